Source: an optimization exercise on an open RTL-to-GDS flow (aim: small area). Production flows keep margins and buffers that such runs may drop.
At most, simulation tests tie the RTL to the original design; equivalence was not proved.
Order is by start time. A run may have started before the one above it ended, and the first run may already hold edits.
Some runs may be left out. An edit can pass the tests and still lose a function that they never use.
Function not checked in runs 2 and 3: the RTL went through the layout flow alone.

[flow/config.mk]
export PLATFORM = sky130hd
export DESIGN_NAME = snake_wrapper
export DESIGN_NICKNAME = snake_wrapper
export VERILOG_FILES = /design/flow/design.v
export SDC_FILE = /design/flow/constraint.sdc
export NUM_CORES = 4
export LEC_CHECK = 0
export CAP_MARGIN = 20
export CORE_MARGIN = 2
export CORE_UTILIZATION = 40
export SLEW_MARGIN = 20
[flow/constraint.sdc]
create_clock -name core_clock -period 10.0 [get_ports {CLK}]
set_input_delay 2.0000 -clock core_clock [delete_from_list [all_inputs] [get_ports {CLK}]]
set_output_delay 2.0000 -clock core_clock [all_outputs]
set_load 0.01 [all_outputs]
[flow/design.v]
`timescale 1ns / 1ps
module Generic_counter(
    CLK,
    RESET,
    ENABLE_IN,
    TRIG_OUT,
    COUNT
);
    parameter COUNTER_WIDTH = 1;
    parameter COUNTER_MAX = 1;
    input CLK;
    input RESET;
    input ENABLE_IN;
    output TRIG_OUT;
    output [COUNTER_WIDTH-1:0] COUNT;
    reg [COUNTER_WIDTH-1:0] count_value;
    reg Trigger_out;
    always @ (posedge CLK)
        if (RESET)
            count_value <= 0;
        else
            if (ENABLE_IN)
                if (count_value == COUNTER_MAX)
                    count_value <= 0;
                else
                    count_value <= count_value + 1;
    always @ (posedge CLK)
        if (RESET)
            Trigger_out <= 0;
        else
            if (ENABLE_IN && (count_value == COUNTER_MAX))
                Trigger_out <= 1;
            else
                Trigger_out <= 0;
    assign COUNT = count_value;
    assign TRIG_OUT = Trigger_out;
endmodule
`timescale 1ns / 1ps
module Master_state_machine(
    input BTNC,
    input CLK,
    input RESET,
    input LOST,
    output [1:0] MSM_STATE
);
    parameter START = 2'b00;
    parameter PLAY = 2'b01;
    parameter LOSS = 2'b10;
    reg [1:0] Curr_state;
    reg [1:0] Next_state;
    assign MSM_STATE = Curr_state;
    always @ (posedge CLK)
        if (RESET) 
            Curr_state <= START;
        else if (LOST)
            Curr_state <= LOSS;
        else 
            Curr_state <= Next_state;
    always @ (Curr_state or RESET or BTNC)
        case (Curr_state)
            START :
                if (BTNC)
                    Next_state = PLAY;
                else
                    Next_state = Curr_state;
            default :
                Next_state = Curr_state;
        endcase
endmodule
`timescale 1ns / 1ps
module Navigation_state_machine(
    input CLK,
    input BTNR,
    input BTNL,
    input BTND,
    input BTNU,
    input RESET,
    output [1:0] NAV_STATE
);
    parameter UP = 2'd0;
    parameter LEFT = 2'd1;
    parameter RIGHT = 2'd2;
    parameter DOWN = 2'd3;
    reg [1:0] Curr_state;
    reg [1:0] Next_state;
    assign NAV_STATE = Curr_state;
    always @ (posedge CLK)
        if (RESET) 
            Curr_state <= 0;
        else 
            Curr_state <= Next_state;
    always @ (Curr_state or BTNL or BTNU or BTNR or BTND or RESET)
        case (Curr_state)
            UP : begin
                if (BTNL)
                    Next_state <= 2'd1;
                else if (BTNR)
                    Next_state <= 2'd2;
                else
                    Next_state <= Curr_state;
            end
            LEFT : begin
                if (BTNU)
                    Next_state <= 2'd0;
                else if (BTND)
                    Next_state <= 2'd3;
                else 
                    Next_state <= Curr_state; 
            end
            RIGHT : begin
                if (BTNU)
                    Next_state <= 2'd0;
                else if (BTND)
                    Next_state <= 2'd3;
                else
                    Next_state <= Curr_state;
            end
            DOWN : begin
                if (BTNL)
                    Next_state <= 2'd1;
                else if (BTNR)
                    Next_state <= 2'd2;
                else
                    Next_state <= Curr_state;
            end
        endcase
endmodule
`timescale 1ns / 1ps
module random_num_gen(
    input RESET,
    input CLK,
    input TARGET_REACHED,
    output reg [7:0] TARGET_ADDR_H,
    output reg [6:0] TARGET_ADDR_V
);
    reg [7:0] LFSR_1;
    reg [6:0] LFSR_2;
    wire R_INPUT_1 = (LFSR_1[3] ~^ (LFSR_1[4] ~^ (LFSR_1[5] ~^ LFSR_1[7])));   
    wire R_INPUT_2 = LFSR_2[6] ~^ LFSR_2[5];
    always @ (posedge CLK)
        if (RESET)
            LFSR_1 <= 8'b00000000;
        else begin
            LFSR_1[7] <= LFSR_1[6];
            LFSR_1[6] <= LFSR_1[5];
            LFSR_1[5] <= LFSR_1[4];
            LFSR_1[4] <= LFSR_1[3];
            LFSR_1[3] <= LFSR_1[2];
            LFSR_1[2] <= LFSR_1[1];
            LFSR_1[1] <= LFSR_1[0];
            LFSR_1[0] <= R_INPUT_1;
        end
    always @ (posedge CLK)
        if (RESET) 
            LFSR_2 <= 7'b0000000;
        else begin
            LFSR_2[6] <= LFSR_2[5];
            LFSR_2[5] <= LFSR_2[4];
            LFSR_2[4] <= LFSR_2[3];
            LFSR_2[3] <= LFSR_2[2];
            LFSR_2[2] <= LFSR_2[1];
            LFSR_2[1] <= LFSR_2[0];
            LFSR_2[0] <= R_INPUT_2;
        end
    always @ (posedge CLK)
        if (TARGET_REACHED) begin
            if (LFSR_1 < 160)
                TARGET_ADDR_H <= LFSR_1;
            else
                TARGET_ADDR_H <= 80;
            if (LFSR_2 < 120)
                TARGET_ADDR_V <= LFSR_2;
            else 
                TARGET_ADDR_V <= 60;
        end else if (RESET) begin
            TARGET_ADDR_H <= 80;
            TARGET_ADDR_V <= 60;
        end
endmodule
`timescale 1ns / 1ps
module VGA_module(
    input CLK,
    input RESET,
    input [11:0] COLOUR_IN,
    output reg [11:0] COLOUR_OUT,
    output reg HS,
    output reg VS,
    output reg [9:0] ADDRH,
    output reg [8:0] ADDRV
);
    wire  TRIG_1;
    wire  HorTriggOut;
    wire  VerticalTriggOut;
    wire  [9:0] HorCount;
    wire  [9:0] VerticalCount;
    parameter VertTimeToPulseWidthEnd   = 10'd2;
    parameter VertTimeToBackPorchEnd    = 10'd31;
    parameter VertTimeToDisplayTimeEnd  = 10'd511;
    parameter VertTimeToFrontPorchEnd   = 10'd521;
    parameter HorzTimeToPulseWidthEnd   = 10'd96;
    parameter HorzTimeToBackPorchEnd    = 10'd144;
    parameter HorzTimeToDisplayTimeEnd  = 10'd784;
    parameter HorzTimeToFrontPorchEnd   = 10'd800;
    Generic_counter # (
        .COUNTER_WIDTH(2),
        .COUNTER_MAX(3)
    ) FreqCounter (
        .CLK(CLK),
        .ENABLE_IN(1'b1),
        .RESET(RESET),
        .TRIG_OUT(TRIG_1)
    );
    Generic_counter # (
        .COUNTER_WIDTH(10),
        .COUNTER_MAX(799)
    ) HorizCounter (
        .CLK(CLK),
        .ENABLE_IN(TRIG_1),
        .RESET(RESET),
        .TRIG_OUT(HorTriggOut),
        .COUNT(HorCount)
    );
    Generic_counter # (
        .COUNTER_WIDTH(10),
        .COUNTER_MAX(520)
    ) VerticalCounter (
        .CLK(CLK),
        .ENABLE_IN(HorTriggOut),
        .RESET(RESET),
        .COUNT(VerticalCount)
    );
    always @ (posedge CLK)
        if (HorCount < HorzTimeToPulseWidthEnd)
            HS <= 0;
        else 
            HS <= 1;
    always @ (posedge CLK)
        if (VerticalCount < VertTimeToPulseWidthEnd)
            VS <= 0;
        else 
            VS <= 1;
    always @ (posedge CLK)
        if (HorCount < HorzTimeToDisplayTimeEnd && 
            HorCount > HorzTimeToBackPorchEnd && 
            VerticalCount < VertTimeToDisplayTimeEnd && 
            VerticalCount > VertTimeToBackPorchEnd)
            COLOUR_OUT <= COLOUR_IN;    
        else 
            COLOUR_OUT <= 0;  
    always @ (posedge CLK)
        if (HorCount < HorzTimeToDisplayTimeEnd && HorCount > HorzTimeToBackPorchEnd)
            ADDRH <= HorCount - HorzTimeToBackPorchEnd;
        else 
            ADDRH <= 0;
    always @ (posedge CLK)
        if (VerticalCount < VertTimeToDisplayTimeEnd && VerticalCount > VertTimeToBackPorchEnd)
            ADDRV <= VerticalCount - VertTimeToBackPorchEnd;
        else 
            ADDRV <= 0;
endmodule
`timescale 1ns / 1ps
module Snake_control(
    input       CLK,
    input       RESET,
    input [1:0] MSM_STATE,
    input [1:0] NAV_STATE,
    input [7:0] TARGET_ADDR_H,
    input [6:0] TARGET_ADDR_V,
    input [9:0] ADDRH,
    input [9:0] ADDRV,
    output reg [11:0] COLOUR_OUT,
    output reg TARGET_REACHED,
    output reg LOST
);
    parameter SnakeLength = 30;
    parameter SmallSnake = 2;
    parameter MaxX = 159;
    parameter MaxY = 119;
    parameter RED = 12'b000000001111;
    parameter BLUE = 12'b111100000000;
    parameter DARKBLUE = 12'b011100000000;
    parameter YELLOW = 12'b000011111111;
    parameter BLACK = 12'b000000000000;
    reg [7:0] SnakeState_X [0 : SnakeLength - 1];
    reg [6:0] SnakeState_Y [0 : SnakeLength - 1];
    reg [4:0] SnakeVar;
    integer i;
    wire TRIG_FRAME;
    Generic_counter # (
        .COUNTER_WIDTH(10),
        .COUNTER_MAX(999)
    ) FreqCounter (
        .CLK(CLK),
        .ENABLE_IN(1'b1),
        .RESET(RESET),
        .TRIG_OUT(TRIG_FRAME)
    );
    always @ (posedge CLK)
        if (RESET) begin
            LOST <= 1'b0;
            SnakeVar <= SmallSnake;
            TARGET_REACHED <= 1'b0;
        end else
            case (MSM_STATE)
                2'b00 : begin
                    if ((ADDRH >= 125 && ADDRH <= 250 && ADDRV >= 75 && ADDRV <= 100) ||
                        (ADDRH >= 100 && ADDRH <= 275 && ADDRV >= 100 && ADDRV <= 175) ||
                        (ADDRH >= 75 && ADDRH <= 150 && ADDRV >= 175 && ADDRV <= 350) ||
                        (ADDRH >= 125 && ADDRH <= 225 && ADDRV >= 325 && ADDRV <= 400) ||
                        (ADDRH >= 175 && ADDRH <= 325 && ADDRV >= 375 && ADDRV <= 450) ||
                        (ADDRH >= 250 && ADDRH <= 500 && ADDRV >= 450 && ADDRV <= 480) ||
                        (ADDRH >= 475 && ADDRH <= 500 && ADDRV >= 425 && ADDRV <= 450))
                        COLOUR_OUT <= YELLOW;
                    else if ((ADDRH >= 275 && ADDRH <= 400 && ADDRV >= 150 && ADDRV <= 160) ||
                             (ADDRH >= 370 && ADDRH <= 380 && ADDRV >= 130 && ADDRV <= 150))
                        COLOUR_OUT <= RED;
                    else if ((ADDRH >= 450 && ADDRH <= 495 && ADDRV >= 225 && ADDRV <= 240) ||
                             (ADDRH >= 450 && ADDRH <= 465 && ADDRV >= 240 && ADDRV <= 270) ||
                             (ADDRH >= 465 && ADDRH <= 495 && ADDRV >= 270 && ADDRV <= 285) ||
                             (ADDRH >= 495 && ADDRH <= 510 && ADDRV >= 285 && ADDRV <= 315) ||
                             (ADDRH >= 465 && ADDRH <= 510 && ADDRV >= 315 && ADDRV <= 330) ||
                             (ADDRH >= 495 && ADDRH <= 510 && ADDRV >= 240 && ADDRV <= 255) ||
                             (ADDRH >= 450 && ADDRH <= 465 && ADDRV >= 300 && ADDRV <= 315))
                        COLOUR_OUT <= BLUE;
                    else
                        COLOUR_OUT <= BLACK;
                    if ((ADDRH >= 210 && ADDRH <= 225 && ADDRV >= 120 && ADDRV <= 135))
                        COLOUR_OUT <= BLACK;
                    SnakeVar <= SmallSnake;
                end
                2'b01 : begin
                    if (ADDRH[9:2] == SnakeState_X[0] && ADDRV[8:2] == SnakeState_Y[0]) 
                        COLOUR_OUT <= YELLOW;
                    else if (ADDRH[9:2] == TARGET_ADDR_H && ADDRV[8:2] == TARGET_ADDR_V)
                        COLOUR_OUT <= RED;
                    else
                        COLOUR_OUT <= DARKBLUE;
                    for (i = 0; i < SnakeLength; i = i + 1)
                        if (i < SnakeVar &&
                            ADDRH[9:2] == SnakeState_X[i] && 
                            ADDRV[8:2] == SnakeState_Y[i])
                            COLOUR_OUT <= YELLOW;
                    if (SnakeState_X[1] == TARGET_ADDR_H && 
                        SnakeState_Y[1] == TARGET_ADDR_V &&
                        TARGET_REACHED == 0) begin
                        TARGET_REACHED <= 1; 
                        if (SnakeVar < SnakeLength)
                            SnakeVar <= SnakeVar + 1; 
                    end else
                        TARGET_REACHED <= 0;
                    if (SnakeState_X[0] < 1 || SnakeState_X[0] > MaxX+1 || 
                        SnakeState_Y[0] < 1 || SnakeState_Y[0] > MaxY+1)
                        LOST <= 1'b1;
                    for (i = 1; i < SnakeLength; i = i + 1)
                        if (i < SnakeVar &&
                            SnakeState_X[0] == SnakeState_X[i] && 
                            SnakeState_Y[0] == SnakeState_Y[i])
                            LOST <= 1'b1;
                end
                2'b10 : begin
                    if ((ADDRH >= 0 && ADDRH <= 275 && ADDRV >= 375 && ADDRV <= 480) ||
                        (ADDRH >= 250 && ADDRH <= 400 && ADDRV >= 400 && ADDRV <= 480))
                        COLOUR_OUT <= YELLOW;
                    else if ((ADDRH >= 400 && ADDRH <= 550 && ADDRV >= 460 && ADDRV <= 470) ||
                             (ADDRH >= 520 && ADDRH <= 530 && ADDRV >= 440 && ADDRV <= 460))
                        COLOUR_OUT <= RED;
                    else if ((ADDRH >= 450 && ADDRH <= 465 && ADDRV >= 175 && ADDRV <= 265) ||
                             (ADDRH >= 465 && ADDRH <= 480 && ADDRV >= 190 && ADDRV <= 205) ||
                             (ADDRH >= 480 && ADDRH <= 510 && ADDRV >= 175 && ADDRV <= 190) ||
                             (ADDRH >= 510 && ADDRH <= 525 && ADDRV >= 190 && ADDRV <= 205))
                        COLOUR_OUT <= BLUE;
                    else
                        COLOUR_OUT <= BLACK;
                    if ((ADDRH >= 205 && ADDRH <= 210 && ADDRV >= 400 && ADDRV <= 405) ||
                        (ADDRH >= 210 && ADDRH <= 215 && ADDRV >= 405 && ADDRV <= 410) ||
                        (ADDRH >= 215 && ADDRH <= 220 && ADDRV >= 410 && ADDRV <= 415) ||
                        (ADDRH >= 220 && ADDRH <= 225 && ADDRV >= 415 && ADDRV <= 420) ||
                        (ADDRH >= 225 && ADDRH <= 230 && ADDRV >= 420 && ADDRV <= 425) ||
                        (ADDRH >= 225 && ADDRH <= 230 && ADDRV >= 400 && ADDRV <= 405) ||
                        (ADDRH >= 220 && ADDRH <= 225 && ADDRV >= 405 && ADDRV <= 410) ||
                        (ADDRH >= 210 && ADDRH <= 215 && ADDRV >= 415 && ADDRV <= 420) ||
                        (ADDRH >= 205 && ADDRH <= 210 && ADDRV >= 420 && ADDRV <= 425))
                        COLOUR_OUT <= BLACK;
                    else if ((ADDRH[9:3] >= 10 && ADDRH[9:3] < 70 && ADDRV[8:3] == 10) && 
                             ((ADDRH[9:3]-10)%2 == 0 && (ADDRH[9:3]-10)/2 < SnakeVar-2))
                        COLOUR_OUT <= RED;
                end
            endcase  
    always @ (posedge CLK)
        for (i = 0; i < SnakeLength - 1; i = i + 1)
            if (RESET) begin
                SnakeState_X[i+1] <= 80;
                SnakeState_Y[i+1] <= 100;
            end else if (TRIG_FRAME) begin
                SnakeState_X[i+1] <= SnakeState_X[i];
                SnakeState_Y[i+1] <= SnakeState_Y[i];
            end
    always @ (posedge CLK)
        if (RESET) begin
            SnakeState_X[0] <= 80;
            SnakeState_Y[0] <= 100;
        end else if (TRIG_FRAME)
            case (NAV_STATE)
                2'b00 : SnakeState_Y[0] <= SnakeState_Y[0] - 1;   
                2'b10 : SnakeState_X[0] <= SnakeState_X[0] + 1;   
                2'b01 : SnakeState_X[0] <= SnakeState_X[0] - 1;   
                2'b11 : SnakeState_Y[0] <= SnakeState_Y[0] + 1;   
            endcase
endmodule
`timescale 1ns / 1ps
module PmodJSTK_Demo(
    input [9:0] posDataX,        
    input [9:0] posDataY,        
    output reg BTNU,
    output reg BTND,
    output reg BTNL,
    output reg BTNR,
    output reg [3:0] LED
);
    always @(posDataX or posDataY)
        if (posDataX >= 1023-256 &&
            posDataY < posDataX &&
            posDataY >= 1023-posDataX) begin
            BTNU <= 1'b1;
            BTND <= 1'b0;
            BTNL <= 1'b0;
            BTNR <= 1'b0;
            LED <= 4'b1000;
        end else if (posDataX < 256 &&
                     posDataY >= posDataX &&
                     posDataY < 1023-posDataX) begin
            BTNU <= 1'b0;
            BTND <= 1'b1;
            BTNL <= 1'b0;
            BTNR <= 1'b0;
            LED <= 4'b0100;
        end else if (posDataY >= 1023-256 &&
                     posDataX < posDataY &&
                     posDataX >= 1023-posDataY) begin
            BTNU <= 1'b0;
            BTND <= 1'b0;
            BTNL <= 1'b1;
            BTNR <= 1'b0;
            LED <= 4'b0010;
        end else if (posDataY < 256 &&
                     posDataX >= posDataY &&
                     posDataX < 1023-posDataY) begin
            BTNU <= 1'b0;
            BTND <= 1'b0;
            BTNL <= 1'b0;
            BTNR <= 1'b1;
            LED <= 4'b0001;
        end else begin
            BTNU <= 1'b0;
            BTND <= 1'b0;
            BTNL <= 1'b0;
            BTNR <= 1'b0;
            LED <= 4'b0000;
        end
endmodule
`timescale 1ns / 1ps
module snake_wrapper(
    input CLK,
    input RESET,
    input BTNC,
    input [9:0] JSTK_X,
    input [9:0] JSTK_Y,
    output [11:0] COLOUR_OUT,
    output HS,
    output VS,
    output [3:0] LED
);
    wire [1:0] MSM_STATE;
    wire [1:0] NAV_STATE;
    wire [7:0] TARGET_ADDR_H;
    wire [6:0] TARGET_ADDR_V;
    wire TARGET_REACHED;
    wire LOST;
    wire [11:0] COLOUR_OUTS;
    wire [9:0] ADDRH;
    wire [8:0] ADDRV;
    wire Timed_Mode;
    wire BTNU;
    wire BTND;
    wire BTNL;
    wire BTNR;
    Master_state_machine Master(
        .BTNC(BTNC),
        .CLK(CLK),
        .RESET(RESET),
        .LOST(LOST),
        .MSM_STATE(MSM_STATE)
    );
    Navigation_state_machine Navigation(
        .BTNU(BTNU),
        .BTND(BTND),
        .BTNR(BTNR),
        .BTNL(BTNL),
        .CLK(CLK),
        .RESET(RESET),
        .NAV_STATE(NAV_STATE)
    );
    random_num_gen Target(
        .RESET(RESET),
        .CLK(CLK),
        .TARGET_REACHED(TARGET_REACHED),
        .TARGET_ADDR_H(TARGET_ADDR_H),
        .TARGET_ADDR_V(TARGET_ADDR_V)
    );                    
    VGA_module VGA(
        .COLOUR_IN(COLOUR_OUTS),
        .CLK(CLK),
        .RESET(RESET),
        .HS(HS),
        .VS(VS),
        .ADDRH(ADDRH),
        .ADDRV(ADDRV),
        .COLOUR_OUT(COLOUR_OUT)
    );
    Snake_control Control(
        .MSM_STATE(MSM_STATE),
        .NAV_STATE(NAV_STATE),
        .TARGET_ADDR_H(TARGET_ADDR_H),
        .TARGET_ADDR_V(TARGET_ADDR_V),
        .ADDRH(ADDRH),
        .ADDRV({1'b0, ADDRV}),
        .COLOUR_OUT(COLOUR_OUTS),
        .TARGET_REACHED(TARGET_REACHED),
        .CLK(CLK),
        .LOST(LOST),
        .RESET(RESET)
    );
    PmodJSTK_Demo PmodJSTK (
        .posDataX(JSTK_X),
        .posDataY(JSTK_Y),
        .BTNU(BTNU),
        .BTND(BTND),
        .BTNL(BTNL),
        .BTNR(BTNR),
        .LED(LED)
    );
endmodule
[flow/run.sh]
#!/bin/bash
# synth_recipe.tcl (not shown) runs the flow's synth.tcl, then flattens the netlist and writes it again
# the make line also repeats each setting of config.mk as NAME=value (left out here)
make -C /OpenROAD-flow-scripts/flow DESIGN_CONFIG=/design/flow/config.mk WORK_HOME=/design/flow/orfs CLKGATE_MAP_FILE= SYNTH_SCRIPT=/design/flow/synth_recipe.tcl finish
==> results of run 1 <==
[per-stage QoR]
stage                     utilization, %  area (sq um)
final                               44.0         36900
after global routing                44.0         36900
after CTS                           44.0         36900
after detailed placement            41.5         34800
after global placement              41.5         34800
after floorplan                        -         34000
[kinds of logic after synthesis]
| family | after synthesis | synth area share (%) |
|---|---|---|
| adders and majority gates | 60 | 2.21 |
| buffers and inverters | 350 | 4.89 |
| and+or+nand+nor | 1181 | 17.0 |
| xor gates and xnor gates | 965 | 24.9 |
| DFF | 555 | 33.3 |
| AOI/OAI and AO/OA | 245 | 4.84 |
| muxes | 438 | 12.9 |
[final cells by class]
| cell class | instances | area (sq um) | share of cell area [%] |
|---|---|---|---|
| tap | 1134 | 1420 | 3.85 |
| inverter | 54 | 208 | 0.563 |
| sequential | 555 | 11300 | 30.8 |
| timing repair buffer | 92 | 808 | 2.19 |
| multi-input combinational | 2889 | 21000 | 56.9 |
| clock inverter | 29 | 394 | 1.07 |
| clock buffer | 82 | 1720 | 4.65 |
[cell usage in the layout, fill, tap and decap left out, types with 49 or more instances in the layout]
master,count
ha_1,60
nand4_1,163
a21oi_1,51
clkbuf_16,62
buf_4,51
o21ai_0,49
nor4_1,133
dfxtp_1,505
nand3_1,51
nand2_1,231
mux2i_1,437
nor2_1,403
inv_1,53
xor2_1,417
xnor2_1,548
[critical path, delay by kind of cell]
kind	cells	cell delay, ps
and+or+nand+nor	3	920
AOI/OAI and AO/OA	2	330
adders and majority gates	1	310
buffers and inverters	3	1210
[state kept, by name, summed over array words and instances (netlist names), 2 cells and up]
register                         flops
Target.LFSR_1                        8
Control.SnakeState_X               240
Navigation.Curr_state                2
Target.TARGET_ADDR_H                 8
Target.TARGET_ADDR_V                 7
Control.SnakeState_Y               210
VGA.VerticalCounter.count_value     10
Control.FreqCounter.count_value     10
VGA.ADDRV                            9
VGA.HorizCounter.count_value        10
Target.LFSR_2                        7
Control.COLOUR_OUT                   4
Master.Curr_state                    2
VGA.COLOUR_OUT                       4
Control.SnakeVar                     5
VGA.ADDRH                           10
VGA.FreqCounter.count_value          2
[final timing paths]
check                                       from                              to  slack, ps  cells after the start
hold / removal    VGA.FreqCounter.count_value[0]  VGA.FreqCounter.count_value[0]        430                      1
hold reg to reg   VGA.FreqCounter.count_value[0]  VGA.FreqCounter.count_value[0]        430                      1
setup / recovery                       JSTK_Y[1]                          LED[1]       3220                      9
setup reg to reg             Control.SnakeVar[2]           Control.COLOUR_OUT[3]       5380                     10
[routing by layer]
layer / global-route usage (%) / vias to the layer above
li1: - / 12600
met1: 34.0 / 13000
met2: 38.7 / 1144
met3: 3.76 / 229
met4: 8.33 / 0
met5: 0 / -
==> qor.yml, run 1 <==
global_route:
  grt_pass1_wl_mm: 165
  grt_max_degree: 125
  grt_pass1_vias: 25700
  antenna_found_initial: 0
  grt-ovfl-total: 0
  grt_util_all_layers_pct: 24.5
place:
  pre_cts_ws_ps: 3230
  gp_congestion: 0.903
  place_hpwl_mm: 71.1
  placed_cells: 4724
  io_buffer_count: 40
worst_setup_path:
  cp_common_cell: "clkdlybuf4s50_1"
  path_max_fanout: 4
  cp_cell_sequence: "clkdlybuf4s50_1 > inv_1 > ha_1 > or4b_1 > o21bai_1 > a21oi_1 > nor2_1 > nor3_1 > clkdlybuf4s50_1"
  start_kind: "input port"
  worstPathArrival_ps: 4780
  cpMaxStageDelayCell: "clkdlybuf4s50_1"
  crit_type: "input port to primary output"
  critPathCaptureType: "primary output"
  critPathRequiredTime_ps: 8000
  max_stage_delay_ps: 620
floorplan:
  io_pins: 41
  die_area_sq_mm: 0.0872
  start_util_pct: 40.5
  rows: 106
  die_w_um: 295
  fp.dieH_um: 295
  core_area_sq_mm: 0.0838
yosys:
  netlist_area_sq_mm: 0.0340
  yosysSeqAreaShare_pct: 33.3
  netlist_top_cells_area: "dfxtp_1 32%, xnor2_1 14%, mux2i_1 13%"
  synthFlopType: "dfxtp_1"
  netlist_instances: 3794
  synth-seq-cells: 555
  synth_commonest_cells: "548 x xnor2_1, 536 x dfxtp_1, 437 x mux2i_1, 417 x xor2_1, 403 x nor2_1"
  yosysMostFrequentCell: "xnor2_1"
  yosysTopAreaCellShare_pct: 31.6
  syn-num-nets: 3877
  synth_edf_count: 19
  synthArstFlopShare_pct: 0
  yosysUniqueCellTypes: 80
  avgSynthCellArea_sq_um: 8.95
  ys_warn_count: 12
  yosysTopAreaCell: "dfxtp_1"
routing:
  drtPass1Iterations: 6
  dr_wl_met2_mm: 48.8
  wl_met3_mm: 8.37
  wl_met1_mm: 48.7
  vias_per_cell: 5.59
  detail_route.iter0.violations: 2723
  wl_per_cell_um: 22.6
  vias: 27000
  routed_wl_mm: 109
  antenna_left: 0
  drc_errors: 0
  top_layer: "met4"
timing:
  final_max_slew_viol_count: 0
  final.setup.tns_ps: 0
  worst_clock_skew_ps: 34.4
  worst-slew-pin-transition_ps: 1180
  slew_headroom_pct: 20.9
  min_period_ps: 6780
  hold_viol: 0
  max_freq_mhz: 148
  finalSetupViolations: 0
  setup_ws_ps: 3220
  hold_ws_ps: 433
  finalCritPeriodShare_pct: 67.8
  rsz0062_at_grt: "false"
clock_tree:
  cts-resized-gates: 0
  cts_buffers: 60
  cts_root_buf: "clkbuf_16"
  clock_sinks: 555
  cts_hold_buf: 0
  h-tree-depth: 2
  postCtsSetupBuffers: 0
  clk_path_buf_depth: 3
  clk_latency_ps: 650
  path_clk_slew_ps: 60
  cts_tree: "built"
flow_run:
  cap_viol_max_count: 0
hold_path:
  hold_class: "register to register"
cells_and_area:
  syn_to_final_growth_pct: 8.67
  instances_no_fill: 4835
  n_antenna_cell: 0
  nets: 3735
  layout-drive-gt1-share_pct: 5.16
  nFillCells: 8364
status:
  status: "timing/DRC/antenna clean"
Power of run 1 is not shown: the default activity estimate is doubtful for this run.
==> inputs of run 2 (changes only) <==
--- a/flow/design.v
+++ b/flow/design.v
@@ -182,24 +182,20 @@
     input CLK,
     input RESET,
-    input [11:0] COLOUR_IN,
-    output reg [11:0] COLOUR_OUT,
+    input [3:0] COLOUR_IN,
+    output reg [3:0] COLOUR_OUT,
     output reg HS,
     output reg VS,
-    output reg [9:0] ADDRH,
-    output reg [8:0] ADDRV
+    output [9:0] ADDRH,
+    output reg [8:0] ADDRV,
+    output [7:0] NEXTX,
+    output SLOT_END
 );
-    wire  TRIG_1;
-    wire  HorTriggOut;
-    wire  VerticalTriggOut;
-    wire  [9:0] HorCount;
-    wire  [9:0] VerticalCount;
-    parameter VertTimeToPulseWidthEnd   = 10'd2;
-    parameter VertTimeToBackPorchEnd    = 10'd31;
-    parameter VertTimeToDisplayTimeEnd  = 10'd511;
-    parameter VertTimeToFrontPorchEnd   = 10'd521;
-    parameter HorzTimeToPulseWidthEnd   = 10'd96;
-    parameter HorzTimeToBackPorchEnd    = 10'd144;
-    parameter HorzTimeToDisplayTimeEnd  = 10'd784;
-    parameter HorzTimeToFrontPorchEnd   = 10'd800;
+    wire TRIG_1;
+    wire HorTriggOut;
+    wire [1:0] PixCount;
+    wire [9:0] HorCount;
+    wire [9:0] VerticalCount;
+    reg [9:0] raw_h;    
+    reg in_h;           
     Generic_counter # (
         .COUNTER_WIDTH(2),
@@ -209,5 +205,6 @@
         .ENABLE_IN(1'b1),
         .RESET(RESET),
-        .TRIG_OUT(TRIG_1)
+        .TRIG_OUT(TRIG_1),
+        .COUNT(PixCount)
     );
     Generic_counter # (
@@ -231,30 +228,24 @@
     );
     always @ (posedge CLK)
-        if (HorCount < HorzTimeToPulseWidthEnd)
-            HS <= 0;
-        else 
-            HS <= 1;
-    always @ (posedge CLK)
-        if (VerticalCount < VertTimeToPulseWidthEnd)
-            VS <= 0;
-        else 
-            VS <= 1;
-    always @ (posedge CLK)
-        if (HorCount < HorzTimeToDisplayTimeEnd && 
-            HorCount > HorzTimeToBackPorchEnd && 
-            VerticalCount < VertTimeToDisplayTimeEnd && 
-            VerticalCount > VertTimeToBackPorchEnd)
-            COLOUR_OUT <= COLOUR_IN;    
-        else 
-            COLOUR_OUT <= 0;  
-    always @ (posedge CLK)
-        if (HorCount < HorzTimeToDisplayTimeEnd && HorCount > HorzTimeToBackPorchEnd)
-            ADDRH <= HorCount - HorzTimeToBackPorchEnd;
-        else 
-            ADDRH <= 0;
-    always @ (posedge CLK)
-        if (VerticalCount < VertTimeToDisplayTimeEnd && VerticalCount > VertTimeToBackPorchEnd)
-            ADDRV <= VerticalCount - VertTimeToBackPorchEnd;
-        else 
+        HS <= !(HorCount < 96);
+    always @ (posedge CLK)
+        VS <= !(VerticalCount < 2);
+    always @ (posedge CLK)
+        if (HorCount < 784 && HorCount > 144 &&
+            VerticalCount < 511 && VerticalCount > 31)
+            COLOUR_OUT <= COLOUR_IN;
+        else
+            COLOUR_OUT <= 0;
+    always @ (posedge CLK) begin
+        raw_h <= HorCount - 10'd144;
+        in_h <= (HorCount < 784 && HorCount > 144);
+    end
+    assign ADDRH = in_h ? raw_h : 10'd0;
+    assign NEXTX = raw_h[9:2] + 8'd1;
+    assign SLOT_END = (PixCount == 2'd1) && (raw_h[1:0] == 2'd3);
+    always @ (posedge CLK)
+        if (VerticalCount < 511 && VerticalCount > 31)
+            ADDRV <= VerticalCount - 10'd31;
+        else
             ADDRV <= 0;
 endmodule
@@ -268,6 +259,8 @@
     input [6:0] TARGET_ADDR_V,
     input [9:0] ADDRH,
-    input [9:0] ADDRV,
-    output reg [11:0] COLOUR_OUT,
+    input [8:0] ADDRV,
+    input [7:0] NEXTX,
+    input       SLOT_END,
+    output reg [3:0] COLOUR_OUT,    
     output reg TARGET_REACHED,
     output reg LOST
@@ -277,23 +270,134 @@
     parameter MaxX = 159;
     parameter MaxY = 119;
-    parameter RED = 12'b000000001111;
-    parameter BLUE = 12'b111100000000;
-    parameter DARKBLUE = 12'b011100000000;
-    parameter YELLOW = 12'b000011111111;
-    parameter BLACK = 12'b000000000000;
-    reg [7:0] SnakeState_X [0 : SnakeLength - 1];
-    reg [6:0] SnakeState_Y [0 : SnakeLength - 1];
+    parameter RED      = 4'b0001;
+    parameter BLUE     = 4'b1100;
+    parameter DARKBLUE = 4'b0100;
+    parameter YELLOW   = 4'b0011;
+    parameter BLACK    = 4'b0000;
+    localparam NONE = 5'd31;
     reg [4:0] SnakeVar;
+    reg [9:0] step_cnt;
+    wire tick = (step_cnt == 10'd999);
+    always @ (posedge CLK)
+        if (RESET || tick)
+            step_cnt <= RESET ? 10'd1023 : 10'd0;
+        else
+            step_cnt <= step_cnt + 1'b1;
+    reg [7:0] head_x;
+    reg [6:0] head_y;
+    reg [1:0] last_dir;
+    reg [4:0] steps;           
+    function [14:0] back;
+        input [14:0] p;
+        input [1:0] d;
+        input v;
+        begin
+            back = p;
+            if (v)
+                case (d)
+                    2'd0: back[6:0]  = p[6:0]  + 1'b1;   
+                    2'd1: back[14:7] = p[14:7] + 1'b1;   
+                    2'd2: back[14:7] = p[14:7] - 1'b1;   
+                    2'd3: back[6:0]  = p[6:0]  - 1'b1;   
+                endcase
+        end
+    endfunction
+    always @ (posedge CLK)
+        if (RESET) begin
+            head_x <= 80;
+            head_y <= 100;
+            steps <= 0;
+        end else if (tick) begin
+            case (NAV_STATE)
+                2'b00 : head_y <= head_y - 1;   
+                2'b10 : head_x <= head_x + 1;   
+                2'b01 : head_x <= head_x - 1;   
+                2'b11 : head_y <= head_y + 1;   
+            endcase
+            last_dir <= NAV_STATE;
+            if (steps != 5'd29)
+                steps <= steps + 1'b1;
+        end
+    reg [1:0] ring [0:28];
     integer i;
-    wire TRIG_FRAME;
-    Generic_counter # (
-        .COUNTER_WIDTH(10),
-        .COUNTER_MAX(999)
-    ) FreqCounter (
-        .CLK(CLK),
-        .ENABLE_IN(1'b1),
-        .RESET(RESET),
-        .TRIG_OUT(TRIG_FRAME)
-    );
+    always @ (posedge CLK) begin
+        for (i = 1; i < 29; i = i + 1)
+            ring[i] <= ring[i-1];
+        ring[0] <= tick ? NAV_STATE : ring[28];
+    end
+    reg [4:0] kb;
+    wire [4:0] ka = (kb == 5'd28) ? 5'd0 : kb + 1'b1;
+    always @ (posedge CLK)
+        if (RESET)
+            kb <= 5'd26;
+        else if (tick)
+            kb <= 5'd0;
+        else
+            kb <= (kb >= 5'd27) ? kb - 5'd27 : kb + 5'd2;
+    reg [14:0] walk;
+    wire [14:0] in1 = (kb == 5'd0 || steps == 5'd0) ? 15'd0 : walk;
+    wire [14:0] o1 = back(in1, ring[0], kb < steps);
+    wire [14:0] in2 = (ka == 5'd0) ? 15'd0 : o1;
+    wire [14:0] o2 = back(in2, ring[14], ka < steps);
+    wire [4:0] i1 = kb + 1'b1;    
+    wire [4:0] i2 = ka + 1'b1;    
+    always @ (posedge CLK)
+        walk <= o2;
+    wire [14:0] trel = {NEXTX - head_x, ADDRV[8:2] - head_y};
+    wire m1 = (o1 == trel);
+    wire m2 = (o2 == trel);
+    reg [4:0] acc;      
+    reg [4:0] cur;      
+    wire [4:0] a1 = (m1 && i1 < acc) ? i1 : acc;
+    wire [4:0] a2 = (m2 && i2 < a1) ? i2 : a1;
+    wire [4:0] a_next = !tick ? a2 :
+                        (trel == 15'd0) ? 5'd1 :
+                        (a2 >= 5'd29) ? NONE : a2 + 1'b1;
+    wire head_hit = (ADDRH[9:2] == head_x) && (ADDRV[8:2] == head_y);
+    wire [4:0] cur_tick = head_hit ? 5'd1 : (cur >= 5'd29) ? NONE : cur + 1'b1;
+    always @ (posedge CLK)
+        if (SLOT_END) begin
+            cur <= a_next;
+            acc <= NONE;
+        end else begin
+            acc <= a_next;
+            if (tick)
+                cur <= cur_tick;
+        end
+    function [3:0] unit;
+        input [14:0] p;
+        begin
+            unit[0] = (p[14:7] == 8'd0)   && (p[6:0] == 7'd127);
+            unit[1] = (p[14:7] == 8'd255) && (p[6:0] == 7'd0);
+            unit[2] = (p[14:7] == 8'd1)   && (p[6:0] == 7'd0);
+            unit[3] = (p[14:7] == 8'd0)   && (p[6:0] == 7'd1);
+        end
+    endfunction
+    wire [3:0] u1 = unit(o1) & {4{kb != 5'd28}};
+    wire [3:0] u2 = unit(o2) & {4{ka != 5'd28}};
+    reg [4:0] near [0:3];
+    reg [4:0] near_next [0:3];
+    reg [4:0] hit;     
+    integer u;
+    always @ (*)
+        for (u = 0; u < 4; u = u + 1) begin
+            near_next[u] = near[u];
+            if (near_next[u] == NONE && u1[u])
+                near_next[u] = i1;
+            if (near_next[u] == NONE && u2[u])
+                near_next[u] = i2;
+        end
+    always @ (posedge CLK)
+        for (u = 0; u < 4; u = u + 1)
+            if (RESET || tick)
+                near[u] <= NONE;
+            else
+                near[u] <= near_next[u];
+    always @ (posedge CLK)
+        if (RESET)
+            hit <= 5'd1;
+        else if (tick)
+            hit <= (near_next[NAV_STATE] == NONE) ? NONE : near_next[NAV_STATE] + 1'b1;
+    wire [14:0] seg1 = back({head_x, head_y}, last_dir, steps != 5'd0);
     always @ (posedge CLK)
         if (RESET) begin
@@ -330,5 +434,5 @@
                 end
                 2'b01 : begin
-                    if (ADDRH[9:2] == SnakeState_X[0] && ADDRV[8:2] == SnakeState_Y[0]) 
+                    if (head_hit || cur < SnakeVar)
                         COLOUR_OUT <= YELLOW;
                     else if (ADDRH[9:2] == TARGET_ADDR_H && ADDRV[8:2] == TARGET_ADDR_V)
@@ -336,25 +440,15 @@
                     else
                         COLOUR_OUT <= DARKBLUE;
-                    for (i = 0; i < SnakeLength; i = i + 1)
-                        if (i < SnakeVar &&
-                            ADDRH[9:2] == SnakeState_X[i] && 
-                            ADDRV[8:2] == SnakeState_Y[i])
-                            COLOUR_OUT <= YELLOW;
-                    if (SnakeState_X[1] == TARGET_ADDR_H && 
-                        SnakeState_Y[1] == TARGET_ADDR_V &&
+                    if (seg1 == {TARGET_ADDR_H, TARGET_ADDR_V} &&
                         TARGET_REACHED == 0) begin
-                        TARGET_REACHED <= 1; 
+                        TARGET_REACHED <= 1;
                         if (SnakeVar < SnakeLength)
-                            SnakeVar <= SnakeVar + 1; 
+                            SnakeVar <= SnakeVar + 1;
                     end else
                         TARGET_REACHED <= 0;
-                    if (SnakeState_X[0] < 1 || SnakeState_X[0] > MaxX+1 || 
-                        SnakeState_Y[0] < 1 || SnakeState_Y[0] > MaxY+1)
+                    if (head_x < 1 || head_x > MaxX+1 ||
+                        head_y < 1 || head_y > MaxY+1 ||
+                        hit < SnakeVar)
                         LOST <= 1'b1;
-                    for (i = 1; i < SnakeLength; i = i + 1)
-                        if (i < SnakeVar &&
-                            SnakeState_X[0] == SnakeState_X[i] && 
-                            SnakeState_Y[0] == SnakeState_Y[i])
-                            LOST <= 1'b1;
                 end
                 2'b10 : begin
@@ -382,28 +476,8 @@
                         (ADDRH >= 205 && ADDRH <= 210 && ADDRV >= 420 && ADDRV <= 425))
                         COLOUR_OUT <= BLACK;
-                    else if ((ADDRH[9:3] >= 10 && ADDRH[9:3] < 70 && ADDRV[8:3] == 10) && 
+                    else if ((ADDRH[9:3] >= 10 && ADDRH[9:3] < 70 && ADDRV[8:3] == 10) &&
                              ((ADDRH[9:3]-10)%2 == 0 && (ADDRH[9:3]-10)/2 < SnakeVar-2))
                         COLOUR_OUT <= RED;
                 end
-            endcase  
-    always @ (posedge CLK)
-        for (i = 0; i < SnakeLength - 1; i = i + 1)
-            if (RESET) begin
-                SnakeState_X[i+1] <= 80;
-                SnakeState_Y[i+1] <= 100;
-            end else if (TRIG_FRAME) begin
-                SnakeState_X[i+1] <= SnakeState_X[i];
-                SnakeState_Y[i+1] <= SnakeState_Y[i];
-            end
-    always @ (posedge CLK)
-        if (RESET) begin
-            SnakeState_X[0] <= 80;
-            SnakeState_Y[0] <= 100;
-        end else if (TRIG_FRAME)
-            case (NAV_STATE)
-                2'b00 : SnakeState_Y[0] <= SnakeState_Y[0] - 1;   
-                2'b10 : SnakeState_X[0] <= SnakeState_X[0] + 1;   
-                2'b01 : SnakeState_X[0] <= SnakeState_X[0] - 1;   
-                2'b11 : SnakeState_Y[0] <= SnakeState_Y[0] + 1;   
             endcase
 endmodule
@@ -477,8 +551,10 @@
     wire TARGET_REACHED;
     wire LOST;
-    wire [11:0] COLOUR_OUTS;
+    wire [3:0] COLOUR_OUTS;
+    wire [3:0] COLOUR;
     wire [9:0] ADDRH;
     wire [8:0] ADDRV;
-    wire Timed_Mode;
+    wire [7:0] NEXTX;
+    wire SLOT_END;
     wire BTNU;
     wire BTND;
@@ -507,5 +583,5 @@
         .TARGET_ADDR_H(TARGET_ADDR_H),
         .TARGET_ADDR_V(TARGET_ADDR_V)
-    );                    
+    );
     VGA_module VGA(
         .COLOUR_IN(COLOUR_OUTS),
@@ -516,5 +592,7 @@
         .ADDRH(ADDRH),
         .ADDRV(ADDRV),
-        .COLOUR_OUT(COLOUR_OUT)
+        .NEXTX(NEXTX),
+        .SLOT_END(SLOT_END),
+        .COLOUR_OUT(COLOUR)
     );
     Snake_control Control(
@@ -524,5 +602,7 @@
         .TARGET_ADDR_V(TARGET_ADDR_V),
         .ADDRH(ADDRH),
-        .ADDRV({1'b0, ADDRV}),
+        .ADDRV(ADDRV),
+        .NEXTX(NEXTX),
+        .SLOT_END(SLOT_END),
         .COLOUR_OUT(COLOUR_OUTS),
         .TARGET_REACHED(TARGET_REACHED),
@@ -531,4 +611,5 @@
         .RESET(RESET)
     );
+    assign COLOUR_OUT = {COLOUR[3], {3{COLOUR[2]}}, {4{COLOUR[1]}}, {4{COLOUR[0]}}};
     PmodJSTK_Demo PmodJSTK (
         .posDataX(JSTK_X),
==> qor.yml, run 2 <==
timing:
  min_period_ps: 9100  # was 6780 ps
  rsz0062_at_grt: "false"  # unchanged
  hold_viol: 0  # unchanged
  final_max_slew_viol_count: 0  # unchanged
  final.setup.tns_ps: 0  # unchanged
  worst-slew-pin-transition_ps: 1070  # was 1180 ps
  worst_clock_skew_ps: 18.7  # was 34.4 ps
  max_freq_mhz: 110  # was 148 MHz
  finalCritPeriodShare_pct: 91.0  # was 67.8%
  slew_headroom_pct: 29.0  # was 20.9%
  finalSetupViolations: 0  # unchanged
cells_and_area:
  nFillCells: 4389  # was 8364
  top_register: "Control.ring"  # was Control.SnakeState_X
  register_area_sq_mm: 0.00506  # was 0.0113 sq mm
  largest_reg_flops: 58  # was 240
  n_antenna_cell: 0  # unchanged
  multi_input_area_sq_mm: 0.0119  # was 0.0210 sq mm
  reg_top3: "Control.ring: 58 flops, Control.near: 20 flops, Control.walk: 15 flops"  # was Control.SnakeState_X: 240 flops, Control.SnakeState_Y: 210 flops
  layout-drive-gt1-share_pct: 5.76  # was 5.16%
  fin_area_sq_mm: 0.0198  # was 0.0369 sq mm
  final_common_cell: "dfxtp_1"  # was xnor2_1
  syn_to_final_growth_pct: 10.0  # was 8.67%
  nets: 2408  # was 3735
  layout_common_cells: "214 x dfxtp_1, 212 x nand2_1, 177 x nor2_1"  # was 548 x xnor2_1, 505 x dfxtp_1, 437 x mux2i_1
yosys:
  netlist_top_cells_area: "dfxtp_1 24%, ha_1 9.9%, nand2_1 4.4%"  # was dfxtp_1 32%, xnor2_1 14%, mux2i_1 13%
  synth_commonest_cells: "214 x dfxtp_1, 212 x nand2_1, 177 x nor2_1, 144 x o21ai_0, 142 x ha_1"  # was 548 x xnor2_1, 536 x dfxtp_1, 437 x mux2i_1, 417 x xor2_1, 403 x nor2_1
  yosysTopAreaCellShare_pct: 23.8  # was 31.6%
  syn-num-nets: 2424  # was 3877
  synthFlopType: "dfxtp_1"  # unchanged
  synth-seq-cells: 240  # was 555
  yosysSeqAreaShare_pct: 28.1  # was 33.3%
  avgSynthCellArea_sq_um: 8.00  # was 8.95 sq um
  netlist_instances: 2253  # was 3794
  yosysTopAreaCell: "dfxtp_1"  # unchanged
  synth_edf_count: 26  # was 19
  synthArstFlopShare_pct: 0  # unchanged
  ys_warn_count: 12  # unchanged
  yosysMostFrequentCell: "dfxtp_1"  # was xnor2_1
  netlist_area_sq_mm: 0.0180  # was 0.0340 sq mm
  yosysUniqueCellTypes: 105  # was 80
routing:
  vias: 17000  # was 27.0k
  antenna_left: 0  # unchanged
  drtPass1Iterations: 6  # unchanged
  vias_per_cell: 5.95  # was 5.59
  drc_errors: 0  # unchanged
  detail_route.iter0.violations: 1789  # was 2723
  routed_wl_mm: 55.9  # was 109 mm
  wl_per_cell_um: 19.6  # was 22.6 um
place:
  io_buffer_count: 40  # unchanged
  gp_congestion: 0.971  # was 0.903
  placed_area_sq_mm: 0.0189  # was 0.0348 sq mm
  place_hpwl_mm: 42.5  # was 71.1 mm
global_route:
  grt_pass1_wl_mm: 87.9  # was 165 mm
  grt_pass1_vias: 15700  # was 25.7k
  grt-ovfl-total: 0  # unchanged
  grt_max_degree: 51  # was 125
  grt_util_all_layers_pct: 23.2  # was 24.5%
  antenna_found_initial: 0  # unchanged
flow_run:
  cap_viol_max_count: 0  # unchanged
clock_tree:
  cts-resized-gates: 0  # unchanged
  h-tree-depth: 1  # was 2
  cts_hold_buf: 0  # unchanged
  cts_root_buf: "clkbuf_16"  # unchanged
  clk_latency_ps: 580  # was 650 ps
  cts_tree: "built"  # unchanged
  postCtsSetupBuffers: 0  # unchanged
  clock_sinks: 240  # was 555
  cts_buffers: 27  # was 60
  clk_path_buf_depth: 3  # unchanged
  path_clk_slew_ps: 70  # was 60 ps
floorplan:
  start_util_pct: 40.7  # was 40.5%
  die_w_um: 216  # was 295 um
  rows: 77  # was 106
  die_area_sq_mm: 0.0468  # was 0.0872 sq mm
  io_pins: 41  # unchanged
  core_area_sq_mm: 0.0443  # was 0.0838 sq mm
  fp.dieH_um: 216  # was 295 um
worst_setup_path:
  cpLargestDelayFamily: "compound AO/OA/AOI/OAI gates"  # was buffers and inverters
  crit_type: "register to register"  # was input port to primary output
  worstPathArrival_ps: 9420  # was 4780 ps
  max_stage_delay_ps: 540  # was 620 ps
  critPathCaptureType: "register"  # was primary output
  r2r_setup_slack_ps: 900  # was 5380 ps
  critPathRequiredTime_ps: 10310  # was 8000 ps
  start_kind: "register"  # was input port
  worst-path-buf-inv: 3  # unchanged
  path_max_fanout: 16  # was 4
  cpMaxStageDelayCell: "nor4_4"  # was clkdlybuf4s50_1
hold_path:
  hold_class: "register to register"  # unchanged
status:
  status: "timing/DRC/antenna clean"  # unchanged
## run 2: cell types whose count changed after synthesis, sizes merged, moves of 34 or more
| cell | change |
|---|---|
| a21oi | +62 |
| buf | -172 |
| dfxtp | -322 |
| ha | +82 |
| inv | +86 |
| mux2i | -412 |
| nand3 | +34 |
| nand4 | -107 |
| nor2 | -224 |
| nor4 | -115 |
| o21ai | +100 |
| xnor2 | -457 |
| xor2 | -346 |
## run 2: final timing paths
path | depth (start not counted) | to | start
min | 0 | Control.ring[28][1] | Control.ring[27][1]
max reg2reg | 33 | Control.cur[3] | Control.kb[1]
max | 33 | Control.cur[3] | Control.kb[1]
min reg2reg | 0 | Control.ring[28][1] | Control.ring[27][1]
## run 2: stage by stage
stage	hold slack, ps	worst slack [ps]	utilization, %	instances
2_1_floorplan	310	1550	-	2253
3_3_place_gp	312	1380	42.6	2800
3_5_place_dp	312	1110	42.6	2800
4_1_cts	325	1080	44.8	2850
5_1_grt	325	288	44.8	2850
6_report	321	896	44.8	2850
## run 2: area by class of cell
type,instances,area share [%]
Clock buffer,32,3.77
Clock inverter,18,1.15
Inverter,144,2.72
Multi-Input combinational cell,1759,60.2
Sequential cell,240,25.5
Tap cell,592,3.73
Timing Repair Buffer,65,2.94
## run 2: kinds of logic after synthesis
logic type	synth area share (%)
fa+ha+maj	10.5
simple gates	24.1
xor+xnor	8.17
buf+inv	5.72
mux	2.14
compound gates	21.3
flops	28.1
## run 2: routing by layer
metal / track usage (%) / wire, um / vias to the layer above
met5: 0 / 0 / -
met4: 6.89 / 1490 / 0
li1: - / - / 8125
met3: 2.79 / 4460 / 107
met1: 34.0 / 26000 / 7977
met2: 35.6 / 23900 / 753
Power of run 2 is not shown: the default activity estimate is doubtful for this run.
==> inputs of run 3 (changes only) <==
--- a/flow/config.mk
+++ b/flow/config.mk
@@ -6,6 +6,7 @@
 export NUM_CORES = 4
 export LEC_CHECK = 0
+export ABC_AREA = 1
 export CAP_MARGIN = 20
 export CORE_MARGIN = 2
-export CORE_UTILIZATION = 40
+export CORE_UTILIZATION = 60
 export SLEW_MARGIN = 20
==> qor.yml, run 3 <==
timing:
  setup_ws_ps: 2860  # was 896 ps
  worst_clock_skew_ps: 20.7  # was 18.7 ps
  finalSetupViolations: 0  # unchanged
  finalCritPeriodShare_pct: 71.4  # was 91.0%
  min_period_ps: 7140  # was 9100 ps
  final.setup.tns_ps: 0  # unchanged
  final_max_slew_viol_count: 0  # unchanged
  max_freq_mhz: 140  # was 110 MHz
  hold_viol: 0  # unchanged
  slew_headroom_pct: 33.4  # was 29.0%
  worst-slew-pin-transition_ps: 973  # was 1070 ps
  rsz0062_at_grt: "false"  # unchanged
hold_path:
  worstHoldStart: "Control.ring[8][1]"  # was Control.ring[27][1]
  worstHoldPathCells: 0  # unchanged
  hold_class: "register to register"  # unchanged
  whs_endpoint: "Control.ring[9][1]"  # was Control.ring[28][1]
yosys:
  synthSimpleGateAreaFrac_pct: 31.7  # was 24.1%
  netlist_area_sq_mm: 0.0178  # was 0.0180 sq mm
  synth_top_family_by_area: "simple AND/OR/NAND/NOR gates"  # unchanged
  synth_commonest_cells: "562 x nand2_1, 371 x inv_1, 257 x nor2_1, 214 x dfxtp_1, 178 x nand3_1"  # was 214 x dfxtp_1, 212 x nand2_1, 177 x nor2_1, 144 x o21ai_0, 142 x ha_1
  netlist_top_cells_area: "dfxtp_1 24%, nand2_1 12%, ha_1 10%"  # was dfxtp_1 24%, ha_1 9.9%, nand2_1 4.4%
  synth_xor_area_share_pct: 4.72  # was 8.17%
  synth_fa_ha_area_share_pct: 10.7  # was 10.5%
  synth_compound_area_share_pct: 14.3  # was 21.3%
  syn-num-nets: 2766  # was 2424
  yosysUniqueCellTypes: 77  # was 105
  yosysSeqAreaShare_pct: 28.5  # was 28.1%
  synthFlopType: "dfxtp_1"  # unchanged
  synthArstFlopShare_pct: 0  # unchanged
  synthMuxAreaShare_pct: 0.0563  # was 2.14%
  yosysTopAreaCellShare_pct: 24.1  # was 23.8%
  netlist_instances: 2595  # was 2253
  yosysMostFrequentCell: "nand2_1"  # was dfxtp_1
  synth-seq-cells: 240  # unchanged
  avgSynthCellArea_sq_um: 6.85  # was 8.00 sq um
  yosysTopAreaCell: "dfxtp_1"  # unchanged
  synth_edf_count: 26  # unchanged
  ys_warn_count: 12  # unchanged
cells_and_area:
  largest_reg_flops: 58  # unchanged
  final_common_cell: "nand2_1"  # was dfxtp_1
  nets: 2787  # was 2408
  layout-drive-gt1-share_pct: 6.41  # was 5.76%
  utilization_pct: 65.5  # was 44.8%
  layout_common_cells: "562 x nand2_1, 371 x inv_1, 256 x nor2_1"  # was 214 x dfxtp_1, 212 x nand2_1, 177 x nor2_1
  n_antenna_cell: 0  # unchanged
  syn_to_final_growth_pct: 8.21  # was 10.0%
  fin_area_sq_mm: 0.0192  # was 0.0198 sq mm
  reg_top3: "Control.ring: 58 flops, Control.near: 20 flops, Control.walk: 15 flops"  # unchanged
  top_register: "Control.ring"  # unchanged
worst_setup_path:
  worstReg2RegEnd: "Control.cur[2]"  # was Control.cur[3]
  worstSetupStartpoint: "Control.kb[0]"  # was Control.kb[1]
  crit_type: "register to register"  # unchanged
  cp_common_cell: "nand2_1"
  max_stage_delay_ps: 550  # was 540 ps
  r2r-start: "Control.kb[0]"  # was Control.kb[1]
  worstPathArrival_ps: 7450  # was 9420 ps
  worst-path-buf-inv: 6  # was 3
  critPathRequiredTime_ps: 10310  # about the same
  critPathCaptureType: "register"  # unchanged
  start_kind: "register"  # unchanged
  cpMaxStageDelayCell: "dfxtp_1"  # was nor4_4
  r2r_setup_slack_ps: 2860  # was 900 ps
  path_max_fanout: 12  # was 16
  cpLargestDelayFamily: "simple AND/OR/NAND/NOR gates"  # was compound AO/OA/AOI/OAI gates
  r2r.worst_path.cells: 41  # was 33
clock_tree:
  cts_tree: "built"  # unchanged
  clk_path_buf_depth: 3  # unchanged
  path_clk_slew_ps: 70  # about the same
  clock_sinks: 240  # unchanged
  cts-resized-gates: 0  # unchanged
  cts_root_buf: "clkbuf_16"  # unchanged
  postCtsSetupBuffers: 0  # unchanged
  cts_buffers: 26  # was 27
  clk_latency_ps: 550  # was 580 ps
  h-tree-depth: 1  # unchanged
  cts_hold_buf: 0  # unchanged
routing:
  drc_errors: 0  # unchanged
  drtPass1Iterations: 7  # was 6
  routed_wl_mm: 55.1  # was 55.9 mm
  vias: 18200  # was 17.0k
  wl_per_cell_um: 18.2  # was 19.6 um
  antenna_left: 0  # unchanged
  detail_route.iter0.violations: 2357  # was 1789
  vias_per_cell: 6.02  # was 5.95
place:
  gp_congestion: 1.01  # was 0.971
  place_hpwl_mm: 43.0  # was 42.5 mm
  placed_area_sq_mm: 0.0184  # was 0.0189 sq mm
  pre_cts_ws_ps: 3140  # was 1110 ps
  io_buffer_count: 40  # unchanged
global_route:
  grt-ovfl-total: 0  # unchanged
  antenna_found_initial: 0  # unchanged
  grt_util_all_layers_pct: 34.7  # was 23.2%
  grt_max_degree: 42  # was 51
  grt_pass1_wl_mm: 86.9  # was 87.9 mm
  grt_pass1_vias: 16600  # was 15.7k
floorplan:
  fp.dieH_um: 176  # was 216 um
  die_area_sq_mm: 0.0310  # was 0.0468 sq mm
  io_pins: 41  # unchanged
  start_util_pct: 60.5  # was 40.7%
  rows: 63  # was 77
  core_area_sq_mm: 0.0294  # was 0.0443 sq mm
  die_w_um: 176  # was 216 um
status:
  status: "timing/DRC/antenna clean"  # unchanged
flow_run:
  cap_viol_max_count: 0  # unchanged
run 3: changes by cell type after synthesis, sizes merged, moves of 17 or more:
cell,previous run,this run
nand2,212,588
inv,140,392
nand3,85,190
nor2,180,281
xnor2,91,11
clkbuf,84,30
nand2b,43,0
nor2b,38,0
and3,33,3
mux2i,25,1
nand4,56,78
a211oi,26,8
and2,22,5
run 3: worst max-delay path by stage:
stage,endpoint,slack [ps],cells past startpoint
floorplan,Control.cur[4],4380,49
global placement,LED[0],3180,13
detailed placement,LED[0],3140,12
CTS,LED[0],3100,13
global route,Control.cur[4],2350,49
finish,Control.cur[2],2860,41
run 3: cell families after synthesis:
family | count (synthesis)
AO/OA/AOI/OAI | 417
XOR/XNOR | 89
adder cells (fa/ha/maj) | 148
buffers and inverters | 457
flip-flops | 240
multiplexers | 1
AND/OR/NAND/NOR | 1243
run 3: through the flow:
stage | hold slack, ps | cells
4_1_cts | 320 | 3025
6_report | 319 | 3025
2_1_floorplan | 310 | 2595
3_3_place_gp | 310 | 2978
3_5_place_dp | 312 | 2978
5_1_grt | 333 | 3025
run 3: worst register-to-register path: cells and delay by family, from the launching register on:
family	cells	cell delay (ps)
AO/OA/AOI/OAI	6	1130
buffers and inverters	6	710
XOR/XNOR	1	190
flip-flops	1	550
adder cells (fa/ha/maj)	4	1370
AND/OR/NAND/NOR	24	2960
run 3: layer usage:
layer	up-vias	track usage [%]	share of wire (%)
met2	1007	55.2	43
met4	0	11.7	3.7
met3	187	6.33	9.9
met5	-	0	0
met1	8339	47.6	43
li1	8663	-	-
run 3: area by class of cell:
class / instances / area [sq um]
multi-input cells: 1898 / 10900
fillers: 2571 / 10200
flip-flops and latches: 240 / 5060
inverters: 406 / 1530
clock buffers: 31 / 689
well taps: 390 / 488
repair buffers: 44 / 425
clock inverters: 16 / 126
Power of run 3 is not shown: the default activity estimate is doubtful for this run.
==> inputs of run 4 (changes only) <==
--- a/flow/design.v
+++ b/flow/design.v
@@ -187,66 +187,53 @@
     output reg VS,
     output [9:0] ADDRH,
-    output reg [8:0] ADDRV,
+    output [8:0] ADDRV,
     output [7:0] NEXTX,
     output SLOT_END
 );
-    wire TRIG_1;
-    wire HorTriggOut;
-    wire [1:0] PixCount;
-    wire [9:0] HorCount;
-    wire [9:0] VerticalCount;
-    reg [9:0] raw_h;    
-    reg in_h;           
-    Generic_counter # (
-        .COUNTER_WIDTH(2),
-        .COUNTER_MAX(3)
-    ) FreqCounter (
-        .CLK(CLK),
-        .ENABLE_IN(1'b1),
-        .RESET(RESET),
-        .TRIG_OUT(TRIG_1),
-        .COUNT(PixCount)
-    );
-    Generic_counter # (
-        .COUNTER_WIDTH(10),
-        .COUNTER_MAX(799)
-    ) HorizCounter (
-        .CLK(CLK),
-        .ENABLE_IN(TRIG_1),
-        .RESET(RESET),
-        .TRIG_OUT(HorTriggOut),
-        .COUNT(HorCount)
-    );
-    Generic_counter # (
-        .COUNTER_WIDTH(10),
-        .COUNTER_MAX(520)
-    ) VerticalCounter (
-        .CLK(CLK),
-        .ENABLE_IN(HorTriggOut),
-        .RESET(RESET),
-        .COUNT(VerticalCount)
-    );
+    reg [2:0] phase;
+    wire [1:0] pix = phase[1:0];
     always @ (posedge CLK)
-        HS <= !(HorCount < 96);
+        if (RESET)
+            phase <= 3'd4;
+        else if (phase == 3'd4)
+            phase <= 3'd5;
+        else if (phase == 3'd5)
+            phase <= 3'd2;
+        else
+            phase <= {1'b0, phase[1:0] + 2'd1};
+    reg [9:0] hcnt;
+    reg reset_d;
+    always @ (posedge CLK)
+        reset_d <= RESET;
+    wire [9:0] hcnt_next = reset_d ? 10'd880 :
+                           (phase == 3'd1) ? ((hcnt == 10'd655) ? 10'd880 : hcnt + 1'b1) :
+                           hcnt;
+    always @ (posedge CLK)
+        hcnt <= hcnt_next;
+    reg [9:0] vcnt;
+    reg h_end;
+    always @ (posedge CLK)
+        if (RESET) begin
+            h_end <= 1'b0;
+            vcnt <= 10'd993;
+        end else begin
+            h_end <= (phase == 3'd0) && (hcnt_next == 10'd655);
+            if (h_end)
+                vcnt <= (vcnt == 10'd489) ? 10'd993 : vcnt + 1'b1;
+        end
+    always @ (posedge CLK)
+        HS <= !(hcnt_next >= 10'd880 && hcnt_next <= 10'd975);
     always @ (posedge CLK)
-        VS <= !(VerticalCount < 2);
+        VS <= !(vcnt == 10'd993 || vcnt == 10'd994);
     always @ (posedge CLK)
-        if (HorCount < 784 && HorCount > 144 &&
-            VerticalCount < 511 && VerticalCount > 31)
+        if (hcnt_next >= 10'd1 && hcnt_next <= 10'd639 &&
+            vcnt >= 10'd1 && vcnt <= 10'd479)
             COLOUR_OUT <= COLOUR_IN;
         else
             COLOUR_OUT <= 0;
-    always @ (posedge CLK) begin
-        raw_h <= HorCount - 10'd144;
-        in_h <= (HorCount < 784 && HorCount > 144);
-    end
-    assign ADDRH = in_h ? raw_h : 10'd0;
-    assign NEXTX = raw_h[9:2] + 8'd1;
-    assign SLOT_END = (PixCount == 2'd1) && (raw_h[1:0] == 2'd3);
-    always @ (posedge CLK)
-        if (VerticalCount < 511 && VerticalCount > 31)
-            ADDRV <= VerticalCount - 10'd31;
-        else
-            ADDRV <= 0;
+    assign ADDRH = hcnt;
+    assign ADDRV = vcnt[8:0];
+    assign NEXTX = hcnt[9:2] + 8'd1;
+    assign SLOT_END = (pix == 2'd1) && (hcnt[1:0] == 2'd3);
 endmodule
 `timescale 1ns / 1ps
@@ -303,4 +290,8 @@
         end
     endfunction
+    wire [7:0] hx_inc = head_x + 1'b1;
+    wire [7:0] hx_dec = head_x - 1'b1;
+    wire [6:0] hy_inc = head_y + 1'b1;
+    wire [6:0] hy_dec = head_y - 1'b1;
     always @ (posedge CLK)
         if (RESET) begin
@@ -310,8 +301,8 @@
         end else if (tick) begin
             case (NAV_STATE)
-                2'b00 : head_y <= head_y - 1;   
-                2'b10 : head_x <= head_x + 1;   
-                2'b01 : head_x <= head_x - 1;   
-                2'b11 : head_y <= head_y + 1;   
+                2'b00 : head_y <= hy_dec;   
+                2'b10 : head_x <= hx_inc;   
+                2'b01 : head_x <= hx_dec;   
+                2'b11 : head_y <= hy_inc;   
             endcase
             last_dir <= NAV_STATE;
@@ -319,4 +310,17 @@
                 steps <= steps + 1'b1;
         end
+    reg [7:0] seg1_x;
+    reg [6:0] seg1_y;
+    always @ (*) begin
+        seg1_x = head_x;
+        seg1_y = head_y;
+        if (steps != 5'd0)
+            case (last_dir)
+                2'd0: seg1_y = hy_inc;
+                2'd1: seg1_x = hx_inc;
+                2'd2: seg1_x = hx_dec;
+                2'd3: seg1_y = hy_dec;
+            endcase
+    end
     reg [1:0] ring [0:28];
     integer i;
@@ -354,5 +358,5 @@
                         (trel == 15'd0) ? 5'd1 :
                         (a2 >= 5'd29) ? NONE : a2 + 1'b1;
-    wire head_hit = (ADDRH[9:2] == head_x) && (ADDRV[8:2] == head_y);
+    wire head_hit = (trel == {8'd1, 7'd0});    
     wire [4:0] cur_tick = head_hit ? 5'd1 : (cur >= 5'd29) ? NONE : cur + 1'b1;
     always @ (posedge CLK)
@@ -399,5 +403,4 @@
         else if (tick)
             hit <= (near_next[NAV_STATE] == NONE) ? NONE : near_next[NAV_STATE] + 1'b1;
-    wire [14:0] seg1 = back({head_x, head_y}, last_dir, steps != 5'd0);
     always @ (posedge CLK)
         if (RESET) begin
@@ -440,5 +443,5 @@
                     else
                         COLOUR_OUT <= DARKBLUE;
-                    if (seg1 == {TARGET_ADDR_H, TARGET_ADDR_V} &&
+                    if (seg1_x == TARGET_ADDR_H && seg1_y == TARGET_ADDR_V &&
                         TARGET_REACHED == 0) begin
                         TARGET_REACHED <= 1;
==> qor.yml, run 4 <==
yosys:
  synth-seq-cells: 221  # was 240
  synth_commonest_cells: "562 x nand2_1, 356 x inv_1, 265 x nor2_1, 208 x nand3_1, 195 x dfxtp_1"  # was 562 x nand2_1, 371 x inv_1, 257 x nor2_1, 214 x dfxtp_1, 178 x nand3_1
  yosysSeqAreaShare_pct: 27.0  # was 28.5%
  synthFlopType: "dfxtp_1"  # unchanged
  ys_warn_count: 9  # was 12
  yosysUniqueCellTypes: 79  # was 77
  yosysMostFrequentCell: "nand2_1"  # unchanged
  yosysTopAreaCellShare_pct: 22.5  # was 24.1%
  avgSynthCellArea_sq_um: 6.77  # was 6.85 sq um
  netlist_top_cells_area: "dfxtp_1 22%, nand2_1 12%, ha_1 10%"  # was dfxtp_1 24%, nand2_1 12%, ha_1 10%
  netlist_instances: 2564  # was 2595
  synth_edf_count: 26  # unchanged
  synthArstFlopShare_pct: 0  # unchanged
  syn-num-nets: 2731  # was 2766
  netlist_area_sq_mm: 0.0174  # was 0.0178 sq mm
  yosysTopAreaCell: "dfxtp_1"  # unchanged
routing:
  antenna_left: 0  # unchanged
  detail_route.iter0.violations: 2189  # was 2357
  routed_wl_mm: 54.9  # was 55.1 mm
  vias_per_cell: 5.99  # was 6.02
  vias: 17900  # was 18.2k
  drc_errors: 0  # unchanged
  wl_per_cell_um: 18.4  # was 18.2 um
  drtPass1Iterations: 6  # was 7
clock_tree:
  postCtsSetupBuffers: 0  # unchanged
  clock_sinks: 221  # was 240
  cts_root_buf: "clkbuf_16"  # unchanged
  clk_path_buf_depth: 3  # unchanged
  clk_latency_ps: 560  # was 550 ps
  path_clk_slew_ps: 60  # was 70 ps
  cts_buffers: 26  # unchanged
  cts-resized-gates: 0  # unchanged
  h-tree-depth: 1  # unchanged
  cts_tree: "built"  # unchanged
  cts_hold_buf: 0  # unchanged
global_route:
  grt_pass1_vias: 16700  # was 16.6k
  antenna_found_initial: 0  # unchanged
  grt-ovfl-total: 0  # unchanged
  grt_util_all_layers_pct: 35.5  # was 34.7%
  grt_max_degree: 37  # was 42
  grt_pass1_wl_mm: 86.8  # was 86.9 mm
timing:
  finalSetupViolations: 0  # unchanged
  finalCritPeriodShare_pct: 71.9  # was 71.4%
  rsz0062_at_grt: "false"  # unchanged
  min_period_ps: 7190  # was 7140 ps
  final.setup.tns_ps: 0  # unchanged
  hold_viol: 0  # unchanged
  worst-slew-pin-transition_ps: 965  # was 973 ps
  setup_ws_ps: 2810  # was 2860 ps
  max_freq_mhz: 139  # was 140 MHz
  slew_headroom_pct: 34.0  # was 33.4%
  final_max_slew_viol_count: 0  # unchanged
  worst_clock_skew_ps: 16.6  # was 20.7 ps
worst_setup_path:
  crit_type: "input port to primary output"  # was register to register
  worstPathArrival_ps: 5190  # was 7450 ps
  critPathRequiredTime_ps: 8000  # was 10310 ps
  critPathCaptureType: "primary output"  # was register
  start_kind: "input port"  # was register
  path_max_fanout: 5  # was 12
floorplan:
  io_pins: 41  # unchanged
  die_w_um: 174  # was 176 um
  core_area_sq_mm: 0.0286  # was 0.0294 sq mm
  rows: 62  # was 63
  start_util_pct: 60.6  # was 60.5%
  fp.dieH_um: 174  # was 176 um
  die_area_sq_mm: 0.0303  # was 0.0310 sq mm
place:
  place_hpwl_mm: 42.5  # was 43.0 mm
  io_buffer_count: 40  # unchanged
  pre_cts_ws_ps: 2880  # was 3140 ps
  gp_congestion: 1.06  # was 1.01
cells_and_area:
  nFillCells: 2465  # was 2571
  layout-drive-gt1-share_pct: 7.19  # was 6.41%
  n_antenna_cell: 0  # unchanged
  syn_to_final_growth_pct: 8.78  # was 8.21%
  largest_reg_flops: 58  # unchanged
  final_common_cell: "nand2_1"  # unchanged
  nets: 2749  # was 2787
  layout_common_cells: "562 x nand2_1, 356 x inv_1, 265 x nor2_1"  # was 562 x nand2_1, 371 x inv_1, 256 x nor2_1
  top_register: "Control.ring"  # unchanged
  reg_top3: "Control.ring: 58 flops, Control.near: 20 flops, Control.walk: 15 flops"  # unchanged
flow_run:
  cap_viol_max_count: 0  # unchanged
hold_path:
  hold_class: "register to register"  # unchanged
status:
  status: "timing/DRC/antenna clean"  # unchanged
==> run 4: changes by cell type in the layout (fill, tap and decap cells not counted), sizes merged, moves of 11 or more <==
cell	before	now
nand3	190	226
dfxtp	214	195
a21oi	115	97
nand2	588	602
xnor2	11	24
inv	397	386
==> run 4: per-layer routing <==
layer / GRT usage (%) / vias up / routed length (um) / share of wire, %
met5: 0 / - / 0 / 0
met4: 13.3 / 0 / 1910 / 3.5
met3: 6.30 / 155 / 5430 / 9.9
met2: 56.0 / 991 / 24000 / 44
met1: 48.5 / 8241 / 23600 / 43
li1: - / 8496 / - / -
==> run 4: final timing paths <==
| kind | startpoint | depth (start not counted) | slack [ps] | endpoint |
|---|---|---|---|---|
| max | JSTK_Y[9] | 9 | 2810 | LED[0] |
| min | Control.ring[20][1] | 0 | 320 | Control.ring[21][1] |
| max reg2reg | Control.kb[0] | 46 | 3000 | Control.cur[2] |
| min reg2reg | Control.ring[20][1] | 0 | 320 | Control.ring[21][1] |
==> run 4: cell type report <==
class | count | area, sq um | share of cell area, %
flip-flops and latches | 221 | 4680 | 24.8
multi-input cells | 1892 | 10900 | 57.6
inverters | 395 | 1490 | 7.90
clock inverters | 16 | 174 | 0.921
clock buffers | 32 | 734 | 3.89
repair buffers | 46 | 445 | 2.36
well taps | 384 | 480 | 2.55
==> run 4: cell families (layout without fill, tap and decap cells) <==
group / Yosys count / count (layout) / share of synthesized area (%)
compound gates: 373 / 373 / 13.1
xor+xnor: 103 / 103 / 5.44
fa+ha+maj: 144 / 144 / 10.6
buf+inv: 451 / 489 / 10.4
flops: 221 / 221 / 27.0
simple gates: 1272 / 1272 / 33.6
==> run 4: worst max-delay path, stage by stage <==
cell and delay (ps):
clkdlybuf4s50_1 480, inv_1 70, ha_1 360, nand2_1 120, nor4_1 410, nand2_1 170
a2111oi_0 880, nor4_1 160, clkdlybuf4s50_1 540
==> run 4: through the flow <==
step | std cells | cell area (sq um) | util [%] | hold WS, ps
floorplan | 2564 | 17400 | - | 310
global placement | 2938 | 18000 | 62.8 | 310
detailed placement | 2938 | 18000 | 62.8 | 312
CTS | 2986 | 18900 | 65.9 | 327
global route | 2986 | 18900 | 65.9 | 331
finish | 2986 | 18900 | 65.9 | 324
Power of run 4 is not shown: the default activity estimate is doubtful for this run.
==> inputs of run 5 (changes only) <==
==> flow/flow/run.sh (new file) <==
#!/bin/bash
# Standard ORFS layout with two synthesis changes that keep every register
# (names, count, cell types) as the standard synthesis makes them:
#  - no adder extraction (ADDER_MAP_FILE empty), so ABC maps the arithmetic
#  - an area-only ABC mapping script (repeated choice-based area mapping)
#    instead of ORFS's abc_area.script, which also buffers and upsizes
set -euo pipefail
cp -r "$FLOW_HOME/scripts" ./scripts_area
printf 'strash\ndch\nmap -a\nstrash\ndch\nmap -a\nstrash\ndch\nmap -a\ntopo\n' > ./scripts_area/abc_area.script
export SCRIPTS_DIR="$PWD/scripts_area"
export ADDER_MAP_FILE=
bash standard.sh > flow_make.log 2>&1
==> flow/standard.sh (new file) <==
#!/bin/bash
# synth_recipe.tcl (not shown) runs the flow's synth.tcl, then flattens the netlist and writes it again
# the make line also repeats each setting of config.mk as NAME=value (left out here)
make -C /OpenROAD-flow-scripts/flow DESIGN_CONFIG=/design/flow/config.mk WORK_HOME=/design/flow/orfs CLKGATE_MAP_FILE= SYNTH_SCRIPT=/design/flow/synth_recipe.tcl "${@:-finish}"
removed: flow/run.sh
==> qor.yml, run 5 <==
yosys:
  synth_commonest_cells: "416 x nor2_1, 372 x clkinv_1, 269 x nand2_1, 195 x dfxtp_1, 165 x o21ai_0"  # was 562 x nand2_1, 356 x inv_1, 265 x nor2_1, 208 x nand3_1, 195 x dfxtp_1
  ys_warn_count: 9  # unchanged
  yosysMostFrequentCell: "nor2_1"  # was nand2_1
  synth-seq-cells: 221  # unchanged
  yosysSeqAreaShare_pct: 34.4  # was 27.0%
  synthFlopType: "dfxtp_1"  # unchanged
  yosysTopAreaCellShare_pct: 28.7  # was 22.5%
  avgSynthCellArea_sq_um: 6.55  # was 6.77 sq um
  synthArstFlopShare_pct: 0  # unchanged
  yosysTopAreaCell: "dfxtp_1"  # unchanged
  syn-num-nets: 2104  # was 2731
  synth_edf_count: 26  # unchanged
  netlist_top_cells_area: "dfxtp_1 29%, nor2_1 11%, clkinv_1 10%"  # was dfxtp_1 22%, nand2_1 12%, ha_1 10%
  netlist_area_sq_mm: 0.0136  # was 0.0174 sq mm
  yosysUniqueCellTypes: 44  # was 79
  netlist_instances: 2081  # was 2564
clock_tree:
  path_clk_slew_ps: 60  # about the same
  clk_path_buf_depth: 3  # unchanged
  clk_latency_ps: 540  # was 560 ps
  clock_sinks: 221  # unchanged
  cts_tree: "built"  # unchanged
  h-tree-depth: 1  # unchanged
  cts_root_buf: "clkbuf_16"  # unchanged
  cts_buffers: 24  # was 26
  cts-resized-gates: 0  # unchanged
  cts_hold_buf: 0  # unchanged
  postCtsSetupBuffers: 0  # unchanged
worst_setup_path:
  worstPathArrival_ps: 8320  # was 5190 ps
  start_kind: "register"  # was input port
  cpMaxStageDelayCell: "clkinv_1"  # was a2111oi_0
  cp_common_cell: "clkinv_1"
  max_stage_delay_ps: 500  # was 880 ps
  critPathRequiredTime_ps: 10270  # was 8000 ps
  path_max_fanout: 18  # was 5
  crit_type: "register to register"  # was input port to primary output
  critPathCaptureType: "register"  # was primary output
routing:
  drc_errors: 0  # unchanged
  vias_per_cell: 6.14  # was 5.99
  antenna_left: 0  # unchanged
  detail_route.iter0.violations: 1579  # was 2189
  drtPass1Iterations: 7  # was 6
  routed_wl_mm: 45.1  # was 54.9 mm
  wl_per_cell_um: 18.4  # about the same
  vias: 15000  # was 17.9k
timing:
  finalCritPeriodShare_pct: 80.4  # was 71.9%
  max_freq_mhz: 124  # was 139 MHz
  final.setup.tns_ps: 0  # unchanged
  finalSetupViolations: 0  # unchanged
  hold_viol: 0  # unchanged
  rsz0062_at_grt: "false"  # unchanged
  final_max_slew_viol_count: 0  # unchanged
  setup_ws_ps: 1960  # was 2810 ps
  worst-slew-pin-transition_ps: 1040  # was 965 ps
  slew_headroom_pct: 29.6  # was 34.0%
  worst_clock_skew_ps: 10.6  # was 16.6 ps
  min_period_ps: 8040  # was 7190 ps
cells_and_area:
  nFillCells: 1987  # was 2465
  nets: 2165  # was 2749
  largest_reg_flops: 58  # unchanged
  instances_no_fill: 2445  # was 2986
  syn_to_final_growth_pct: 11.5  # was 8.78%
  register_area_sq_mm: 0.00468  # unchanged
  reg_top3: "Control.ring: 58 flops, Control.near: 20 flops, Control.walk: 15 flops"  # unchanged
  multi_input_area_sq_mm: 0.00746  # was 0.0109 sq mm
  layout_common_cells: "416 x nor2_1, 373 x clkinv_1, 269 x nand2_1"  # was 562 x nand2_1, 356 x inv_1, 265 x nor2_1
  top_register: "Control.ring"  # unchanged
  final_common_cell: "nor2_1"  # was nand2_1
  n_antenna_cell: 0  # unchanged
  layout-drive-gt1-share_pct: 3.47  # was 7.19%
status:
  status: "timing/DRC/antenna clean"  # unchanged
floorplan:
  die_w_um: 155  # was 174 um
  fp.dieH_um: 155  # was 174 um
  start_util_pct: 60.7  # was 60.6%
  io_pins: 41  # unchanged
  die_area_sq_mm: 0.0239  # was 0.0303 sq mm
  core_area_sq_mm: 0.0224  # was 0.0286 sq mm
  rows: 55  # was 62
global_route:
  grt_max_degree: 41  # was 37
  grt_pass1_vias: 14300  # was 16.7k
  antenna_found_initial: 0  # unchanged
  grt_pass1_wl_mm: 71.2  # was 86.8 mm
  grt_util_all_layers_pct: 36.8  # was 35.5%
  grt-ovfl-total: 0  # unchanged
place:
  placed_cells: 2401  # was 2938
  place_hpwl_mm: 34.6  # was 42.5 mm
  gp_congestion: 1.11  # was 1.06
  pre_cts_ws_ps: 2390  # was 2880 ps
  io_buffer_count: 40  # unchanged
hold_path:
  hold_class: "register to register"  # unchanged
flow_run:
  cap_viol_max_count: 0  # unchanged
run 5: critical path: cells and delay by family, from the launching register on:
kind | cells | cell delay [ps]
flops | 1 | 370
simple gates | 17 | 3390
xor+xnor | 1 | 210
compound gates | 10 | 2350
buf+inv | 9 | 1470
run 5: area by class of cell:
type                    count  area share, %
multi-input cells        1476           49.1
flip-flops and latches    221           30.8
inverters                 372           9.20
clock buffers              32           4.49
repair buffers             47           2.95
well taps                 285           2.35
clock inverters            12           1.05
run 5: cells by family (layout without fill, tap and decap cells):
family                    count (synthesis)  count (layout)  share of synthesized area, %
and+or+nand+nor                         919             919                          28.4
DFF                                     221             221                          34.4
buffers and inverters                   384             463                          10.9
xor gates and xnor gates                 90              90                          5.79
AOI/OAI and AO/OA                       467             467                          20.5
run 5: path summary, 6_finish.rpt:
kind                                       endpoint  slack, ps  cells past startpoint                start
worst min-delay path            Control.ring[25][1]        330                      0  Control.ring[24][1]
worst max register to register       Control.cur[2]       1960                     37     Control.steps[4]
worst min register to register  Control.ring[25][1]        330                      0  Control.ring[24][1]
worst max-delay path                 Control.cur[2]       1960                     37     Control.steps[4]
run 5: layer usage:
layer	wire, um	vias to the layer above	global-route usage (%)
met5	0	-	0
met4	2960	0	21.4
met3	3970	239	5.30
met2	20900	842	62.8
met1	17200	6791	44.4
li1	-	7140	-
run 5: stage by stage:
step	util, %	cell area (sq um)	hold slack, ps
after CTS	67.7	15200	328
after global routing	67.7	15200	333
after detailed placement	63.9	14300	313
after global placement	63.9	14300	310
final	67.7	15200	327
after floorplan	-	13600	310
Power of run 5 is not shown: the default activity estimate is doubtful for this run.
==> inputs of run 6 (changes only) <==
--- a/flow/design.v
+++ b/flow/design.v
@@ -344,6 +344,4 @@
     wire [14:0] in2 = (ka == 5'd0) ? 15'd0 : o1;
     wire [14:0] o2 = back(in2, ring[14], ka < steps);
-    wire [4:0] i1 = kb + 1'b1;    
-    wire [4:0] i2 = ka + 1'b1;    
     always @ (posedge CLK)
         walk <= o2;
@@ -353,11 +351,11 @@
     reg [4:0] acc;      
     reg [4:0] cur;      
-    wire [4:0] a1 = (m1 && i1 < acc) ? i1 : acc;
-    wire [4:0] a2 = (m2 && i2 < a1) ? i2 : a1;
+    wire [4:0] a1 = (m1 && kb < acc) ? kb : acc;
+    wire [4:0] a2 = (m2 && ka < a1) ? ka : a1;
     wire [4:0] a_next = !tick ? a2 :
-                        (trel == 15'd0) ? 5'd1 :
-                        (a2 >= 5'd29) ? NONE : a2 + 1'b1;
+                        (trel == 15'd0) ? 5'd0 :
+                        (a2 >= 5'd28) ? NONE : a2 + 1'b1;
     wire head_hit = (trel == {8'd1, 7'd0});    
-    wire [4:0] cur_tick = head_hit ? 5'd1 : (cur >= 5'd29) ? NONE : cur + 1'b1;
+    wire [4:0] cur_tick = head_hit ? 5'd0 : (cur >= 5'd28) ? NONE : cur + 1'b1;
     always @ (posedge CLK)
         if (SLOT_END) begin
@@ -380,27 +378,29 @@
     wire [3:0] u1 = unit(o1) & {4{kb != 5'd28}};
     wire [3:0] u2 = unit(o2) & {4{ka != 5'd28}};
-    reg [4:0] near [0:3];
-    reg [4:0] near_next [0:3];
-    reg [4:0] hit;     
+    reg [3:0] near [0:3];
+    reg [3:0] near_next [0:3];
+    reg [3:0] hit;     
     integer u;
     always @ (*)
         for (u = 0; u < 4; u = u + 1) begin
             near_next[u] = near[u];
-            if (near_next[u] == NONE && u1[u])
-                near_next[u] = i1;
-            if (near_next[u] == NONE && u2[u])
-                near_next[u] = i2;
+            if (near_next[u] == 4'd15 && u1[u])
+                near_next[u] = kb[4:1];
+            if (near_next[u] == 4'd15 && u2[u])
+                near_next[u] = ka[4:1];
         end
     always @ (posedge CLK)
         for (u = 0; u < 4; u = u + 1)
             if (RESET || tick)
-                near[u] <= NONE;
+                near[u] <= 4'd15;
             else
                 near[u] <= near_next[u];
     always @ (posedge CLK)
         if (RESET)
-            hit <= 5'd1;
+            hit <= 4'd15;
         else if (tick)
-            hit <= (near_next[NAV_STATE] == NONE) ? NONE : near_next[NAV_STATE] + 1'b1;
+            hit <= near_next[NAV_STATE];
+    wire [4:0] sv_m1 = SnakeVar - 1'b1;
+    wire self_hit = (steps == 5'd0) || (hit < sv_m1[4:1]);
     always @ (posedge CLK)
         if (RESET) begin
@@ -437,5 +437,5 @@
                 end
                 2'b01 : begin
-                    if (head_hit || cur < SnakeVar)
+                    if (head_hit || cur < sv_m1)
                         COLOUR_OUT <= YELLOW;
                     else if (ADDRH[9:2] == TARGET_ADDR_H && ADDRV[8:2] == TARGET_ADDR_V)
@@ -452,5 +452,5 @@
                     if (head_x < 1 || head_x > MaxX+1 ||
                         head_y < 1 || head_y > MaxY+1 ||
-                        hit < SnakeVar)
+                        self_hit)
                         LOST <= 1'b1;
                 end
@@ -489,50 +489,26 @@
     input [9:0] posDataX,        
     input [9:0] posDataY,        
-    output reg BTNU,
-    output reg BTND,
-    output reg BTNL,
-    output reg BTNR,
-    output reg [3:0] LED
+    output BTNU,
+    output BTND,
+    output BTNL,
+    output BTNR,
+    output [3:0] LED
 );
-    always @(posDataX or posDataY)
-        if (posDataX >= 1023-256 &&
-            posDataY < posDataX &&
-            posDataY >= 1023-posDataX) begin
-            BTNU <= 1'b1;
-            BTND <= 1'b0;
-            BTNL <= 1'b0;
-            BTNR <= 1'b0;
-            LED <= 4'b1000;
-        end else if (posDataX < 256 &&
-                     posDataY >= posDataX &&
-                     posDataY < 1023-posDataX) begin
-            BTNU <= 1'b0;
-            BTND <= 1'b1;
-            BTNL <= 1'b0;
-            BTNR <= 1'b0;
-            LED <= 4'b0100;
-        end else if (posDataY >= 1023-256 &&
-                     posDataX < posDataY &&
-                     posDataX >= 1023-posDataY) begin
-            BTNU <= 1'b0;
-            BTND <= 1'b0;
-            BTNL <= 1'b1;
-            BTNR <= 1'b0;
-            LED <= 4'b0010;
-        end else if (posDataY < 256 &&
-                     posDataX >= posDataY &&
-                     posDataX < 1023-posDataY) begin
-            BTNU <= 1'b0;
-            BTND <= 1'b0;
-            BTNL <= 1'b0;
-            BTNR <= 1'b1;
-            LED <= 4'b0001;
-        end else begin
-            BTNU <= 1'b0;
-            BTND <= 1'b0;
-            BTNL <= 1'b0;
-            BTNR <= 1'b0;
-            LED <= 4'b0000;
-        end
+    wire y_lt_x = posDataY < posDataX;
+    wire x_lt_y = posDataX < posDataY;
+    wire sum_lt = posDataY < ~posDataX;        
+    wire x_hi = posDataX >= 10'd767;
+    wire x_lo = posDataX < 10'd256;
+    wire y_hi = posDataY >= 10'd767;
+    wire y_lo = posDataY < 10'd256;
+    wire u = x_hi && y_lt_x && !sum_lt;
+    wire d = x_lo && !y_lt_x && sum_lt;
+    wire l = y_hi && x_lt_y && !sum_lt;
+    wire r = y_lo && !x_lt_y && sum_lt;
+    assign BTNU = u;
+    assign BTND = !u && d;
+    assign BTNL = !u && !d && l;
+    assign BTNR = !u && !d && !l && r;
+    assign LED = {BTNU, BTND, BTNL, BTNR};
 endmodule
 `timescale 1ns / 1ps
==> flow/flow/run.sh (replaced) <==
#!/bin/bash
# Standard ORFS layout with changes that keep every register (names, count,
# cell types) as the standard synthesis makes them:
#  - no adder extraction (ADDER_MAP_FILE empty), so ABC maps the arithmetic
#  - an area-only ABC mapping script (repeated choice-based area mapping)
#    instead of ORFS's abc_area.script, which also buffers and upsizes
#  - clock tree with smaller buffers and no dummy loads
set -euo pipefail
cp -r "$FLOW_HOME/scripts" ./scripts_area
printf 'strash\ndch\nmap -a\nstrash\ndch\nmap -a\nstrash\ndch\nmap -a\ntopo\n' > ./scripts_area/abc_area.script
export SCRIPTS_DIR="$PWD/scripts_area"
export ADDER_MAP_FILE=
export CTS_ARGS="-sink_clustering_enable -repair_clock_nets -dont_use_dummy_load -buf_list sky130_fd_sc_hd__clkbuf_4 -root_buf sky130_fd_sc_hd__clkbuf_8 -sink_clustering_size 20"
bash standard.sh > flow_make.log 2>&1
==> qor.yml, run 6 <==
status:
  status: "timing/DRC/antenna clean"  # unchanged
global_route:
  grt_util_all_layers_pct: 35.2  # was 36.8%
  grt_pass1_wl_mm: 67.5  # was 71.2 mm
  antenna_found_initial: 2  # was 0
  grt_max_degree: 39  # was 41
  grt-ovfl-total: 0  # unchanged
  grt_pass1_vias: 13400  # was 14.3k
cells_and_area:
  n_antenna_cell: 0  # unchanged
  nets: 2167  # was 2165
  layout-drive-gt1-share_pct: 3.87  # was 3.47%
  layout_common_cells: "455 x nor2_1, 344 x clkinv_1, 275 x nand2_1"  # was 416 x nor2_1, 373 x clkinv_1, 269 x nand2_1
  reg_top3: "Control.ring: 58 flops, Control.near: 16 flops, Control.walk: 15 flops"  # was Control.ring: 58 flops, Control.near: 20 flops, Control.walk: 15 flops
  syn_to_final_growth_pct: 8.64  # was 11.5%
  top_register: "Control.ring"  # unchanged
  largest_reg_flops: 58  # unchanged
  final_common_cell: "nor2_1"  # unchanged
  fin_area_sq_mm: 0.0145  # was 0.0152 sq mm
yosys:
  synth_commonest_cells: "455 x nor2_1, 344 x clkinv_1, 275 x nand2_1, 190 x dfxtp_1, 162 x o21ai_0"  # was 416 x nor2_1, 372 x clkinv_1, 269 x nand2_1, 195 x dfxtp_1, 165 x o21ai_0
  yosysUniqueCellTypes: 49  # was 44
  synth_edf_count: 26  # unchanged
  avgSynthCellArea_sq_um: 6.51  # was 6.55 sq um
  yosysSeqAreaShare_pct: 34.3  # was 34.4%
  syn-num-nets: 2077  # was 2104
  yosysTopAreaCellShare_pct: 28.5  # was 28.7%
  netlist_instances: 2054  # was 2081
  netlist_area_sq_mm: 0.0134  # was 0.0136 sq mm
  synthArstFlopShare_pct: 0  # unchanged
  ys_warn_count: 8  # was 9
  yosysTopAreaCell: "dfxtp_1"  # unchanged
  synthFlopType: "dfxtp_1"  # unchanged
  yosysMostFrequentCell: "nor2_1"  # unchanged
  synth-seq-cells: 216  # was 221
  netlist_top_cells_area: "dfxtp_1 28%, nor2_1 13%, clkinv_1 9.7%"  # was dfxtp_1 29%, nor2_1 11%, clkinv_1 10%
clock_tree:
  clock_sinks: 216  # was 221
  clk_latency_ps: 550  # was 540 ps
  path_clk_slew_ps: 60  # about the same
  h-tree-depth: 2  # was 1
  cts-resized-gates: 0  # unchanged
  clk_path_buf_depth: 3  # unchanged
  cts_hold_buf: 0  # unchanged
  cts_tree: "built"  # unchanged
  postCtsSetupBuffers: 0  # unchanged
  cts_buffers: 54  # was 24
  cts_root_buf: "clkbuf_8"  # was clkbuf_16
worst_setup_path:
  r2r-start: "Control.steps[4]"  # unchanged
  critPathCaptureType: "register"  # unchanged
  path_max_fanout: 24  # was 18
  critPathRequiredTime_ps: 10320  # was 10270 ps
  r2r_setup_slack_ps: 2230  # was 1960 ps
  max_stage_delay_ps: 580  # was 500 ps
  worstPathArrival_ps: 8100  # was 8320 ps
  worstSetupStartpoint: "Control.steps[4]"  # unchanged
  cp_common_cell: "nand2_1"  # was clkinv_1
  cpMaxStageDelayCell: "nand4_1"  # was clkinv_1
  r2r.worst_path.cells: 37  # unchanged
  start_kind: "register"  # unchanged
  crit_type: "register to register"  # unchanged
  worstReg2RegEnd: "Control.cur[3]"  # was Control.cur[2]
flow_run:
  cap_viol_max_count: 0  # unchanged
place:
  io_buffer_count: 40  # unchanged
  place_hpwl_mm: 32.9  # was 34.6 mm
  placed_area_sq_mm: 0.0141  # was 0.0143 sq mm
  gp_congestion: 1.07  # was 1.11
routing:
  wl_per_cell_um: 17.7  # was 18.4 um
  vias: 14800  # was 15.0k
  antenna_left: 0  # unchanged
  wl_met1_mm: 18.1  # was 17.2 mm
  wl_met3_mm: 5.10  # was 3.97 mm
  dr_wl_met2_mm: 18.3  # was 20.9 mm
  detail_route.iter0.violations: 2122  # was 1579
  routed_wl_mm: 42.9  # was 45.1 mm
  drc_errors: 0  # unchanged
  top_layer: "met4"  # unchanged
  drtPass1Iterations: 8  # was 7
  vias_per_cell: 6.10  # was 6.14
floorplan:
  io_pins: 41  # unchanged
  rows: 54  # was 55
  fp.dieH_um: 153  # was 155 um
  die_w_um: 153  # was 155 um
  start_util_pct: 61.2  # was 60.7%
  core_area_sq_mm: 0.0218  # was 0.0224 sq mm
  die_area_sq_mm: 0.0235  # was 0.0239 sq mm
hold_path:
  whs_endpoint: "Control.ring[12][1]"  # was Control.ring[25][1]
  worstHoldStart: "Control.ring[11][1]"  # was Control.ring[24][1]
  worstHoldPathCells: 0  # unchanged
  hold_class: "register to register"  # unchanged
timing:
  min_period_ps: 7770  # was 8040 ps
  hold_viol: 0  # unchanged
  worst-slew-pin-transition_ps: 1050  # was 1040 ps
  worst_clock_skew_ps: 67.8  # was 10.6 ps
  final_max_slew_viol_count: 0  # unchanged
  hold_ws_ps: 311  # was 327 ps
  slew_headroom_pct: 29.4  # was 29.6%
  finalCritPeriodShare_pct: 77.7  # was 80.4%
  max_freq_mhz: 129  # was 124 MHz
  rsz0062_at_grt: "false"  # unchanged
  final.setup.tns_ps: 0  # unchanged
  finalSetupViolations: 0  # unchanged
## run 6: cell types whose count changed in the layout (fill, tap and decap cells not counted), sizes merged, moves of 6 or more
cell / change
clkinv: -35
nand2: +6
clkbuf: +22
nand3: -16
or2: -7
a21oi: -9
o221ai: -6
nor2: +39
## run 6: logic make-up after synthesis
kind of cell           count (synthesis)  share of synthesized area, %
flip-flops                           216                          34.3
AND/OR/NAND/NOR                      941                          29.2
XOR/XNOR                              89                          5.83
buffers and inverters                356                          10.3
AO/OA/AOI/OAI                        452                          20.3
## run 6: how the worst max path moves through the flow
| stage | endpoint | slack, ps | cells after the start |
|---|---|---|---|
| finish | Control.cur[3] | 2230 | 37 |
| global placement | Control.cur[2] | 2950 | 38 |
| global route | Control.cur[2] | 1340 | 36 |
| detailed placement | Control.cur[3] | 2650 | 37 |
| floorplan | Control.cur[2] | 4110 | 31 |
| CTS | Control.cur[3] | 2520 | 37 |
## run 6: area by class of cell
class	count	area [sq um]
Clock buffer	54	437
Fill cell	1956	7310
Inverter	344	1290
Multi-Input combinational cell	1482	7410
Sequential cell	216	4580
Tap cell	280	350
Timing Repair Buffer	46	445
## run 6: worst max-delay path, delay by kind of cell (launching register included)
family | cells | cell delay (ps)
buf+inv | 5 | 1030
flops | 1 | 390
xor+xnor | 2 | 590
simple gates | 22 | 4160
compound gates | 8 | 1390
## run 6: routing by layer
metal  up-vias  track usage, %
met5         -               0
li1       7063               -
met2       954            54.3
met4         0            11.1
met1      6606            50.0
met3       150            6.83
## run 6: through the flow
step           utilization (%)  setup slack [ps]  instances
6_report                  66.5              2230       2422
5_1_grt                   66.5              1340       2422
4_1_cts                   66.5              2520       2422
3_5_place_dp              64.5              2650       2368
3_3_place_gp              64.5              2950       2368
2_1_floorplan                -              4110       2054
Power of run 6 is not shown: the default activity estimate is doubtful for this run.
==> inputs of run 7 (changes only) <==
--- a/flow/design.v
+++ b/flow/design.v
@@ -184,10 +184,11 @@
     input [3:0] COLOUR_IN,
     output reg [3:0] COLOUR_OUT,
-    output reg HS,
+    output HS,
     output reg VS,
     output [9:0] ADDRH,
     output [8:0] ADDRV,
     output [7:0] NEXTX,
-    output SLOT_END
+    output SLOT_END,
+    output PIX0           
 );
     reg [2:0] phase;
@@ -203,8 +204,5 @@
             phase <= {1'b0, phase[1:0] + 2'd1};
     reg [9:0] hcnt;
-    reg reset_d;
-    always @ (posedge CLK)
-        reset_d <= RESET;
-    wire [9:0] hcnt_next = reset_d ? 10'd880 :
+    wire [9:0] hcnt_next = (phase == 3'd4) ? 10'd880 :
                            (phase == 3'd1) ? ((hcnt == 10'd655) ? 10'd880 : hcnt + 1'b1) :
                            hcnt;
@@ -212,16 +210,11 @@
         hcnt <= hcnt_next;
     reg [9:0] vcnt;
-    reg h_end;
+    wire h_end = (phase == 3'd1) && (hcnt == 10'd655);
     always @ (posedge CLK)
-        if (RESET) begin
-            h_end <= 1'b0;
+        if (RESET)
             vcnt <= 10'd993;
-        end else begin
-            h_end <= (phase == 3'd0) && (hcnt_next == 10'd655);
-            if (h_end)
-                vcnt <= (vcnt == 10'd489) ? 10'd993 : vcnt + 1'b1;
-        end
-    always @ (posedge CLK)
-        HS <= !(hcnt_next >= 10'd880 && hcnt_next <= 10'd975);
+        else if (h_end)
+            vcnt <= (vcnt == 10'd489) ? 10'd993 : vcnt + 1'b1;
+    assign HS = !(hcnt >= 10'd880 && hcnt <= 10'd975);
     always @ (posedge CLK)
         VS <= !(vcnt == 10'd993 || vcnt == 10'd994);
@@ -235,4 +228,5 @@
     assign ADDRV = vcnt[8:0];
     assign NEXTX = hcnt[9:2] + 8'd1;
+    assign PIX0 = (phase == 3'd0);
     assign SLOT_END = (pix == 2'd1) && (hcnt[1:0] == 2'd3);
 endmodule
@@ -249,4 +243,5 @@
     input [7:0] NEXTX,
     input       SLOT_END,
+    input       PIX0,            
     output reg [3:0] COLOUR_OUT,    
     output reg TARGET_REACHED,
@@ -264,10 +259,10 @@
     localparam NONE = 5'd31;
     reg [4:0] SnakeVar;
-    reg [9:0] step_cnt;
-    wire tick = (step_cnt == 10'd999);
+    reg [7:0] step_cnt;
+    wire tick = PIX0 && (step_cnt == 8'd249);
     always @ (posedge CLK)
         if (RESET || tick)
-            step_cnt <= RESET ? 10'd1023 : 10'd0;
-        else
+            step_cnt <= 8'd0;
+        else if (PIX0)
             step_cnt <= step_cnt + 1'b1;
     reg [7:0] head_x;
@@ -536,4 +531,5 @@
     wire [7:0] NEXTX;
     wire SLOT_END;
+    wire PIX0;
     wire BTNU;
     wire BTND;
@@ -573,4 +569,5 @@
         .NEXTX(NEXTX),
         .SLOT_END(SLOT_END),
+        .PIX0(PIX0),
         .COLOUR_OUT(COLOUR)
     );
@@ -584,4 +581,5 @@
         .NEXTX(NEXTX),
         .SLOT_END(SLOT_END),
+        .PIX0(PIX0),
         .COLOUR_OUT(COLOUR_OUTS),
         .TARGET_REACHED(TARGET_REACHED),
--- a/flow/flow/run.sh
+++ b/flow/flow/run.sh
@@ -6,4 +6,5 @@
 #    instead of ORFS's abc_area.script, which also buffers and upsizes
 #  - clock tree with smaller buffers and no dummy loads
+#  - the smallest buffer (buf_1) on the ports
 set -euo pipefail
 cp -r "$FLOW_HOME/scripts" ./scripts_area
@@ -12,3 +13,4 @@
 export ADDER_MAP_FILE=
 export CTS_ARGS="-sink_clustering_enable -repair_clock_nets -dont_use_dummy_load -buf_list sky130_fd_sc_hd__clkbuf_4 -root_buf sky130_fd_sc_hd__clkbuf_8 -sink_clustering_size 20"
+export BUFFER_PORTS_ARGS="-inputs -outputs -buffer_cell sky130_fd_sc_hd__buf_1"
 bash standard.sh > flow_make.log 2>&1
==> qor.yml, run 7 <==
status:
  status: "timing/DRC/antenna clean"  # unchanged
timing:
  max_freq_mhz: 121  # was 129 MHz
  finalCritPeriodShare_pct: 82.6  # was 77.7%
  final_max_slew_viol_count: 0  # unchanged
  final.setup.tns_ps: 0  # unchanged
  min_period_ps: 8260  # was 7770 ps
  worst_clock_skew_ps: 67.5  # was 67.8 ps
  rsz0062_at_grt: "false"  # unchanged
  worst-slew-pin-transition_ps: 1160  # was 1050 ps
  hold_viol: 0  # unchanged
  finalSetupViolations: 0  # unchanged
  hold_ws_ps: 314  # was 311 ps
  slew_headroom_pct: 22.1  # was 29.4%
floorplan:
  io_pins: 41  # unchanged
  die_area_sq_mm: 0.0231  # was 0.0235 sq mm
  die_w_um: 152  # was 153 um
  start_util_pct: 60.7  # was 61.2%
  fp.dieH_um: 152  # was 153 um
  core_area_sq_mm: 0.0217  # was 0.0218 sq mm
  rows: 54  # unchanged
worst_setup_path:
  crit_end: "Control.cur[3]"  # unchanged
  crit_type: "register to register"  # unchanged
  path_max_fanout: 11  # was 24
  r2r-start: "Control.kb[3]"  # was Control.steps[4]
  worstSetupStartpoint: "Control.kb[3]"  # was Control.steps[4]
  worstReg2RegEnd: "Control.cur[3]"  # unchanged
  critPathRequiredTime_ps: 10380  # was 10320 ps
  cpMaxStageDelayCell: "o31ai_1"  # was nand4_1
  cp_common_cell: "clkinv_1"  # was nand2_1
  r2r_setup_slack_ps: 1740  # was 2230 ps
  worstPathArrival_ps: 8640  # was 8100 ps
  critPathCaptureType: "register"  # unchanged
  max_stage_delay_ps: 700  # was 580 ps
  start_kind: "register"  # unchanged
  r2r.worst_path.cells: 35  # was 37
place:
  place_hpwl_mm: 32.4  # was 32.9 mm
  placed_area_sq_mm: 0.0136  # was 0.0141 sq mm
  gp_congestion: 1.02  # was 1.07
  io_buffer_count: 40  # unchanged
global_route:
  grt_pass1_vias: 13200  # was 13.4k
  grt_util_all_layers_pct: 35.1  # was 35.2%
  grt_pass1_wl_mm: 66.4  # was 67.5 mm
  grt-ovfl-total: 0  # unchanged
  grt_max_degree: 37  # was 39
  antenna_found_initial: 1  # was 2
yosys:
  synth_fa_ha_area_share_pct: 0  # unchanged
  yosysMostFrequentCell: "nor2_1"  # unchanged
  synthMuxAreaShare_pct: 0  # unchanged
  ys_warn_count: 8  # unchanged
  yosysSeqAreaShare_pct: 34.1  # was 34.3%
  synth_compound_area_share_pct: 20.4  # was 20.3%
  avgSynthCellArea_sq_um: 6.44  # was 6.51 sq um
  yosysUniqueCellTypes: 44  # was 49
  syn-num-nets: 2067  # was 2077
  netlist_instances: 2044  # was 2054
  synth_commonest_cells: "451 x nor2_1, 361 x clkinv_1, 278 x nand2_1, 185 x dfxtp_1, 175 x o21ai_0"  # was 455 x nor2_1, 344 x clkinv_1, 275 x nand2_1, 190 x dfxtp_1, 162 x o21ai_0
  synthSimpleGateAreaFrac_pct: 29.3  # was 29.2%
  synth-seq-cells: 211  # was 216
  synthFlopType: "dfxtp_1"  # unchanged
  synthArstFlopShare_pct: 0  # unchanged
  synth_edf_count: 26  # unchanged
  yosysTopAreaCellShare_pct: 28.2  # was 28.5%
  netlist_area_sq_mm: 0.0132  # was 0.0134 sq mm
  synth_xor_area_share_pct: 5.26  # was 5.83%
  netlist_top_cells_area: "dfxtp_1 28%, nor2_1 13%, clkinv_1 10%"  # was dfxtp_1 28%, nor2_1 13%, clkinv_1 9.7%
  yosysTopAreaCell: "dfxtp_1"  # unchanged
  synth_top_family_by_area: "simple AND/OR/NAND/NOR gates"  # unchanged
clock_tree:
  cts-resized-gates: 0  # unchanged
  cts_root_buf: "clkbuf_8"  # unchanged
  cts_buffers: 55  # was 54
  h-tree-depth: 2  # unchanged
  path_clk_slew_ps: 60  # about the same
  clk_latency_ps: 550  # about the same
  clock_sinks: 211  # was 216
  postCtsSetupBuffers: 0  # unchanged
  cts_hold_buf: 0  # unchanged
  cts_tree: "built"  # unchanged
  clk_path_buf_depth: 3  # unchanged
routing:
  dr_wl_met2_mm: 17.5  # was 18.3 mm
  drtPass1Iterations: 6  # was 8
  antenna_left: 0  # unchanged
  wl_per_cell_um: 17.4  # was 17.7 um
  wl_met1_mm: 17.6  # was 18.1 mm
  routed_wl_mm: 42.1  # was 42.9 mm
  vias: 14500  # was 14.8k
  wl_met3_mm: 5.28  # was 5.10 mm
  drc_errors: 0  # unchanged
  detail_route.iter0.violations: 1664  # was 2122
  vias_per_cell: 6.01  # was 6.10
  top_layer: "met4"  # unchanged
cells_and_area:
  layout_common_cells: "451 x nor2_1, 361 x clkinv_1, 278 x nand2_1"  # was 455 x nor2_1, 344 x clkinv_1, 275 x nand2_1
  syn_to_final_growth_pct: 6.88  # was 8.64%
  reg_top3: "Control.ring: 58 flops, Control.near: 16 flops, Control.walk: 15 flops"  # unchanged
  nets: 2158  # was 2167
  largest_reg_flops: 58  # unchanged
  layout-drive-gt1-share_pct: 3.66  # was 3.87%
  top_register: "Control.ring"  # unchanged
  fin_area_sq_mm: 0.0141  # was 0.0145 sq mm
  final_common_cell: "nor2_1"  # unchanged
hold_path:
  hold_class: "register to register"  # unchanged
flow_run:
  cap_viol_max_count: 0  # unchanged
## run 7: per-layer routing
metal  global-route usage, %  vias up
met3                    8.39      162
met1                    48.7     6422
met4                    14.3        0
met5                       0        -
li1                        -     7025
met2                    52.8      907
## run 7: cell families after synthesis
group,count (synthesis)
flip-flops,211
AO/OA/AOI/OAI,451
AND/OR/NAND/NOR,930
XOR/XNOR,79
buffers and inverters,373
## run 7: critical path: cells and delay by family, from the launching register on
kind                   cells  cell delay (ps)
and+or+nand+nor           17             3800
AOI/OAI and AO/OA         12             2750
DFF                        1              400
buffers and inverters      6             1130
## run 7: final cells by class
class	instances	area, sq um
Clock buffer	55	444
Tap cell	280	350
Inverter	361	1360
Fill cell	2061	7630
Sequential cell	211	4480
Multi-Input combinational cell	1460	7230
Timing Repair Buffer	46	196
Antenna cell	1	2.50
## run 7: metrics by stage
step	instances	setup slack, ps	utilization (%)
2_1_floorplan	2044	3220	-
3_3_place_gp	2358	2060	62.8
3_5_place_dp	2358	2020	62.8
4_1_cts	2413	2010	64.8
5_1_grt	2413	922	64.8
6_report	2414	1740	64.8
## run 7: worst min-delay path by stage
| stage | start | to | slack, ps | cells past startpoint |
|---|---|---|---|---|
| CTS | Control.ring[24][0] | Control.ring[25][0] | 320 | 0 |
| floorplan | Control.ring[9][0] | Control.ring[10][0] | 310 | 0 |
| global placement | Control.ring[1][1] | Control.ring[2][1] | 310 | 0 |
| detailed placement | Control.ring[3][1] | Control.ring[4][1] | 310 | 0 |
| finish | Control.ring[1][1] | Control.ring[2][1] | 310 | 0 |
| global route | Control.ring[24][0] | Control.ring[25][0] | 320 | 0 |
Power of run 7 is not shown: the default activity estimate is doubtful for this run.
==> inputs of run 8 (changes only) <==
==> flow/flow/run.sh (replaced) <==
#!/bin/bash
# Standard ORFS layout with changes that keep every register (names, count,
# cell types) as the standard synthesis makes them:
#  - no adder extraction (ADDER_MAP_FILE empty), so ABC maps the arithmetic
#  - an area-only ABC script (SAT-based deep resynthesis, then area mapping)
#    instead of ORFS's abc_area.script, which also buffers and upsizes
#  - clock tree with smaller buffers and no dummy loads
#  - the smallest buffer (buf_1) on the ports
set -euo pipefail
cp -r "$FLOW_HOME/scripts" ./scripts_area
printf '&get -n\n&deepsyn -T 60\n&put\ndch\namap\ntopo\n' > ./scripts_area/abc_area.script
export SCRIPTS_DIR="$PWD/scripts_area"
export ADDER_MAP_FILE=
export CTS_ARGS="-sink_clustering_enable -repair_clock_nets -dont_use_dummy_load -buf_list sky130_fd_sc_hd__clkbuf_8 -root_buf sky130_fd_sc_hd__clkbuf_8 -sink_clustering_size 16 -sink_clustering_max_diameter 50"
export BUFFER_PORTS_ARGS="-inputs -outputs -buffer_cell sky130_fd_sc_hd__buf_1"
bash standard.sh > flow_make.log 2>&1
==> qor.yml, run 8 <==
status:
  status: "timing/DRC/antenna clean"  # unchanged
worst_setup_path:
  critPathRequiredTime_ps: 10380  # about the same
  cp_common_cell: "nor2_1"  # was clkinv_1
  start_kind: "register"  # unchanged
  r2r.worst_path.cells: 35  # unchanged
  crit_type: "register to register"  # unchanged
  path_max_fanout: 17  # was 11
  cpMaxStageDelayCell: "nor3_1"  # was o31ai_1
  critPathCaptureType: "register"  # unchanged
  r2r-start: "Control.kb[1]"  # was Control.kb[3]
  max_stage_delay_ps: 780  # was 700 ps
  worstPathArrival_ps: 8460  # was 8640 ps
  worstSetupStartpoint: "Control.kb[1]"  # was Control.kb[3]
  cp_num_cells: 35  # unchanged
  cpLargestDelayFamily: "compound AO/OA/AOI/OAI gates"  # was simple AND/OR/NAND/NOR gates
  r2r_setup_slack_ps: 1930  # was 1740 ps
  worstReg2RegEnd: "Control.cur[3]"  # unchanged
  crit_end: "Control.cur[3]"  # unchanged
  worst-path-buf-inv: 3  # was 6
floorplan:
  core_area_sq_mm: 0.0187  # was 0.0217 sq mm
  rows: 50  # was 54
  die_w_um: 142  # was 152 um
  io_pins: 41  # unchanged
  start_util_pct: 61.1  # was 60.7%
  fp.dieH_um: 142  # was 152 um
  die_area_sq_mm: 0.0202  # was 0.0231 sq mm
timing:
  max_freq_mhz: 124  # was 121 MHz
  min_period_ps: 8070  # was 8260 ps
  finalCritPeriodShare_pct: 80.7  # was 82.6%
  final_max_slew_viol_count: 0  # unchanged
  worst_clock_skew_ps: 74.7  # was 67.5 ps
  finalSetupViolations: 0  # unchanged
  hold_viol: 0  # unchanged
  worst-slew-pin-transition_ps: 1050  # was 1160 ps
  slew_headroom_pct: 29.2  # was 22.1%
  rsz0062_at_grt: "false"  # unchanged
  final.setup.tns_ps: 0  # unchanged
cells_and_area:
  nets: 1652  # was 2158
  top_register: "Control.ring"  # unchanged
  n_antenna_cell: 0  # was 1
  reg_top3: "Control.ring: 58 flops, Control.near: 16 flops, Control.walk: 15 flops"  # unchanged
  layout_common_cells: "306 x nor2_1, 222 x clkinv_1, 185 x dfxtp_1"  # was 451 x nor2_1, 361 x clkinv_1, 278 x nand2_1
  final_common_cell: "nor2_1"  # unchanged
  largest_reg_flops: 58  # unchanged
  nFillCells: 1665  # was 2061
  syn_to_final_growth_pct: 6.49  # was 6.88%
  layout-drive-gt1-share_pct: 2.03  # was 3.66%
routing:
  drtPass1Iterations: 7  # was 6
  detail_route.iter0.violations: 1869  # was 1664
  vias_per_cell: 6.61  # was 6.01
  antenna_left: 0  # unchanged
  vias: 12300  # was 14.5k
  drc_errors: 0  # unchanged
  wl_per_cell_um: 19.4  # was 17.4 um
  routed_wl_mm: 36.1  # was 42.1 mm
clock_tree:
  cts_buffers: 24  # was 55
  cts_root_buf: "clkbuf_8"  # unchanged
  clock_sinks: 211  # unchanged
  clk_path_buf_depth: 3  # unchanged
  cts-resized-gates: 0  # unchanged
  clk_latency_ps: 580  # was 550 ps
  path_clk_slew_ps: 100  # was 60 ps
  cts_tree: "built"  # unchanged
  cts_hold_buf: 0  # unchanged
  postCtsSetupBuffers: 0  # unchanged
  h-tree-depth: 1  # was 2
yosys:
  synth_edf_count: 26  # unchanged
  synth_commonest_cells: "306 x nor2_1, 222 x clkinv_1, 185 x dfxtp_1, 134 x nand2_1, 117 x o21ai_0"  # was 451 x nor2_1, 361 x clkinv_1, 278 x nand2_1, 185 x dfxtp_1, 175 x o21ai_0
  yosysSeqAreaShare_pct: 39.2  # was 34.1%
  yosysUniqueCellTypes: 52  # was 44
  avgSynthCellArea_sq_um: 7.29  # was 6.44 sq um
  netlist_area_sq_mm: 0.0114  # was 0.0132 sq mm
  synthFlopType: "dfxtp_1"  # unchanged
  yosysMostFrequentCell: "nor2_1"  # unchanged
  ys_warn_count: 8  # unchanged
  netlist_top_cells_area: "dfxtp_1 32%, nor2_1 10%, clkinv_1 7.3%"  # was dfxtp_1 28%, nor2_1 13%, clkinv_1 10%
  yosysTopAreaCellShare_pct: 32.4  # was 28.2%
  synth-seq-cells: 211  # unchanged
  syn-num-nets: 1591  # was 2067
  netlist_instances: 1568  # was 2044
  synthArstFlopShare_pct: 0  # unchanged
  yosysTopAreaCell: "dfxtp_1"  # unchanged
global_route:
  grt_max_degree: 46  # was 37
  antenna_found_initial: 0  # was 1
  grt_pass1_wl_mm: 57.1  # was 66.4 mm
  grt-ovfl-total: 0  # unchanged
  grt_util_all_layers_pct: 35.5  # was 35.1%
  grt_pass1_vias: 11000  # was 13.2k
hold_path:
  hold_class: "register to register"  # unchanged
flow_run:
  cap_viol_max_count: 0  # unchanged
place:
  io_buffer_count: 40  # unchanged
  gp_congestion: 1.02  # about the same
  place_hpwl_mm: 27.8  # was 32.4 mm
-- run 8: cell types whose count changed after synthesis, moves of 17 or more --
cell      delta
a21oi_1     -31
clkinv_1   -139
nand2_1    -144
nand3_1     -38
nor2_1     -145
o21ai_0     -58
o221ai_1    +28
o22ai_1     +40
or2_0       +17
xnor2_1     -21
xor2_1      -58
-- run 8: stage by stage --
stage	hold slack (ps)	utilization, %	setup slack [ps]	std cells	cell area, sq um
final	308	65.1	1930	1861	12200
after global routing	302	65.1	955	1861	12200
after CTS	305	65.1	2160	1861	12200
after detailed placement	312	63.3	2270	1837	11800
after global placement	310	63.3	2400	1837	11800
after floorplan	310	-	3020	1568	11400
-- run 8: cells by family after synthesis --
kind of cell           Yosys count  share of synthesized area (%)
AOI/OAI and AO/OA              486                           28.2
and+or+nand+nor                637                           24.5
DFF                            211                           39.2
buffers and inverters          234                           8.08
-- run 8: cell type report --
class / count / area, sq um / share of cell area, %
Multi-Input combinational cell: 1123 / 6030 / 49.5
Inverter: 222 / 833 / 6.84
Clock buffer: 24 / 330 / 2.71
Tap cell: 234 / 293 / 2.40
Sequential cell: 211 / 4480 / 36.8
Timing Repair Buffer: 47 / 204 / 1.68
-- run 8: per-layer routing --
metal  vias to the layer above  GRT usage [%]  routed length (um)
li1                       5818              -                   -
met1                      5493           49.1               15300
met2                       838           54.7               15300
met3                       148           5.92                3810
met4                         0           15.6                1670
met5                         -              0                   0
-- run 8: worst min path at each step --
stage | startpoint | to | slack [ps] | cells past startpoint
4_1_cts | Control.ring[15][0] | Control.ring[16][0] | 300 | 0
2_1_floorplan | Control.ring[9][0] | Control.ring[10][0] | 310 | 0
6_report | Control.ring[15][0] | Control.ring[16][0] | 310 | 0
5_1_grt | Control.ring[15][0] | Control.ring[16][0] | 300 | 0
3_5_place_dp | Control.ring[3][1] | Control.ring[4][1] | 310 | 0
3_3_place_gp | Control.ring[27][1] | Control.ring[28][1] | 310 | 0
Power of run 8 is not shown: the default activity estimate is doubtful for this run.
==> inputs of run 9 (changes only) <==
--- a/flow/flow/run.sh
+++ b/flow/flow/run.sh
@@ -12,5 +12,5 @@
 export SCRIPTS_DIR="$PWD/scripts_area"
 export ADDER_MAP_FILE=
-export CTS_ARGS="-sink_clustering_enable -repair_clock_nets -dont_use_dummy_load -buf_list sky130_fd_sc_hd__clkbuf_8 -root_buf sky130_fd_sc_hd__clkbuf_8 -sink_clustering_size 16 -sink_clustering_max_diameter 50"
+export CTS_ARGS="-sink_clustering_enable -repair_clock_nets -dont_use_dummy_load -buf_list sky130_fd_sc_hd__clkbuf_4 -root_buf sky130_fd_sc_hd__clkbuf_8 -sink_clustering_size 20"
 export BUFFER_PORTS_ARGS="-inputs -outputs -buffer_cell sky130_fd_sc_hd__buf_1"
 bash standard.sh > flow_make.log 2>&1
==> qor.yml, run 9 <==
status:
  status: "timing/DRC/antenna clean"  # unchanged
clock_tree:
  cts_root_buf: "clkbuf_8"  # unchanged
  clk_path_buf_depth: 3  # unchanged
  h-tree-depth: 2  # was 1
  clk_latency_ps: 540  # was 580 ps
  clock_sinks: 211  # unchanged
  postCtsSetupBuffers: 0  # unchanged
  cts_hold_buf: 0  # unchanged
  cts_tree: "built"  # unchanged
  cts_buffers: 53  # was 24
  cts-resized-gates: 0  # unchanged
  path_clk_slew_ps: 60  # was 100 ps
timing:
  worst_clock_skew_ps: 36.9  # was 74.7 ps
  final_max_slew_viol_count: 0  # unchanged
  max_freq_mhz: 123  # was 124 MHz
  min_period_ps: 8120  # was 8070 ps
  hold_viol: 0  # unchanged
  final.setup.tns_ps: 0  # unchanged
  worst-slew-pin-transition_ps: 1050  # about the same
  finalCritPeriodShare_pct: 81.2  # was 80.7%
  slew_headroom_pct: 28.2  # was 29.2%
  finalSetupViolations: 0  # unchanged
  rsz0062_at_grt: "false"  # unchanged
worst_setup_path:
  max_stage_delay_ps: 790  # was 780 ps
  worstPathArrival_ps: 8370  # was 8460 ps
  cpLargestDelayFamily: "compound AO/OA/AOI/OAI gates"  # unchanged
  start_kind: "register"  # unchanged
  crit_type: "register to register"  # unchanged
  cp_common_cell: "nor2_1"  # unchanged
  worst-path-buf-inv: 3  # unchanged
  critPathRequiredTime_ps: 10240  # was 10380 ps
  critPathCaptureType: "register"  # unchanged
  cpMaxStageDelayCell: "nor3_1"  # unchanged
  path_max_fanout: 17  # unchanged
cells_and_area:
  final_common_cell: "nor2_1"  # unchanged
  syn_to_final_growth_pct: 7.35  # was 6.49%
  reg_top3: "Control.ring: 58 flops, Control.near: 16 flops, Control.walk: 15 flops"  # unchanged
  layout_common_cells: "306 x nor2_1, 222 x clkinv_1, 185 x dfxtp_1"  # unchanged
  largest_reg_flops: 58  # unchanged
  nFillCells: 1666  # was 1665
  top_register: "Control.ring"  # unchanged
  n_antenna_cell: 0  # unchanged
  nets: 1681  # was 1652
  layout-drive-gt1-share_pct: 3.74  # was 2.03%
yosys:
  synth_edf_count: 26  # unchanged
  synthArstFlopShare_pct: 0  # unchanged
  ys_warn_count: 8  # unchanged
  netlist_area_sq_mm: 0.0114  # unchanged
  netlist_instances: 1568  # unchanged
  yosysTopAreaCell: "dfxtp_1"  # unchanged
  syn-num-nets: 1591  # unchanged
  synth_commonest_cells: "306 x nor2_1, 222 x clkinv_1, 185 x dfxtp_1, 134 x nand2_1, 117 x o21ai_0"  # unchanged
  yosysSeqAreaShare_pct: 39.2  # unchanged
  yosysUniqueCellTypes: 52  # unchanged
  yosysTopAreaCellShare_pct: 32.4  # unchanged
  synth-seq-cells: 211  # unchanged
  yosysMostFrequentCell: "nor2_1"  # unchanged
  netlist_top_cells_area: "dfxtp_1 32%, nor2_1 10%, clkinv_1 7.3%"  # unchanged
  synthFlopType: "dfxtp_1"  # unchanged
  avgSynthCellArea_sq_um: 7.29  # unchanged
place:
  io_buffer_count: 40  # unchanged
  place_hpwl_mm: 27.8  # unchanged
  gp_congestion: 1.02  # unchanged
global_route:
  grt_util_all_layers_pct: 36.1  # was 35.5%
  grt_pass1_vias: 11200  # was 11.0k
  grt_pass1_wl_mm: 58.0  # was 57.1 mm
  grt_max_degree: 46  # unchanged
  antenna_found_initial: 0  # unchanged
  grt-ovfl-total: 0  # unchanged
hold_path:
  hold_class: "register to register"  # unchanged
routing:
  vias_per_cell: 6.57  # was 6.61
  routed_wl_mm: 36.6  # was 36.1 mm
  wl_per_cell_um: 19.4  # about the same
  drtPass1Iterations: 7  # unchanged
  detail_route.iter0.violations: 1897  # was 1869
  drc_errors: 0  # unchanged
  antenna_left: 0  # unchanged
  vias: 12400  # was 12.3k
floorplan:
  core_area_sq_mm: 0.0187  # unchanged
  die_w_um: 142  # unchanged
  rows: 50  # unchanged
  start_util_pct: 61.1  # unchanged
  die_area_sq_mm: 0.0202  # unchanged
  fp.dieH_um: 142  # unchanged
  io_pins: 41  # unchanged
flow_run:
  cap_viol_max_count: 0  # unchanged
-- run 9: changes by cell type in the layout (fill, tap and decap cells not counted) --
cell | previous run | this run
clkbuf_4 | 0 | 48
clkbuf_8 | 24 | 5
-- run 9: path summary, 6_finish.rpt --
| kind | from | end | slack, ps | depth (start not counted) |
|---|---|---|---|---|
| hold / removal | Control.ring[2][1] | Control.ring[3][1] | 310 | 0 |
| setup / recovery | Control.kb[1] | Control.cur[1] | 1880 | 34 |
| setup reg to reg | Control.kb[1] | Control.cur[1] | 1880 | 34 |
| hold reg to reg | Control.ring[2][1] | Control.ring[3][1] | 310 | 0 |
-- run 9: cell type report --
| class | instances | area (sq um) | area share (%) |
|---|---|---|---|
| clock buffers | 53 | 429 | 3.50 |
| multi-input cells | 1123 | 6030 | 49.1 |
| inverters | 222 | 833 | 6.79 |
| flip-flops and latches | 211 | 4480 | 36.5 |
| repair buffers | 47 | 204 | 1.66 |
| well taps | 234 | 293 | 2.39 |
-- run 9: metal layers --
metal / GRT usage [%] / routed length [um]
met4: 16.7 / 1770
met1: 49.3 / 15500
met3: 7.13 / 3870
met5: 0 / 0
met2: 55.1 / 15400
-- run 9: metrics by stage --
step	instance area [sq um]	cells	worst slack [ps]	utilization, %	hold WS (ps)
6_report	12300	1890	1880	65.6	313
5_1_grt	12300	1890	1010	65.6	324
4_1_cts	12300	1890	2190	65.6	320
3_5_place_dp	11800	1837	2270	63.3	312
3_3_place_gp	11800	1837	2400	63.3	310
2_1_floorplan	11400	1568	3020	-	310
-- run 9: cell families after synthesis --
| kind of cell | Yosys count | synth area share, % |
|---|---|---|
| simple gates | 637 | 24.5 |
| compound gates | 486 | 28.2 |
| buf+inv | 234 | 8.08 |
| flops | 211 | 39.2 |
Power of run 9 is not shown: the default activity estimate is doubtful for this run.
==> inputs of run 10 (changes only) <==
--- a/flow/flow/run.sh
+++ b/flow/flow/run.sh
@@ -9,8 +9,8 @@
 set -euo pipefail
 cp -r "$FLOW_HOME/scripts" ./scripts_area
-printf '&get -n\n&deepsyn -T 60\n&put\ndch\namap\ntopo\n' > ./scripts_area/abc_area.script
+printf '&get -n\n&deepsyn -I 4 -T 100\n&put\ndch\namap\ntopo\n' > ./scripts_area/abc_area.script
 export SCRIPTS_DIR="$PWD/scripts_area"
 export ADDER_MAP_FILE=
-export CTS_ARGS="-sink_clustering_enable -repair_clock_nets -dont_use_dummy_load -buf_list sky130_fd_sc_hd__clkbuf_4 -root_buf sky130_fd_sc_hd__clkbuf_8 -sink_clustering_size 20"
+export CTS_ARGS="-sink_clustering_enable -repair_clock_nets -dont_use_dummy_load -buf_list sky130_fd_sc_hd__clkbuf_8 -root_buf sky130_fd_sc_hd__clkbuf_8 -sink_clustering_size 20 -sink_clustering_max_diameter 60"
 export BUFFER_PORTS_ARGS="-inputs -outputs -buffer_cell sky130_fd_sc_hd__buf_1"
 bash standard.sh > flow_make.log 2>&1
==> qor.yml, run 10 <==
routing:
  detail_route.iter0.violations: 1819  # was 1897
  drc_errors: 0  # unchanged
  antenna_left: 0  # unchanged
  vias_per_cell: 6.56  # was 6.57
  routed_wl_mm: 36.1  # was 36.6 mm
  vias: 12300  # was 12.4k
  drtPass1Iterations: 6  # was 7
  wl_per_cell_um: 19.3  # was 19.4 um
yosys:
  yosysMostFrequentCell: "nor2_1"  # unchanged
  ys_warn_count: 8  # unchanged
  yosysTopAreaCell: "dfxtp_1"  # unchanged
  yosysSeqAreaShare_pct: 39.3  # was 39.2%
  netlist_top_cells_area: "dfxtp_1 32%, nor2_1 11%, clkinv_1 7.5%"  # was dfxtp_1 32%, nor2_1 10%, clkinv_1 7.3%
  netlist_instances: 1583  # was 1568
  synth_commonest_cells: "343 x nor2_1, 227 x clkinv_1, 185 x dfxtp_1, 121 x nand2_1, 109 x o21ai_0"  # was 306 x nor2_1, 222 x clkinv_1, 185 x dfxtp_1, 134 x nand2_1, 117 x o21ai_0
  synthArstFlopShare_pct: 0  # unchanged
  avgSynthCellArea_sq_um: 7.21  # was 7.29 sq um
  netlist_area_sq_mm: 0.0114  # about the same
  synth_edf_count: 26  # unchanged
  yosysUniqueCellTypes: 52  # unchanged
  yosysTopAreaCellShare_pct: 32.4  # about the same
  syn-num-nets: 1606  # was 1591
  synth-seq-cells: 211  # unchanged
  synthFlopType: "dfxtp_1"  # unchanged
cells_and_area:
  nFillCells: 1733  # was 1666
  top_register: "Control.ring"  # unchanged
  utilization_pct: 64.6  # was 65.6%
  multi_input_area_sq_mm: 0.00601  # was 0.00603 sq mm
  nets: 1662  # was 1681
  final_common_cell: "nor2_1"  # unchanged
  instances_no_fill: 1871  # was 1890
  layout_common_cells: "342 x nor2_1, 227 x clkinv_1, 185 x dfxtp_1"  # was 306 x nor2_1, 222 x clkinv_1, 185 x dfxtp_1
  syn_to_final_growth_pct: 5.94  # was 7.35%
  register_area_sq_mm: 0.00448  # unchanged
  largest_reg_flops: 58  # unchanged
  n_antenna_cell: 0  # unchanged
  reg_top3: "Control.ring: 58 flops, Control.near: 16 flops, Control.walk: 15 flops"  # unchanged
  layout-drive-gt1-share_pct: 1.83  # was 3.74%
worst_setup_path:
  critPathRequiredTime_ps: 10400  # was 10240 ps
  cpMaxStageDelayCell: "o32ai_1"  # was nor3_1
  start_kind: "register"  # unchanged
  cp_common_cell: "nor2_1"  # unchanged
  critPathCaptureType: "register"  # unchanged
  worstPathArrival_ps: 9490  # was 8370 ps
  max_stage_delay_ps: 790  # about the same
  crit_type: "register to register"  # unchanged
  path_max_fanout: 9  # was 17
clock_tree:
  clk_path_buf_depth: 3  # unchanged
  cts_buffers: 18  # was 53
  cts_tree: "built"  # unchanged
  cts_hold_buf: 0  # unchanged
  cts_root_buf: "clkbuf_8"  # unchanged
  postCtsSetupBuffers: 0  # unchanged
  path_clk_slew_ps: 110  # was 60 ps
  clk_latency_ps: 560  # was 540 ps
  cts-resized-gates: 0  # unchanged
  h-tree-depth: 1  # was 2
  clock_sinks: 211  # unchanged
place:
  placed_cells: 1852  # was 1837
  pre_cts_ws_ps: 553  # was 2270 ps
  place_hpwl_mm: 27.9  # was 27.8 mm
  io_buffer_count: 40  # unchanged
  gp_congestion: 1.02  # about the same
floorplan:
  core_area_sq_mm: 0.0187  # unchanged
  die_w_um: 142  # about the same
  fp.dieH_um: 142  # about the same
  start_util_pct: 61.0  # was 61.1%
  io_pins: 41  # unchanged
  rows: 50  # unchanged
  die_area_sq_mm: 0.0201  # was 0.0202 sq mm
flow_run:
  cap_viol_max_count: 0  # unchanged
timing:
  setup_ws_ps: 917  # was 1880 ps
  worst_clock_skew_ps: 94.9  # was 36.9 ps
  max_freq_mhz: 110  # was 123 MHz
  hold_viol: 0  # unchanged
  hold_ws_ps: 294  # was 313 ps
  finalSetupViolations: 0  # unchanged
  slew_headroom_pct: 35.8  # was 28.2%
  min_period_ps: 9080  # was 8120 ps
  worst-slew-pin-transition_ps: 951  # was 1050 ps
  final_max_slew_viol_count: 0  # unchanged
  finalCritPeriodShare_pct: 90.8  # was 81.2%
global_route:
  grt_pass1_wl_mm: 56.4  # was 58.0 mm
  grt_max_degree: 49  # was 46
  antenna_found_initial: 0  # unchanged
  grt_pass1_vias: 10800  # was 11.2k
  grt-ovfl-total: 0  # unchanged
  grt_util_all_layers_pct: 35.1  # was 36.1%
hold_path:
  hold_class: "register to register"  # unchanged
status:
  status: "timing/DRC/antenna clean"  # unchanged
==> run 10: changes by cell type after synthesis, moves of 5 or more <==
cell,change
o211ai_1,-5
o21ai_0,-8
o22ai_1,-8
nand2_1,-13
a31oi_1,+6
o32ai_1,+8
a211oi_1,-5
nor2_1,+37
a2111oi_0,-5
nand3_1,+12
clkinv_1,+5
==> run 10: kinds of logic (layout without fill, tap and decap cells) <==
family / after synthesis / in the layout / share of synthesized area [%]
AOI/OAI and AO/OA: 463 / 463 / 26.8
xor gates and xnor gates: 1 / 1 / 0.0768
buffers and inverters: 239 / 293 / 8.25
DFF: 211 / 211 / 39.3
and+or+nand+nor: 669 / 669 / 25.6
==> run 10: area by class of cell <==
cell class	instances	area share, %
clock buffer	18	2.05
inverter	227	7.05
multi-input combinational	1133	49.7
sequential	211	37.1
tap	234	2.42
timing repair buffer	48	1.73
==> run 10: metal layers <==
layer / track usage [%] / vias up / routed length [um]
met5: 0 / - / 0
met4: 13.5 / 0 / 1530
met3: 7.22 / 136 / 4130
met2: 54.4 / 794 / 15400
met1: 48.5 / 5531 / 15000
li1: - / 5816 / -
==> run 10: path summary, 6_finish.rpt <==
kind	startpoint	slack [ps]	cells past startpoint	to
worst max-delay path	Control.kb[1]	920	35	Control.cur[3]
worst max register to register	Control.kb[1]	920	35	Control.cur[3]
worst min-delay path	Control.ring[3][0]	290	0	Control.ring[4][0]
worst min register to register	Control.ring[3][0]	290	0	Control.ring[4][0]
==> run 10: stage by stage <==
| step | setup TNS [ps] | area, sq um |
|---|---|---|
| 4_1_cts | 0 | 12100 |
| 6_report | 0 | 12100 |
| 3_3_place_gp | 0 | 11800 |
| 5_1_grt | -35.0 | 12100 |
| 2_1_floorplan | 0 | 11400 |
| 3_5_place_dp | 0 | 11800 |
==> run 10: worst max-delay path, delay by kind of cell, from the launching register on <==
| family | cells | cell delay [ps] |
|---|---|---|
| flops | 1 | 510 |
| compound gates | 19 | 5550 |
| simple gates | 12 | 2020 |
| buf+inv | 4 | 850 |
Power of run 10 is not shown: the default activity estimate is doubtful for this run.
==> inputs of run 11 (changes only) <==
--- a/flow/flow/run.sh
+++ b/flow/flow/run.sh
@@ -12,5 +12,5 @@
 export SCRIPTS_DIR="$PWD/scripts_area"
 export ADDER_MAP_FILE=
-export CTS_ARGS="-sink_clustering_enable -repair_clock_nets -dont_use_dummy_load -buf_list sky130_fd_sc_hd__clkbuf_8 -root_buf sky130_fd_sc_hd__clkbuf_8 -sink_clustering_size 20 -sink_clustering_max_diameter 60"
+export CTS_ARGS="-sink_clustering_enable -repair_clock_nets -dont_use_dummy_load -buf_list sky130_fd_sc_hd__clkbuf_8 -root_buf sky130_fd_sc_hd__clkbuf_8 -sink_clustering_size 16 -sink_clustering_max_diameter 50"
 export BUFFER_PORTS_ARGS="-inputs -outputs -buffer_cell sky130_fd_sc_hd__buf_1"
 bash standard.sh > flow_make.log 2>&1
==> qor.yml, run 11 <==
routing:
  routed_wl_mm: 36.1  # about the same
  drtPass1Iterations: 6  # unchanged
  top_layer: "met4"  # unchanged
  drc_errors: 0  # unchanged
  antenna_left: 0  # unchanged
  wl_met1_mm: 15.2  # was 15.0 mm
  dr_wl_met2_mm: 15.5  # was 15.4 mm
  detail_route.iter0.violations: 1849  # was 1819
  vias_per_cell: 6.54  # was 6.56
  wl_met3_mm: 3.95  # was 4.13 mm
  vias: 12300  # about the same
  wl_per_cell_um: 19.2  # was 19.3 um
timing:
  hold_ws_ps: 292  # was 294 ps
  setup_ws_ps: 998  # was 917 ps
  worst_clock_skew_ps: 94.0  # was 94.9 ps
  finalSetupViolations: 0  # unchanged
  final_max_slew_viol_count: 0  # unchanged
  min_period_ps: 9000  # was 9080 ps
  hold_viol: 0  # unchanged
  final.setup.tns_ps: 0  # unchanged
  max_freq_mhz: 111  # was 110 MHz
  rsz0062_at_grt: "false"
  worst-slew-pin-transition_ps: 944  # was 951 ps
  slew_headroom_pct: 36.3  # was 35.8%
  finalCritPeriodShare_pct: 90.0  # was 90.8%
yosys:
  netlist_top_cells_area: "dfxtp_1 32%, nor2_1 11%, clkinv_1 7.5%"  # unchanged
  synth_commonest_cells: "343 x nor2_1, 227 x clkinv_1, 185 x dfxtp_1, 121 x nand2_1, 109 x o21ai_0"  # unchanged
  synth-seq-cells: 211  # unchanged
  yosysTopAreaCellShare_pct: 32.4  # unchanged
  yosysTopAreaCell: "dfxtp_1"  # unchanged
  syn-num-nets: 1606  # unchanged
  yosysUniqueCellTypes: 52  # unchanged
  netlist_area_sq_mm: 0.0114  # unchanged
  avgSynthCellArea_sq_um: 7.21  # unchanged
  synth_edf_count: 26  # unchanged
  yosysMostFrequentCell: "nor2_1"  # unchanged
  synthFlopType: "dfxtp_1"  # unchanged
  netlist_instances: 1583  # unchanged
  yosysSeqAreaShare_pct: 39.3  # unchanged
  synthArstFlopShare_pct: 0  # unchanged
  ys_warn_count: 8  # unchanged
floorplan:
  die_area_sq_mm: 0.0201  # unchanged
  fp.dieH_um: 142  # unchanged
  rows: 50  # unchanged
  start_util_pct: 61.0  # unchanged
  io_pins: 41  # unchanged
  die_w_um: 142  # unchanged
  core_area_sq_mm: 0.0187  # unchanged
global_route:
  grt_pass1_vias: 10900  # was 10.8k
  grt_util_all_layers_pct: 35.2  # was 35.1%
  grt_max_degree: 49  # unchanged
  grt_pass1_wl_mm: 56.5  # was 56.4 mm
  antenna_found_initial: 0  # unchanged
  grt-ovfl-total: 0  # unchanged
clock_tree:
  path_clk_slew_ps: 90  # was 110 ps
  cts_root_buf: "clkbuf_8"  # unchanged
  cts_buffers: 23  # was 18
  cts_hold_buf: 0  # unchanged
  clock_sinks: 211  # unchanged
  h-tree-depth: 1  # unchanged
  clk_latency_ps: 580  # was 560 ps
  clk_path_buf_depth: 3  # unchanged
  cts_tree: "built"  # unchanged
cells_and_area:
  register_area_sq_mm: 0.00448  # unchanged
  top_register: "Control.ring"  # unchanged
  largest_reg_flops: 58  # unchanged
  layout-drive-gt1-share_pct: 2.13  # was 1.83%
  syn_to_final_growth_pct: 6.54  # was 5.94%
  nets: 1667  # was 1662
  final_common_cell: "nor2_1"  # unchanged
  n_antenna_cell: 0  # unchanged
  layout_common_cells: "342 x nor2_1, 227 x clkinv_1, 185 x dfxtp_1"  # unchanged
  reg_top3: "Control.ring: 58 flops, Control.near: 16 flops, Control.walk: 15 flops"  # unchanged
  nFillCells: 1715  # was 1733
  multi_input_area_sq_mm: 0.00601  # unchanged
place:
  gp_congestion: 1.02  # unchanged
  place_hpwl_mm: 27.9  # unchanged
  io_buffer_count: 40  # unchanged
  pre_cts_ws_ps: 553  # unchanged
worst_setup_path:
  crit_type: "register to register"  # unchanged
  start_kind: "register"  # unchanged
  cpMaxStageDelayCell: "o32ai_1"  # unchanged
  critPathCaptureType: "register"  # unchanged
  path_max_fanout: 9  # unchanged
  cp_common_cell: "nor2_1"  # unchanged
  critPathRequiredTime_ps: 10400  # about the same
  max_stage_delay_ps: 770  # was 790 ps
  worstPathArrival_ps: 9400  # was 9490 ps
hold_path:
  hold_class: "register to register"  # unchanged
status:
  status: "timing/DRC/antenna clean"  # unchanged
flow_run:
  cap_viol_max_count: 0  # unchanged
## run 11: cell counts after synthesis
Identical to the previous run, type by type.
## run 11: cell type report
class | count | area share, %
clock buffers | 23 | 2.60
inverters | 227 | 7.01
multi-input cells | 1133 | 49.4
flip-flops and latches | 211 | 36.9
well taps | 234 | 2.41
repair buffers | 48 | 1.72
## run 11: what timing repair did
item | CTS | global route
endpoints found under the hold margin | 0 | 0
endpoints found under the setup margin | 0 | 10
buffers inserted | 0 | 0
resized for setup | 0 | 4
## run 11: per-layer routing
metal | vias up | GRT usage [%]
li1 | 5825 | -
met1 | 5539 | 48.6
met2 | 782 | 54.5
met3 | 130 | 7.26
met4 | 0 | 13.2
met5 | - | 0
## run 11: final timing paths
path / startpoint / to / slack, ps / depth (start not counted)
min reg2reg: Control.ring[18][0] / Control.ring[19][0] / 290 / 0
max: Control.kb[1] / Control.cur[3] / 1000 / 35
max reg2reg: Control.kb[1] / Control.cur[3] / 1000 / 35
min: Control.ring[18][0] / Control.ring[19][0] / 290 / 0
## run 11: kinds of logic after synthesis
group                     after synthesis  share of synthesized area, %
AOI/OAI and AO/OA                     463                          26.8
xor gates and xnor gates                1                        0.0768
buffers and inverters                 239                          8.25
DFF                                   211                          39.3
and+or+nand+nor                       669                          25.6
## run 11: worst max-delay path: cells and delay by family, from the launching register on
kind | cells | cell delay (ps)
AO/OA/AOI/OAI | 19 | 5480
buffers and inverters | 4 | 860
flip-flops | 1 | 500
AND/OR/NAND/NOR | 12 | 2000
## run 11: metrics by stage
step | cells | utilization (%) | instance area [sq um]
finish | 1876 | 65.0 | 12200
global route | 1876 | 65.0 | 12200
CTS | 1875 | 64.9 | 12100
detailed placement | 1852 | 63.2 | 11800
global placement | 1852 | 63.2 | 11800
floorplan | 1583 | - | 11400
Power of run 11 is not shown: the default activity estimate is doubtful for this run.

[afterwards: timing with drivers on the ports]
Ports are ideal in the flow. The routed layouts listed here were re-timed in OpenROAD.
Step 1 (the two cells are an assumption about what drives the block):
set clk [get_ports {CLK}]
set_driving_cell -lib_cell sky130_fd_sc_hd__clkbuf_16 $clk
set_driving_cell -lib_cell sky130_fd_sc_hd__buf_2 [delete_from_list [all_inputs] $clk]
Step 2 also shifts input and output timing later by t, the mid clock arrival at the registers, as if the neighbouring blocks saw the same clock.
Three values: no drivers, after step 1, after step 2; two values: the first two.
| run | t, ns | setup WS [ns] | hold WS [ns] | worst setup path after step 2 |
|---|---|---|---|---|
| run 1 | 0.706 | 3.224 / 3.202 / 3.202 | 0.433 / 0.433 / 0.433 | input to output |
| run 2 | 0.629 | 0.896 / 0.896 / 0.896 | 0.321 / 0.321 / 0.321 | register to register |
| run 3 | 0.595 | 2.859 / 2.859 / 2.859 | 0.319 / 0.319 / 0.319 | register to register |
| run 4 | 0.607 | 2.811 / 2.789 / 2.789 | 0.324 / 0.324 / 0.324 | input to output |
| run 5 | 0.583 | 1.955 / 1.955 / 1.955 | 0.327 / 0.327 / 0.327 | register to register |
| run 6 | 0.559 | 2.226 / 2.226 / 2.226 | 0.311 / 0.311 / 0.311 | register to register |
| run 7 | 0.559 | 1.745 / 1.745 / 1.745 | 0.314 / 0.314 / 0.314 | register to register |
| run 8 | 0.591 | 1.927 / 1.927 / 1.927 | 0.308 / 0.308 / 0.308 | register to register |
| run 9 | 0.571 | 1.876 / 1.876 / 1.876 | 0.313 / 0.313 / 0.313 | register to register |
| run 10 | 0.557 | 0.917 / 0.917 / 0.917 | 0.294 / 0.294 / 0.294 | register to register |
| run 11 | 0.578 | 0.998 / 0.998 / 0.998 | 0.292 / 0.292 / 0.292 | register to register |
After both steps setup and hold are still met in every run listed.
